Context: an optimization exercise on an open-source flow, tuned for small area. The choices shown serve that exercise and are no tape-out recipe. In this exercise RTL edits were held to simulation tests only and were not proved equivalent to the original. The runs stand in the order in which they began. Some may have run side by side, so a run need not build on the results above it, and the first need not be the original design. The series may have gaps, and a smaller design here may also do less where the tests do not look. The clock cells of runs 6 to 9 come from the design's own scripts or RTL, not from TritonCTS. The clock input has no modelled driver; a real chip could not lean on it and would need a root buffer or a full tree. No activity file was given, so power comes from the tool's default toggle rates.

==> design.v <==
`timescale 1ns / 1ps
module processor(control_mem, enable, clk, reset_b, data_in, data_out, memory_assign , error , control_out);
input [2:0] control_mem;
input [2:0] control_out;
input clk;
input reset_b;
input [7:0] data_in;
input enable;
output [7:0] data_out;
output memory_assign;
output [2:0] error;
wire [2:0] control_mem;  
wire [2:0] control_out;
wire clk;
wire reset_b;
wire enable;  
wire [7:0] data_in;
reg [7:0] data_out;
reg memory_assign;
reg [2:0] error;  
reg [7:0] control;  
reg [7:0] program_mem [7:0];  
reg [7:0] a;
reg [7:0] b;
reg [7:0] c;
reg [7:0] memory [1:0];  
reg [2:0] count;  
reg [2:0] count_assign;  
reg count_mem;  
reg [1:0] opcode;
reg [1:0] operand_1;
reg [1:0] operand_2;
reg mem_0;
reg mem_1;
always @(posedge clk)
	begin
	if (reset_b == 0)
		begin
		count <= 3'b000;
		count_assign <= 3'b000;
		count_mem <= 1'b0;
		memory_assign<=0;
		error <= 3'b000;
		control <= 8'h40;
		opcode <= 2'b01;
		operand_1 <= 2'b00;
		operand_2 <= 2'b00;
		mem_0 <= 1'b0;
		mem_1 <= 1'b0;
		end
	else
	begin
		case (control_mem)
			3'b000:
				begin
					a<=data_in;
					memory_assign<=1;
				end
			3'b001:
				begin
					b<=data_in;
					memory_assign<=1;
				end
			3'b010:
				begin
					c<=data_in;
					memory_assign<=1;
				end
			3'b011:
				begin
					memory[count_mem]<=data_in;
					if (count_mem < 1'b1)
						begin
						count_mem <= count_mem + 1'b1;
						end
					memory_assign<=1;
				end
			3'b100:
				begin
					program_mem[count_assign]<=data_in;
					if (count_assign < 3'b111)
						begin
						count_assign <= count_assign + 3'b001;
						end
					memory_assign<=1;
				end
			default:memory_assign<=0;   
		endcase
		case (control_out)
			3'b000:
				begin
					data_out<=a;
				end
			3'b001:
				begin
					data_out<=b;
				end
			3'b010:
				begin
					data_out<=c;
				end
			default:data_out<=8'h00;
		endcase
		if (enable == 1)
			begin
				control <= program_mem[count];
				if (count < count_assign)
					begin
					count <= count + 3'b001;
					end
			end
		opcode <= control[7:6];
		operand_1 <= control[5:4];
      operand_2 <= control[3:2];
		mem_0 <= control[1];
		mem_1 <= control[0];
	if (enable == 1)
		begin
		case (opcode)
			2'b00:    
				begin
					case (operand_1)
						2'b00:
							begin
								case (operand_2)
									2'b00:
										begin
											a <= a + a;
										end
									2'b01:
										begin
											a <= a + b;
										end
									2'b10:
										begin
											a <= a + c;
										end
									2'b11:
										begin
											case (mem_1)
												1'b0:  
													begin
														a <= a + memory[0];
													end
												1'b1:  
													begin
														a <= a + memory[1];
													end
											endcase	 
										end
								endcase	 
							end
						2'b01:
							begin
								case (operand_2)
									2'b00:
										begin
											a <= b + a;
										end
									2'b01:
										begin
											a <= b + b;
										end
									2'b10:
										begin
											a <= b + c;
										end
									2'b11:
										begin
											case (mem_1)
												1'b0:
													begin
														a <= b + memory[0];
													end
												1'b1:
													begin
														a <= b + memory[1];
													end
											endcase	 
										end
								endcase  
							end
						2'b10:
							begin
								case (operand_2)
									2'b00:
										begin
											a <= c + a;
										end
									2'b01:
										begin
											a <= c + b;
										end
									2'b10:
										begin
											a <= c + c;
										end
									2'b11:
										begin
											case (mem_1)
												1'b0:
													begin
														a <= c + memory[0];
													end
												1'b1:
													begin
														a <= c + memory[1];
													end
											endcase	 
										end
								endcase  
							end
						2'b11:
							begin
								case (operand_2)
									2'b00:
										begin
											case (mem_0)
												1'b0:
													begin
														a <= memory[0] + a;
													end
												1'b1:
													begin
														a <= memory[1] + a;
													end
											endcase	 
										end
									2'b01:
										begin
											case (mem_0)
												1'b0:
													begin
														a <= memory[0] + b;
													end
												1'b1:
													begin
														a <= memory[1] + b;
													end
											endcase	 
										end
									2'b10:
										begin
											case (mem_0)
												1'b0:
													begin
														a <= memory[0] + c;
													end
												1'b1:
													begin
														a <= memory[1] + c;
													end
											endcase	 
										end
									2'b11:
										begin
											case (mem_0)
												1'b0:
													begin
														case (mem_1)
															1'b0:
																begin
																	a <= memory[0] + memory[0];
																end
															1'b1:
																begin
																	a <= memory[0] + memory[1];
																end
														endcase	 
													end
												1'b1:
													begin
														case (mem_1)
															1'b0:
																begin
																	a <= memory[0] + memory[1];
																end
															1'b1:
																begin
																	a <= memory[1] + memory[1];
																end
														endcase	 
													end
											endcase	 
										end
								endcase  
							end
					endcase	 
				end   
			2'b01:    
				begin
					case (operand_1)
						2'b00:
							begin
								case (operand_2)
									2'b00:
										begin
											a <= a;
										end
									2'b01:
										begin
											a <= b;
										end
									2'b10:
										begin
											a <= c;
										end
									2'b11:
										begin
											error <= error + 3'b001;  
										end
								endcase  
							end
						2'b01:
							begin
								case (operand_2)
									2'b00:
										begin
											b <= a;
										end
									2'b01:
										begin
											b <= b;
										end
									2'b10:
										begin
											b <= c;
										end
									2'b11:
										begin
											error <= error + 3'b001;  
										end
								endcase  
							end
						2'b10:
							begin
								case (operand_2)
									2'b00:
										begin
											c <= a;
										end
									2'b01:
										begin
											c <= b;
										end
									2'b10:
										begin
											c <= c;
										end
									2'b11:
										begin
											error <= error + 3'b001;  
										end
								endcase  
							end
						2'b11:
							begin
								error <= error + 3'b001; 
								if (operand_2 == 2'b11)
									begin
										error <= error + 3'b001; 
									end
							end
					endcase  
				end  
			2'b10:    
				begin
					case (operand_1)
						2'b00:
							begin
								case (operand_2)
									2'b00:
										begin
											error <= error + 3'b001;   
										end
									2'b01:
										begin
											error <= error + 3'b001;   
										end
									2'b10:
										begin
											error <= error + 3'b001;   
										end
									2'b11:
										begin
											case (mem_1)
												1'b0:
													begin
														a <= memory[0];
													end
												1'b1:
													begin
														a <= memory[1];
													end
											endcase	 
										end
								endcase  
							end
						2'b01:
							begin
								case (operand_2)
									2'b00:
										begin
											error <= error + 3'b001;   
										end
									2'b01:
										begin
											error <= error + 3'b001;   
										end
									2'b10:
										begin
											error <= error + 3'b001;   
										end
									2'b11:
										begin
											case (mem_1)
												1'b0:
													begin
														b <= memory[0];
													end
												1'b1:
													begin
														b <= memory[1];
													end
											endcase	 
										end
								endcase  
							end
						2'b10:
							begin
								case (operand_2)
									2'b00:
										begin
											error <= error + 3'b001;   
										end
									2'b01:
										begin
											error <= error + 3'b001;   
										end
									2'b10:
										begin
											error <= error + 3'b001;   
										end
									2'b11:
										begin
											case (mem_1)
												1'b0:
													begin
														c <= memory[0];
													end
												1'b1:
													begin
														c <= memory[1];
													end
											endcase	 
										end
								endcase  
							end
						2'b11:
							begin
								case (operand_2)
									2'b00:
										begin
											error <= error + 3'b001;   
										end
									2'b01:
										begin
											error <= error + 3'b001;   
										end
									2'b10:
										begin
											error <= error + 3'b001;   
										end
									2'b11:
										begin
											error <= error + 3'b001;   
										end
								endcase  
							end
					endcase  
				end  
			2'b11:    
				begin
					case (operand_1)
						2'b00:
							begin
								error <= error + 3'b001;   
							end
						2'b01:
							begin
								error <= error + 3'b001;   
							end
						2'b10:
							begin
								error <= error + 3'b001;   
							end
						2'b11:
							begin
								case (operand_2)
									2'b00:
										begin
											case (mem_0)
												1'b0:
													begin
														memory[0] <= a;
													end
												1'b1:
													begin
														memory[1] <= a;
													end
											endcase	 
										end
									2'b01:
										begin
											case (mem_0)
												1'b0:
													begin
														memory[0] <= b;
													end
												1'b1:
													begin
														memory[1] <= b;
													end
											endcase	 
										end
									2'b10:
										begin
											case (mem_0)
												1'b0:
													begin
														memory[0] <= c;
													end
												1'b1:
													begin
														memory[1] <= c;
													end
											endcase	 
										end
									2'b11:
										begin
											error <= error + 3'b001;   
										end
								endcase  
							end
					endcase  
				end  
		endcase	 
		end  
	end 
	end  
endmodule
==> run.sh <==
#!/bin/bash
# synth_recipe.tcl (not shown) runs the flow's synth.tcl, then flattens the netlist and writes it again
# the make line also repeats each setting of config.mk as NAME=value (left out here)
make -C /OpenROAD-flow-scripts/flow DESIGN_CONFIG=/design/flow/config.mk WORK_HOME=/design/flow/orfs CLKGATE_MAP_FILE= SYNTH_SCRIPT=/design/flow/synth_recipe.tcl finish
==> config.mk <==
export PLATFORM = sky130hd
export DESIGN_NAME = processor
export DESIGN_NICKNAME = processor
export VERILOG_FILES = /design/flow/design.v
export SDC_FILE = /design/flow/constraint.sdc
export NUM_CORES = 4
export LEC_CHECK = 0
export CAP_MARGIN = 20
export CORE_MARGIN = 2
export CORE_UTILIZATION = 40
export SLEW_MARGIN = 20
==> constraint.sdc <==
create_clock -name core_clock -period 5.0 [get_ports {clk}]
set_input_delay 1.0000 -clock core_clock [delete_from_list [all_inputs] [get_ports {clk}]]
set_output_delay 1.0000 -clock core_clock [all_outputs]
set_load 0.01 [all_outputs]
==> reports/metrics.csv, run 1 <==
stage,metric,value,unit
logic_synthesis,flip-flop and latch count after synthesis,139,
sta,final setup vio count,0,
routing,DR vias,10200,
floorplanning,I/O pin count,29,
min_path,Hold Path Cell Cnt,1,
logic_synthesis,post-synth top area share,29.5,%
pwr,Cell Pwr Density,294,nW/µm²
run,max-cap viol count,0,
sta,Final Cycle Share,68.9,%
cells_and_area,Layout area overhead,12.1,%
global_route,vias in the first global route,9639,
logic_synthesis,Yosys top cell by area,edfxtp_1,
setup_path,Worst setup SP type,flop,
min_path,Worst Hold Class,flop to flop,
routing,routed wire length,40200,µm
run_status,status,no timing/DRC/antenna violations,
cells_and_area,final net count,1315,
global_route,initial antenna violation count,0,
cells_and_area,Final Cell Area,12800,µm²
logic_synthesis,Main synth FF type,edfxtp_1,
sta,Total Neg Setup Slack,0,ps
clock_network,Post-CTS Setup Inserts,0,
setup_path,crit-path cells,"ha_1, fa_1, mux2_2, a222oi_1, nor2_1, a21oi_1, nor2_1, a221oi_1, o21ai_0, a221o_1",
clock_network,CTS Buffer Depth,2,
setup_path,critical path startpoint,memory[0][0],
floorplanning,num rows,61,
logic_synthesis,mapped cell area,11400,µm²
global_route,GRT overflow,0,
clock_network,"Gates resized, CTS repair",0,
sta,Slew HR,25.9,%
setup_path,Crit Reg-Reg Endpoint,a[1],
clock_network,CTS H-tree lvls,4,
logic_synthesis,"EDFF count, synth",112,
sta,Fmax,290,MHz
clock_network,CTS tree,done,
logic_synthesis,"FFs w/ async S/R, synth",0,%
setup_path,required time worst endpoint,5180,ps
setup_path,worst path arrival time,3620,ps
routing,vias per cell,6.41,
logic_synthesis,Post-Syn Nets,1294,
pwr,Max VDD drop,0.226,mV
floorplanning,full die area,29900,µm²
floorplanning,Die X-Extent,173,µm
setup_path,crit path max fanout,6,
clock_network,CTS buffer count,17,
global_route,largest net degree at the start of global routing,32,
setup_path,worst r2r path cells,10,
sta,Slew @ Worst Pin,1110,ps
logic_synthesis,Syn Inst Count,1180,
setup_path,crit-path max cell delay,590,ps
logic_synthesis,most area-consuming cells after synthesis,"edfxtp_1, ha_1, mux2i_1, dfxtp_1, a21oi_1",
setup_path,CP Capture Type,flop,
logic_synthesis,Synth top cells by count,"edfxtp_1, nor2_1, a21oi_1, ha_1, nand2_1",
routing,detailed-router iteration count before antenna repair,8,
sta,Slew Limit Fails,0,
setup_path,CP Class,flop to flop,
place,placed cell count,1560,
setup_path,origin of the critical flop-to-flop path,memory[0][0],
place,HPWL Detailed,28700,µm
sta,Final Hold Fails,0,
place,placed cell areas,12200,µm²
setup_path,CP max-delay cell,edfxtp_1,
setup_path,r2r setup slk,1560,ps
min_path,HP Start,control[6],
min_path,hold endpoint,opcode[0],
sta,Final min period,3440,ps
clock_network,clock latency on the worst-skew pair,430,ps
place,Port Buf Inserts,28,
logic_synthesis,Synth cell types,72,
global_route,gr usage total,26.6,%
logic_synthesis,number of warnings issued by yosys,1,
logic_synthesis,"Avg Cell Area, Syn",9.67,µm²
clock_network,Hold Buf Count CTS,0,
logic_synthesis,most common cell in the netlist,edfxtp_1,
setup_path,"most used cell, CP",nor2_1,
routing,# DRC,0,
sta,Fin Hold WS,451,ps
clock_network,clk sink count,139,
place,gpl congestion,0.983,
clock_network,Worst-path clk slew,70,ps
floorplanning,core area,27900,µm²
cells_and_area,diode count,0,
routing,ANT nets after route,0,
sta,Layout Skew,12.5,ps
setup_path,buffers and inverters on the worst path,0,
global_route,first-pass GRT wire length,60200,µm
routing,detailed router's first-iteration violation count,1086,
cells_and_area,Finished Layout Cells,1591,
floorplanning,DIE HEIGHT,173,µm
floorplanning,initial core utilization,40.8,%
setup_path,CP top delay family,compound AO/OA/AOI/OAI gates,
clock_network,Root Buffer,clkbuf_16,
cells_and_area,share of post-route cells with drive strength above 1,9.89,%
logic_synthesis,post-synthesis sequential area ratio,34.2,%
pwr,Leakage Power,4.58,nW
sta,RSZ-0062 raised after global routing,no,
routing,Routed WL per cell,25.3,µm
[cell usage in the layout, fill, tap and decap left out, types with 19 or more instances in the layout]
master and n:
edfxtp_1 112, nor2_1 109, a21oi_1 97, ha_1 86, nand2_1 85, mux2i_1 76, o21ai_0 58, xnor2_1 47
buf_4 38, nand3_1 35, inv_1 30, clkdlybuf4s50_1 28, mux2_2 27, dfxtp_1 26, a211oi_1 23, a22oi_1 23
xor2_1 22, a21o_1 19, o22ai_1 19
[power by group]
part / leakage [nW] / internal (mW) / switching [mW]
sequential: 1.26 / 1.30 / 0.107
combinational: 3.03 / 0.417 / 0.622
clock: 0.294 / 0.756 / 0.557
total: 4.58 / 2.47 / 1.28
[worst reg2reg max path, cell delays in order, from the launching register on]
cell and delay, ps:
edfxtp_1 590, ha_1 330, fa_1 480, mux2_2 300, a222oi_1 390, nor2_1 80, a21oi_1 120, nor2_1 50
a221oi_1 410, o21ai_0 150, a221o_1 300
[registers in the layout (all words and copies together) (netlist names)]
register       count
opcode             2
memory            16
a                  8
count_mem          1
c                  8
control            8
program_mem       64
operand_1          2
error              3
operand_2          2
data_out           8
mem_1              1
count_assign       3
memory_assign      1
count              3
mem_0              1
b                  8
[per-stage QoR]
| step | worst slack [ps] | power [mW] | utilization [%] |
|---|---|---|---|
| after global placement | 1250 | 2.42 | 43.6 |
| final | 1560 | 3.76 | 45.8 |
| after floorplan | 2020 | 2.09 | - |
| after detailed placement | 1200 | 2.43 | 43.6 |
| after global routing | 1390 | 3.92 | 45.8 |
| after CTS | 1630 | 3.74 | 45.8 |
[cell type report]
cell class                      count  area [µm²]
Fill cell                        2682       15100
Timing Repair Buffer               66         566
Clock buffer                       17         425
Clock inverter                     14         176
Sequential cell                   139        3910
Multi-Input combinational cell    947        7130
Inverter                           30         113
Tap cell                          378         473
[per-layer routing]
metal	routed length [µm]	part of all wire (%)	up-vias	track usage, %
li1	-	-	4595	-
met1	16300	41	4899	34.9
met2	17800	44	566	41.6
met3	3890	9.7	135	6.18
met4	2160	5.4	0	13.0
met5	0	0	-	0
[cells by family (layout without fill, tap and decap cells)]
group                      count (synthesis)  after routing  synth area share, %
AOI/OAI and AO/OA                        367            367                 21.7
muxes                                    119            119                 12.5
xor gates and xnor gates                  69             69                 5.30
and+or+nand+nor                          295            295                 11.7
buffers and inverters                     94            127                 3.31
DFF                                      139            139                 34.2
adders and majority gates                 97             97                 11.3
[worst max-delay path by stage]
stage / end / slack (ps) / depth (start not counted)
after floorplan: a[7] / 2020 / 9
after global placement: a[7] / 1250 / 9
after detailed placement: a[7] / 1200 / 9
after CTS: a[7] / 1630 / 9
after global routing: a[7] / 1390 / 9
final: a[1] / 1560 / 10
==> run 2: changes to the inputs <==
==> design.v (replaced) <==
module processor(control_mem, enable, clk, reset_b, data_in, data_out, memory_assign, error, control_out);
input [2:0] control_mem;
input [2:0] control_out;
input clk;
input reset_b;
input [7:0] data_in;
input enable;
output [7:0] data_out;
output memory_assign;
output [2:0] error;
reg [7:0] data_out;
reg memory_assign;
reg [2:0] error;
localparam [5:0] NOP = 6'b011_000;  
reg [7:0] a, b, c, r0, r1;
reg [5:0] prog [0:7];
reg [5:0] ir;
reg [5:0] dec;
reg [2:0] count;
reg [2:0] count_assign;
reg count_mem;
wire [1:0] e_op = data_in[7:6];
wire [1:0] e_x  = data_in[5:4];
wire [1:0] e_y  = data_in[3:2];
wire e_m0 = data_in[1];
wire e_m1 = data_in[0];
wire e_xm = (e_x == 2'b11);
wire e_ym = (e_y == 2'b11);
wire [2:0] e_xc = e_xm ? {2'b10, e_m0} : {1'b0, e_x};
wire [2:0] e_yc = e_ym ? {2'b10, e_m1} : {1'b0, e_y};
wire [2:0] e_dc = (e_x == 2'b00) ? 3'b011 : {2'b11, e_x[1]};
reg [5:0] enc;
always @(*) begin
	case (e_op)
	2'b00: enc = (e_xm & ~e_ym) ? {e_yc, e_xc} : {e_xc, e_yc};
	2'b01: enc = (~e_xm & ~e_ym) ? {e_dc, e_yc} : {e_dc, 3'b111};
	2'b10: enc = (~e_xm & e_ym) ? {e_dc, e_yc} : {e_dc, 3'b111};
	default: enc = (e_xm & ~e_ym) ? {e_xc, e_yc} : {e_xc, 3'b111};
	endcase
end
wire [2:0] P = dec[5:3];
wire [2:0] Y = dec[2:0];
wire ill = Y[1] & (Y[0] | Y[2]);
wire ya = ~Y[2] & ~Y[1] & ~Y[0];
wire yb = ~Y[2] & ~Y[1] &  Y[0];
wire yc = ~Y[2] &  Y[1];
wire y0 =  Y[2] & ~Y[0];
wire y1 =  Y[2] &  Y[0];
wire [7:0] ybus = ({8{ya}} & a) | ({8{yb}} & b) | ({8{yc}} & c) | ({8{y0}} & r0) | ({8{y1}} & r1);
wire xa = ~P[2] & ~P[1] & ~P[0];
wire xb = ~P[2] & ~P[1] &  P[0];
wire xc = ~P[2] &  P[1] & ~P[0];
wire x0 =  P[2] & ~P[0];
wire x1 =  P[2] &  P[0];
wire [7:0] xbus = ({8{xa}} & a) | ({8{xb}} & b) | ({8{xc}} & c) | ({8{x0}} & r0) | ({8{x1}} & r1);
wire [8:0] cy;
wire [7:0] sum;
assign cy[0] = 1'b0;
genvar gi;
generate for (gi = 0; gi < 8; gi = gi + 1) begin : add
	assign sum[gi] = xbus[gi] ^ ybus[gi] ^ cy[gi];
	assign cy[gi+1] = (xbus[gi] & ybus[gi]) | (cy[gi] & (xbus[gi] ^ ybus[gi]));
end endgenerate
wire ex = enable & ~ill;
wire we_a  = ex & (~P[2] | (~P[1] & Y[2]));
wire we_b  = ex & (P == 3'b110);
wire we_c  = ex & (P == 3'b111);
wire we_r0 = ex & (P == 3'b100) & ~Y[2];
wire we_r1 = ex & (P == 3'b101) & ~Y[2];
wire ld_a  = (control_mem == 3'd0);
wire ld_b  = (control_mem == 3'd1);
wire ld_c  = (control_mem == 3'd2);
wire ld_m  = (control_mem == 3'd3);
wire ld_p  = (control_mem == 3'd4);
always @(posedge clk) begin
	if (!reset_b) begin
		count <= 3'b000;
		count_assign <= 3'b000;
		count_mem <= 1'b0;
		memory_assign <= 1'b0;
		error <= 3'b000;
		ir <= NOP;
		dec <= NOP;
	end else begin
		memory_assign <= ~control_mem[2] | (control_mem[1:0] == 2'b00);
		if (we_a) a <= sum;
		else if (ld_a) a <= data_in;
		if (we_b) b <= ybus;
		else if (ld_b) b <= data_in;
		if (we_c) c <= ybus;
		else if (ld_c) c <= data_in;
		if (we_r0) r0 <= ybus;
		else if (ld_m & ~count_mem) r0 <= data_in;
		if (we_r1) r1 <= ybus;
		else if (ld_m & count_mem) r1 <= data_in;
		if (ld_m) count_mem <= 1'b1;
		if (ld_p) begin
			prog[count_assign] <= enc;
			if (count_assign != 3'b111) count_assign <= count_assign + 3'b001;
		end
		case (control_out)
		3'd0: data_out <= a;
		3'd1: data_out <= b;
		3'd2: data_out <= c;
		default: data_out <= 8'h00;
		endcase
		if (enable) begin
			ir <= prog[count];
			if (count != count_assign) count <= count + 3'b001;
		end
		dec <= ir;
		if (enable & ill) error <= error + 3'b001;
	end
end
endmodule
--- a/config.mk
+++ b/config.mk
@@ -5,6 +5,7 @@
 export SDC_FILE = /design/flow/constraint.sdc
 export NUM_CORES = 4
 export LEC_CHECK = 0
+export ABC_AREA = 1
 export CAP_MARGIN = 20
 export CORE_MARGIN = 2
 export CORE_UTILIZATION = 40
==> reports/metrics.csv, run 2 <==
stage,metric,value,unit,change
cells_and_area,Layout area overhead,17.0,%,
routing,DR vias,4790,,-53%
clock_network,Post-CTS Setup Inserts,0,,unchanged
place,gpl congestion,0.959,,-2.4%
setup_path,Levels on crit path,20,,+10
routing,ANT nets after route,0,,unchanged
pwr,Cell Pwr Density,384,nW/µm²,+31%
cells_and_area,"most common cell after layout, fill and taps aside",nand2_1,,
global_route,initial antenna violation count,0,,unchanged
global_route,GRT overflow,0,,unchanged
logic_synthesis,"Avg Cell Area, Syn",9.34,µm²,-3.4%
logic_synthesis,Syn Inst Count,648,,-45%
logic_synthesis,Yosys top cell by area,edfxtp_1,,
logic_synthesis,flip-flop and latch count after synthesis,119,,-14%
sta,Final min period,4410,ps,+964 ps
place,HPWL Detailed,12200,µm,-58%
sta,Final Hold Fails,0,,unchanged
cells_and_area,share of post-route cells with drive strength above 1,9.09,%,-0.80 points
global_route,largest net degree at the start of global routing,29,,-9.4%
sta,final setup vio count,0,,unchanged
cells_and_area,max reg flops,48,,-25%
sta,Slew Limit Fails,0,,unchanged
global_route,grt met2 use,36.0,%,-5.6 points
floorplanning,I/O pin count,29,,unchanged
setup_path,"most used cell, CP",fa_1,,
sta,Slew HR,32.4,%,+6.5 points
setup_path,Worst setup SP type,flop,,
sta,Final Cycle Share,88.1,%,+19 points
place,Port Buf Inserts,28,,unchanged
cells_and_area,post-layout util,48.3,%,+2.6 points
logic_synthesis,largest family of logic cells by synthesized area,simple AND/OR/NAND/NOR gates,,
routing,vias per cell,5.46,,-15%
setup_path,CP Class,flop to flop,,
cells_and_area,final net count,712,,-46%
global_route,layer with the highest usage,met2,,
logic_synthesis,"EDFF count, synth",96,,-14%
clock_network,CTS Buffer Depth,2,,unchanged
routing,routed wire length,16200,µm,-60%
global_route,first-pass GRT wire length,25700,µm,-57%
clock_network,"Gates resized, CTS repair",0,,unchanged
run,max-cap viol count,0,,unchanged
global_route,gr usage total,21.1,%,-5.5 points
place,placed cell count,845,,-46%
routing,detailed router's first-iteration violation count,412,,-62%
setup_path,r2r setup slk,590,ps,-960 ps
logic_synthesis,Synth Area in Simple Gates,17.5,%,+5.8 points
cells_and_area,"commonest cells after routing, fill and taps aside","nand2_1, edfxtp_1, inv_1",,
logic_synthesis,Synth cell types,39,,-46%
sta,RSZ-0062 raised after global routing,no,,
logic_synthesis,Post-Syn Nets,680,,-47%
cells_and_area,diode count,0,,unchanged
global_route,global routing usage on met3,5.23,%,-0.94 points
logic_synthesis,Main synth FF type,edfxtp_1,,
setup_path,required time worst endpoint,5180,ps,about the same
clock_network,clock latency on the worst-skew pair,420,ps,about the same
logic_synthesis,Synth Area in Compound Gates,15.2,%,-6.4 points
setup_path,critical path endpoint,a[7],,
pwr,total chip power,2.71,mW,-28%
setup_path,CP top delay family,adder cells,,
floorplanning,initial core utilization,41.3,%,+0.48 points
setup_path,worst r2r path cells,20,,+10
setup_path,worst path arrival time,4590,ps,+970 ps
sta,Layout Skew,7.20,ps,-5.30 ps
clock_network,clk sink count,119,,-14%
pwr,Max VDD drop,0.426,mV,+89%
setup_path,CP Capture Type,flop,,
routing,Routed WL per cell,18.5,µm,-27%
logic_synthesis,most common cell in the netlist,nand2_1,,
cells_and_area,Largest Register,prog,,
setup_path,crit path max fanout,8,,+2
routing,detailed-router iteration count before antenna repair,5,,-3
logic_synthesis,mapped cell area,6050,µm²,-47%
min_path,Worst Hold Class,flop to flop,,
global_route,vias in the first global route,4726,,-51%
logic_synthesis,post-synth top area share,47.6,%,+18 points
setup_path,origin of the critical flop-to-flop path,dec[2],,
cells_and_area,Finished Layout Cells,877,,-45%
cells_and_area,fill count,1374,,-49%
logic_synthesis,Synth Area in Adders,3.85,%,-7.5 points
clock_network,CTS H-tree lvls,4,,unchanged
sta,post-route worst setup slack,593,ps,-964 ps
pwr,Leakage Power,2.73,nW,-40%
setup_path,Crit Reg-Reg Endpoint,a[7],,
floorplanning,Die X-Extent,127,µm,-27%
cells_and_area,area of the multi-input gates,2240,µm²,-69%
sta,Fin Hold WS,443,ps,-7.97 ps
global_route,routing usage on met1,25.8,%,-9.0 points
floorplanning,num rows,44,,-28%
cells_and_area,Final Cell Area,7080,µm²,-45%
logic_synthesis,post-synthesis sequential area ratio,55.3,%,+21 points
sta,Slew @ Worst Pin,1000,ps,-107 ps
logic_synthesis,number of warnings issued by yosys,1,,unchanged
clock_network,Hold Buf Count CTS,0,,unchanged
cells_and_area,Register Area,3340,µm²,-14%
logic_synthesis,"FFs w/ async S/R, synth",0,%,unchanged
setup_path,buffers and inverters on the worst path,6,,+6
place,placed cell areas,6480,µm²,-47%
setup_path,CP max-delay cell,dfxtp_1,,
clock_network,CTS tree,done,,
clock_network,CTS buffer count,17,,unchanged
setup_path,crit-path cells,"inv_2, nand2_4, inv_1, a21oi_2, o211ai_2, ha_1, fa_1, fa_1, fa_1, inv_1, fa_1, inv_1, fa_1, inv_1, fa_1, inv_1, nand3_1, nand3_1, nand3_1, nand2_1",,
setup_path,crit-path max cell delay,540,ps,-50 ps
sta,Fmax,227,MHz,-22%
floorplanning,DIE HEIGHT,127,µm,-27%
logic_synthesis,multiplexer share of the synthesized area,0,%,-12 points
floorplanning,full die area,16100,µm²,-46%
logic_synthesis,Synth Area in XOR/XNOR,0.434,%,-4.9 points
place,placement-stage worst setup slack,595,ps,-604 ps
logic_synthesis,Synth top cells by count,"nand2_1, edfxtp_1, inv_1, o21ai_0, nor2_1",,
run_status,status,no timing/DRC/antenna violations,,
setup_path,critical path startpoint,dec[2],,
sta,Total Neg Setup Slack,0,ps,unchanged
clock_network,Root Buffer,clkbuf_16,,
floorplanning,core area,14600,µm²,-48%
clock_network,Worst-path clk slew,60,ps,about the same
logic_synthesis,most area-consuming cells after synthesis,"edfxtp_1, nand2_1, dfxtp_1, o21ai_0, inv_1",,
routing,# DRC,0,,unchanged
==> run 2: changes by cell type after synthesis, sizes merged, moves of 41 or more <==
cell | previous run | this run
ha | 87 | 9
mux2i | 76 | 0
inv | 30 | 91
xnor2 | 47 | 1
a21oi | 97 | 27
nand2 | 85 | 127
nor2 | 110 | 69
==> run 2: final cells by class <==
type	instances	area share (%)
clock buffers	17	6.01
well taps	184	3.25
repair buffers	34	4.60
flip-flops and latches	119	47.2
inverters	91	4.86
clock inverters	15	2.35
multi-input cells	417	31.7
==> run 2: report_power, final <==
part / internal (mW) / total (mW) / switching, mW
clock: 0.743 / 1.22 / 0.476
combinational: 0.116 / 0.343 / 0.227
sequential: 1.12 / 1.15 / 0.0362
total: 1.98 / 2.71 / 0.739
==> run 2: logic make-up (layout without fill, tap and decap cells) <==
kind of cell,count (synthesis),after routing
and+or+nand+nor,240,240
AOI/OAI and AO/OA,159,159
DFF,119,119
buffers and inverters,112,157
adders and majority gates,15,15
xor gates and xnor gates,3,3
==> run 2: tightest hold or removal path: cells and delay by family, from the launching register on <==
family | cells | cell delay (ps)
buffers and inverters | 1 | 50
flip-flops | 1 | 310
AND/OR/NAND/NOR | 1 | 60
==> run 2: worst min path at each step <==
stage | start | endpoint | slack (ps) | cells past startpoint
2_1_floorplan | ir[0] | dec[0] | 400 | 2
3_3_place_gp | ir[1] | dec[1] | 430 | 2
3_5_place_dp | ir[1] | dec[1] | 430 | 2
4_1_cts | ir[1] | dec[1] | 440 | 2
5_1_grt | ir[1] | dec[1] | 480 | 2
6_report | ir[1] | dec[1] | 440 | 2
==> run 2: layer usage <==
layer	part of all wire (%)	vias to the layer above
li1	-	2295
met1	43	2293
met2	49	168
met3	5.5	34
met4	2.6	0
met5	0	-
==> run 3: changes to the inputs <==
==> flow/run.sh (new file) <==
#!/bin/bash
# Layout flow: the standard ORFS flow with three changes.
#  1. Synthesis is synth_recipe.tcl, but ORFS's synth.tcl is sourced from a copy whose
#     ABC call uses flow/abc_area_nf.script (area-oriented &nf mapping) in place of ORFS's
#     script. Everything before ABC (including flip-flop mapping) is unchanged, so the
#     registers are the standard synthesis's.
#  2. Port buffers are sky130_fd_sc_hd__buf_1.
#  3. CTS uses clkbuf_4 and inserts no dummy loads.
set -euo pipefail
W=$PWD
sed 's|log_cmd abc {\*}$abc_args|lset abc_args 1 $::env(MY_ABC_SCRIPT)\n  log_cmd abc {*}$abc_args|' \
  "$FLOW_HOME/scripts/synth.tcl" > "$W/my_orfs_synth.tcl"
grep -q 'lset abc_args 1' "$W/my_orfs_synth.tcl"
sed "s|source \$::env(SCRIPTS_DIR)/synth.tcl|source $W/my_orfs_synth.tcl|" \
  "$W/synth_recipe.tcl" > "$W/my_synth.tcl"
grep -q "source $W/my_orfs_synth.tcl" "$W/my_synth.tcl"
export MY_ABC_SCRIPT="$W/flow/abc_area_nf.script"
bash "$W/standard.sh" finish \
  SYNTH_SCRIPT="$W/my_synth.tcl" \
  "BUFFER_PORTS_ARGS=-buffer_cell sky130_fd_sc_hd__buf_1" \
  "CTS_ARGS=-sink_clustering_enable -repair_clock_nets -sink_clustering_size 30 -sink_clustering_max_diameter 100 -buf_list sky130_fd_sc_hd__clkbuf_4 -dont_use_dummy_load" \
  > "$W/flow_make.log" 2>&1
==> flow/abc_area_nf.script (new file) <==
&get -n
&st
&dch -f
&nf -a
&put
==> standard.sh (new file) <==
#!/bin/bash
# synth_recipe.tcl (not shown) runs the flow's synth.tcl, then flattens the netlist and writes it again
# the make line also repeats each setting of config.mk as NAME=value (left out here)
make -C /OpenROAD-flow-scripts/flow DESIGN_CONFIG=/design/flow/config.mk WORK_HOME=/design/flow/orfs CLKGATE_MAP_FILE= SYNTH_SCRIPT=/design/flow/synth_recipe.tcl "${@:-finish}"
--- a/config.mk
+++ b/config.mk
@@ -6,7 +6,7 @@
 export NUM_CORES = 4
 export LEC_CHECK = 0
 export ABC_AREA = 1
-export CAP_MARGIN = 20
+export CAP_MARGIN = 0
 export CORE_MARGIN = 2
 export CORE_UTILIZATION = 40
-export SLEW_MARGIN = 20
+export SLEW_MARGIN = 0
removed: run.sh
==> reports/metrics.csv, run 3 <==
stage,metric,value,unit,change
run_status,status,no timing/DRC/antenna violations,,
cells_and_area,fill count,1287,,-6.3%
setup_path,origin of the critical flop-to-flop path,dec[0],,
clock_network,CTS H-tree lvls,4,,unchanged
floorplanning,Die X-Extent,122,µm,-3.8%
pwr,Cell Pwr Density,294,nW/µm²,-23%
floorplanning,core area,13800,µm²,-5.9%
cells_and_area,area of the multi-input gates,2170,µm²,-3.3%
routing,DR vias,3932,,-18%
setup_path,CP max-delay cell,fa_1,,
cells_and_area,final net count,541,,-24%
setup_path,worst r2r path cells,17,,-15%
sta,RSZ-0062 raised after global routing,no,,
setup_path,r2r setup slk,300,ps,-290 ps
min_path,Hold Path Cell Cnt,1,,-1
logic_synthesis,Synth Area in Compound Gates,13.7,%,-1.5 points
global_route,first-pass GRT wire length,21000,µm,-18%
place,placed cell count,670,,-21%
sta,Slew HR,19.4,%,-13 points
setup_path,worst path arrival time,4960,ps,+370 ps
logic_synthesis,"EDFF count, synth",96,,unchanged
clock_network,clk sink count,119,,unchanged
logic_synthesis,most common cell in the netlist,edfxtp_1,,
logic_synthesis,Yosys top cell by area,edfxtp_1,,
sta,Final min period,4700,ps,+293 ps
setup_path,required time worst endpoint,5260,ps,+80 ps
cells_and_area,"commonest cells after routing, fill and taps aside","edfxtp_1, nand2_1, o21ai_0",,
logic_synthesis,Synth top cells by count,"edfxtp_1, nand2_1, o21ai_0, a222oi_1, dfxtp_1",,
cells_and_area,Final Cell Area,6160,µm²,-13%
setup_path,crit-path cells,"nor3b_2, a222oi_1, nand2_1, a21oi_2, clkinv_1, ha_1, fa_1, fa_1, fa_1, clkinv_1, fa_1, clkinv_1, fa_1, clkinv_1, fa_1, xor3_1, mux2_1",,
logic_synthesis,mapped cell area,5580,µm²,-7.8%
routing,# DRC,0,,unchanged
setup_path,Crit Reg-Reg Endpoint,a[7],,
place,placed cell areas,6020,µm²,-7.1%
sta,final setup vio count,0,,unchanged
floorplanning,num rows,43,,-2.3%
place,HPWL Detailed,9480,µm,-22%
cells_and_area,Layout area overhead,10.4,%,
cells_and_area,Register Area,3340,µm²,about the same
logic_synthesis,Synth cell types,38,,-2.6%
cells_and_area,"most common cell after layout, fill and taps aside",edfxtp_1,,
setup_path,CP Capture Type,flop,,
logic_synthesis,post-synth top area share,51.6,%,+4.0 points
min_path,Worst Hold Class,flop to flop,,
clock_network,Hold Buf Count CTS,0,,unchanged
floorplanning,full die area,14900,µm²,-7.5%
sta,Total Neg Setup Slack,0,ps,unchanged
place,gpl congestion,0.916,,-4.5%
sta,Fmax,213,MHz,-6.2%
cells_and_area,Largest Register,prog,,
pwr,Max VDD drop,0.186,mV,-56%
global_route,initial antenna violation count,1,,+1
floorplanning,DIE HEIGHT,122,µm,-3.8%
setup_path,"most used cell, CP",fa_1,,
global_route,largest net degree at the start of global routing,20,,-31%
setup_path,Worst setup SP type,flop,,
logic_synthesis,multiplexer share of the synthesized area,7.29,%,+7.3 points
sta,Final Cycle Share,94.0,%,+5.9 points
routing,detailed router's first-iteration violation count,489,,+19%
clock_network,Worst-path clk slew,110,ps,+50 ps
cells_and_area,Finished Layout Cells,688,,-22%
setup_path,crit-path max cell delay,460,ps,-80 ps
clock_network,clock latency on the worst-skew pair,530,ps,+110 ps
run,max-cap viol count,0,,unchanged
pwr,Leakage Power,2.12,nW,-22%
clock_network,CTS Buffer Depth,2,,unchanged
logic_synthesis,"Avg Cell Area, Syn",12.5,µm²,+34%
logic_synthesis,Main synth FF type,edfxtp_1,,
setup_path,CP Class,flop to flop,,
sta,Slew Limit Fails,0,,unchanged
routing,ANT nets after route,0,,unchanged
logic_synthesis,"FFs w/ async S/R, synth",0,%,unchanged
setup_path,crit path max fanout,8,,unchanged
place,Port Buf Inserts,28,,unchanged
logic_synthesis,Synth Area in Simple Gates,12.3,%,-5.2 points
logic_synthesis,Synth Area in XOR/XNOR,1.21,%,+0.78 points
logic_synthesis,post-synthesis sequential area ratio,59.9,%,+4.6 points
sta,Final Hold Fails,0,,unchanged
global_route,GRT overflow,0,,unchanged
routing,routed wire length,13200,µm,-18%
floorplanning,I/O pin count,29,,unchanged
logic_synthesis,Post-Syn Nets,479,,-30%
setup_path,critical path startpoint,dec[0],,
sta,Fin Hold WS,466,ps,+23.4 ps
logic_synthesis,largest family of logic cells by synthesized area,compound AO/OA/AOI/OAI gates,,
pwr,total chip power,1.82,mW,-33%
routing,Routed WL per cell,19.3,µm,+3.9%
global_route,gr usage total,19.1,%,-2.0 points
logic_synthesis,number of warnings issued by yosys,1,,unchanged
clock_network,Root Buffer,clkbuf_4,,
global_route,vias in the first global route,3843,,-19%
clock_network,Post-CTS Setup Inserts,0,,unchanged
min_path,HP Start,ir[4],,
min_path,hold endpoint,dec[4],,
sta,Layout Skew,42.2,ps,+35.0 ps
routing,vias per cell,5.72,,+4.6%
logic_synthesis,flip-flop and latch count after synthesis,119,,unchanged
clock_network,CTS tree,done,,
logic_synthesis,most area-consuming cells after synthesis,"edfxtp_1, dfxtp_1, mux4_2, nand2_1, a222oi_1",,
sta,Slew @ Worst Pin,1210,ps,+203 ps
cells_and_area,share of post-route cells with drive strength above 1,9.27,%,+0.18 points
floorplanning,initial core utilization,40.5,%,-0.79 points
logic_synthesis,Synth Area in Adders,4.17,%,+0.32 points
cells_and_area,max reg flops,48,,unchanged
routing,detailed-router iteration count before antenna repair,9,,+4
clock_network,CTS buffer count,17,,unchanged
logic_synthesis,Syn Inst Count,447,,-31%
==> run 3: repair_timing <==
| item | 4_1_cts | 5_1_grt |
|---|---|---|
| endpoints found under the hold margin | 0 | 0 |
| resized for setup | 0 | 3 |
| endpoints found under the setup margin | 0 | 1 |
==> run 3: logic make-up after synthesis <==
kind of cell,Yosys count
AND/OR/NAND/NOR,146
multiplexers,25
XOR/XNOR,6
buffers and inverters,21
AO/OA/AOI/OAI,115
flip-flops,119
adder cells (fa/ha/maj),15
==> run 3: metrics by stage <==
| stage | utilization, % | worst slack [ps] |
|---|---|---|
| 2_1_floorplan | - | 344 |
| 4_1_cts | 44.7 | 203 |
| 3_3_place_gp | 43.7 | 257 |
| 5_1_grt | 44.8 | 35.4 |
| 6_report | 44.8 | 300 |
| 3_5_place_dp | 43.7 | 212 |
==> run 3: metal layers <==
| metal | up-vias | global-route usage [%] | routed length [µm] |
|---|---|---|---|
| li1 | 1850 | - | - |
| met1 | 1889 | 23.8 | 5630 |
| met2 | 171 | 32.1 | 6430 |
| met4 | 0 | 7.69 | 257 |
| met5 | - | 0 | 0 |
| met3 | 22 | 4.68 | 933 |
==> run 3: layout make-up <==
type / instances / area share, %
multi-input cells: 307 / 35.2
clock buffers: 17 / 2.07
inverters: 21 / 1.28
diodes: 1 / 0.0406
flip-flops and latches: 119 / 54.3
well taps: 180 / 3.65
repair buffers: 43 / 3.53
==> run 3: worst max-delay path: cells and delay by family, from the launching register on <==
kind	cells	cell delay [ps]
and+or+nand+nor	2	340
adders and majority gates	7	2310
DFF	1	360
muxes	1	300
buffers and inverters	4	320
AOI/OAI and AO/OA	2	420
xor gates and xnor gates	1	380
==> run 3: how the worst max path moves through the flow <==
stage	endpoint	slack [ps]	depth (start not counted)
6_report	a[7]	300	17
5_1_grt	a[7]	40	17
4_1_cts	a[7]	200	17
3_5_place_dp	a[7]	210	17
3_3_place_gp	a[7]	260	17
2_1_floorplan	a[7]	340	17
==> run 3: report_power, final <==
| part | internal (mW) | switching [mW] |
|---|---|---|
| logic | 0.0964 | 0.139 |
| registers | 1.11 | 0.0258 |
| clock network | 0.155 | 0.289 |
| total | 1.36 | 0.455 |
==> run 4: changes to the inputs <==
==> design.v (replaced) <==
module processor(control_mem, enable, clk, reset_b, data_in, data_out, memory_assign, error, control_out);
input [2:0] control_mem;
input [2:0] control_out;
input clk;
input reset_b;
input [7:0] data_in;
input enable;
output [7:0] data_out;
output memory_assign;
output [2:0] error;
reg [7:0] data_out;
reg memory_assign;
reg [2:0] error;
localparam [5:0] NOP = 6'b001_000;  
reg [7:0] a, b, c, r0, r1;
reg [5:0] prog [0:7];
reg [5:0] ir;
reg [5:0] dec;
reg [2:0] count;
reg [2:0] count_assign;
reg count_mem;
wire [1:0] e_op = data_in[7:6];
wire [1:0] e_x  = data_in[5:4];
wire [1:0] e_y  = data_in[3:2];
wire e_m0 = data_in[1];
wire e_m1 = data_in[0];
wire e_xm = e_x[1] & e_x[0];
wire e_ym = e_y[1] & e_y[0];
wire e_mov = e_op[1] | e_op[0];
wire e_legal = (e_xm == (e_op[1] & e_op[0])) & (e_ym == (e_op[1] & ~e_op[0]));
wire e_err = e_mov & ~e_legal;
wire e_fx = e_err | (e_xm ? e_m0 : e_mov);
wire e_fy = e_err | (e_ym ? e_m1 : (e_xm & e_mov));
wire [5:0] enc = {e_x & {2{~e_err}}, e_fx, e_y & {2{~e_err}}, e_fy};
wire [1:0] dx = dec[5:4];
wire fx = dec[3];
wire [1:0] dy = dec[2:1];
wire fy = dec[0];
wire xm = dx[1] & dx[0];
wire ym = dy[1] & dy[0];
wire ill = ~xm & ~ym & fy;
wire mov = ~ill & ((~xm & fx) | (xm & ~ym & fy));
wire add = ~ill & ~mov;
wire ya = ~dy[1] & ~dy[0];
wire yb = ~dy[1] &  dy[0];
wire yc =  dy[1] & ~dy[0];
wire y0 = ym & ~fy;
wire y1 = ym &  fy;
wire [7:0] ybus = ({8{ya}} & a) | ({8{yb}} & b) | ({8{yc}} & c) | ({8{y0}} & r0) | ({8{y1}} & r1);
wire xa = ~dx[1] & ~dx[0];
wire xb = ~dx[1] &  dx[0];
wire xc =  dx[1] & ~dx[0];
wire x0 = xm & ~fx;
wire x1 = xm &  fx;
wire [7:0] xbus = {8{add}} & (({8{xa}} & a) | ({8{xb}} & b) | ({8{xc}} & c) | ({8{x0}} & r0) | ({8{x1}} & r1));
wire [8:0] cy;
wire [7:0] sum;
assign cy[0] = 1'b0;
genvar gi;
generate for (gi = 0; gi < 8; gi = gi + 1) begin : add_bit
	assign sum[gi] = xbus[gi] ^ ybus[gi] ^ cy[gi];
	assign cy[gi+1] = (xbus[gi] & ybus[gi]) | (cy[gi] & (xbus[gi] ^ ybus[gi]));
end endgenerate
wire we_a  = enable & (add | (mov & xa));
wire we_b  = enable & mov & xb;
wire we_c  = enable & mov & xc;
wire we_r0 = enable & mov & x0;
wire we_r1 = enable & mov & x1;
wire [7:0] cnt_oh = 8'b1 << count;
reg [5:0] prog_rd;
integer pi;
always @(*) begin
	prog_rd = 6'b0;
	for (pi = 0; pi < 8; pi = pi + 1) prog_rd = prog_rd | ({6{cnt_oh[pi]}} & prog[pi]);
end
wire ld_a  = (control_mem == 3'd0);
wire ld_b  = (control_mem == 3'd1);
wire ld_c  = (control_mem == 3'd2);
wire ld_m  = (control_mem == 3'd3);
wire ld_p  = (control_mem == 3'd4);
function [7:0] nxt;
	input w, l;
	input [7:0] wv, q;
	nxt = ({8{w}} & wv) | ({8{~w & l}} & data_in) | ({8{~w & ~l}} & q);
endfunction
wire rw = reset_b;
always @(posedge clk) begin
	a  <= nxt(rw & we_a,  rw & ld_a, sum, a);
	b  <= nxt(rw & we_b,  rw & ld_b, ybus, b);
	c  <= nxt(rw & we_c,  rw & ld_c, ybus, c);
	r0 <= nxt(rw & we_r0, rw & ld_m & ~count_mem, ybus, r0);
	r1 <= nxt(rw & we_r1, rw & ld_m & count_mem, ybus, r1);
end
wire so_a = rw & (control_out == 3'd0);
wire so_b = rw & (control_out == 3'd1);
wire so_c = rw & (control_out == 3'd2);
always @(posedge clk)
	data_out <= ({8{so_a}} & a) | ({8{so_b}} & b) | ({8{so_c}} & c) | ({8{~rw}} & data_out);
always @(posedge clk) begin
	if (!reset_b) begin
		count <= 3'b000;
		count_assign <= 3'b000;
		count_mem <= 1'b0;
		memory_assign <= 1'b0;
		error <= 3'b000;
		ir <= NOP;
		dec <= NOP;
	end else begin
		memory_assign <= ~control_mem[2] | (control_mem[1:0] == 2'b00);
		if (ld_m) count_mem <= 1'b1;
		if (ld_p) begin
			prog[count_assign] <= enc;
			if (count_assign != 3'b100) count_assign <= {count_assign[1:0], count_assign[2] ^ (count_assign[1] | ~count_assign[0])};
		end
		if (enable) begin
			ir <= prog_rd;
			if (count != count_assign) count <= {count[1:0], count[2] ^ (count[1] | ~count[0])};
		end
		dec <= ir;
		if (enable & ill) error <= error + 3'b001;
	end
end
endmodule
--- a/config.mk
+++ b/config.mk
@@ -9,4 +9,5 @@
 export CAP_MARGIN = 0
 export CORE_MARGIN = 2
 export CORE_UTILIZATION = 40
+export GPL_TIMING_DRIVEN = 0
 export SLEW_MARGIN = 0
==> reports/metrics.csv, run 4 <==
stage,metric,value,unit,change
run_status,status,no timing/DRC/antenna violations,,
logic_synthesis,flip-flop and latch count after synthesis,119,,unchanged
logic_synthesis,post-synth top area share,27.8,%,-24 points
run,max-cap viol count,0,,unchanged
sta,Layout Skew,39.6,ps,-2.68 ps
setup_path,crit-path cells,"nor2b_1, a22oi_1, a31oi_1, ha_1, fa_1, fa_1, clkinv_1, fa_1, fa_1, fa_1, clkinv_1, fa_1, xor3_1, o21ai_0",,
setup_path,required time worst endpoint,5420,ps,+160 ps
routing,# DRC,0,,unchanged
pwr,Leakage Power,1.88,nW,-11%
sta,Final min period,4570,ps,-129 ps
place,Port Buf Inserts,28,,unchanged
global_route,initial antenna violation count,0,,-1
clock_network,CTS buffer count,17,,unchanged
logic_synthesis,mapped cell area,5180,µm²,-7.1%
clock_network,CTS Buffer Depth,2,,unchanged
sta,Slew @ Worst Pin,1210,ps,+7.01 ps
place,gpl congestion,0.846,,-7.6%
floorplanning,DIE HEIGHT,118,µm,-3.5%
setup_path,critical path endpoint,a[7],,
pwr,total chip power,2.31,mW,+27%
setup_path,Worst setup SP type,flop,,
setup_path,origin of the critical flop-to-flop path,dec[5],,
setup_path,worst r2r path cells,14,,-3
floorplanning,num rows,41,,-4.7%
cells_and_area,diode count,0,,-1
setup_path,r2r setup slk,430,ps,+130 ps
setup_path,crit-path max cell delay,600,ps,+140 ps
routing,DR vias,4080,,+3.8%
global_route,GRT overflow,0,,unchanged
cells_and_area,Layout area overhead,8.78,%,
floorplanning,Die X-Extent,118,µm,-3.5%
logic_synthesis,number of warnings issued by yosys,1,,unchanged
setup_path,CP max-delay cell,nor2b_1,,
sta,Fmax,219,MHz,+2.8%
logic_synthesis,"FFs w/ async S/R, synth",0,%,unchanged
routing,vias per cell,5.96,,+4.4%
logic_synthesis,"Avg Cell Area, Syn",11.1,µm²,-11%
sta,Fin Hold WS,447,ps,-18.7 ps
logic_synthesis,most area-consuming cells after synthesis,"edfxtp_1, dfxtp_1, a22oi_1, a222oi_1, nand2_1",,
min_path,Worst Hold Class,flop to flop,,
setup_path,critical path startpoint,dec[5],,
global_route,largest net degree at the start of global routing,34,,+70%
logic_synthesis,Synth top cells by count,"dfxtp_1, a22oi_1, edfxtp_1, nand2_1, a222oi_1",,
setup_path,"most used cell, CP",fa_1,,
floorplanning,core area,12600,µm²,-8.4%
logic_synthesis,Syn Inst Count,467,,+4.5%
pwr,Cell Pwr Density,410,nW/µm²,+39%
logic_synthesis,most common cell in the netlist,dfxtp_1,,
cells_and_area,share of post-route cells with drive strength above 1,3.71,%,-5.6 points
logic_synthesis,Post-Syn Nets,494,,+3.1%
cells_and_area,final net count,541,,unchanged
logic_synthesis,"EDFF count, synth",48,,-50%
place,placed cell areas,5510,µm²,-8.5%
clock_network,CTS tree,done,,
place,HPWL Detailed,9840,µm,+3.9%
clock_network,Hold Buf Count CTS,0,,unchanged
pwr,Max VDD drop,0.195,mV,+4.6%
sta,Total Neg Setup Slack,0,ps,unchanged
global_route,vias in the first global route,4043,,+5.2%
clock_network,Worst-path clk slew,110,ps,about the same
sta,Slew HR,18.3,%,-1.0 points
clock_network,"Gates resized, CTS repair",0,,unchanged
sta,Slew Limit Fails,0,,unchanged
logic_synthesis,post-synthesis sequential area ratio,55.2,%,-4.7 points
floorplanning,I/O pin count,29,,unchanged
setup_path,CP Capture Type,flop,,
clock_network,Post-CTS Setup Inserts,0,,unchanged
routing,routed wire length,13400,µm,+1.2%
cells_and_area,"commonest cells after routing, fill and taps aside","dfxtp_1, a22oi_1, edfxtp_1",,
sta,RSZ-0062 raised after global routing,no,,
setup_path,crit path max fanout,10,,+2
clock_network,Root Buffer,clkbuf_4,,
cells_and_area,post-layout util,44.7,%,-0.063 points
sta,Final Cycle Share,91.4,%,-2.6 points
cells_and_area,"most common cell after layout, fill and taps aside",dfxtp_1,,
setup_path,Crit Reg-Reg Endpoint,a[7],,
cells_and_area,Final Cell Area,5640,µm²,-8.5%
cells_and_area,Largest Register,prog,,
setup_path,CP Class,flop to flop,,
routing,Routed WL per cell,19.6,µm,+1.8%
floorplanning,full die area,13900,µm²,-6.9%
logic_synthesis,Main synth FF type,dfxtp_1,,
sta,Final Hold Fails,0,,unchanged
routing,detailed-router iteration count before antenna repair,6,,-3
cells_and_area,max reg flops,48,,unchanged
setup_path,worst path arrival time,4990,ps,+30 ps
sta,final setup vio count,0,,unchanged
global_route,first-pass GRT wire length,21300,µm,+1.7%
clock_network,clk sink count,119,,unchanged
floorplanning,initial core utilization,41.1,%,+0.56 points
global_route,gr usage total,19.7,%,+0.58 points
clock_network,CTS H-tree lvls,4,,unchanged
logic_synthesis,Synth cell types,44,,+16%
routing,detailed router's first-iteration violation count,472,,-3.5%
logic_synthesis,Yosys top cell by area,edfxtp_1,,
routing,ANT nets after route,0,,unchanged
clock_network,clock latency on the worst-skew pair,530,ps,about the same
[run 4: layout make-up]
class | count | area, µm²
inverter | 27 | 101
clock buffer | 17 | 128
sequential | 119 | 2860
timing repair buffer | 28 | 106
fill | 1198 | 6980
multi-input combinational | 321 | 2230
tap | 172 | 215
[run 4: report_power, final]
group / leakage [nW] / switching [mW] / internal [mW]
Clock: 0.0782 / 0.296 / 0.155
Combinational: 0.786 / 0.312 / 0.241
Sequential: 1.02 / 0.151 / 1.16
Total: 1.88 / 0.760 / 1.55
[run 4: logic make-up (layout without fill, tap and decap cells)]
family,after synthesis,count (layout),share of synthesized area (%)
AO/OA/AOI/OAI,160,160,24.0
AND/OR/NAND/NOR,143,143,13.9
flip-flops,119,119,55.2
buffers and inverters,27,72,1.95
adder cells (fa/ha/maj),10,10,3.28
XOR/XNOR,6,6,1.30
multiplexers,2,2,0.386
[run 4: metrics by stage]
step	std cells	setup WS, ps
detailed placement	667	475
CTS	684	408
global placement	667	537
finish	684	428
global route	684	127
floorplan	467	1000
[run 4: critical path: cells and delay by family, from the launching register on]
| kind | cells | cell delay, ps |
|---|---|---|
| adder cells (fa/ha/maj) | 7 | 2190 |
| XOR/XNOR | 1 | 410 |
| flip-flops | 1 | 510 |
| AND/OR/NAND/NOR | 1 | 600 |
| AO/OA/AOI/OAI | 3 | 590 |
| buffers and inverters | 2 | 170 |
[run 4: how the worst min path moves through the flow]
stage / end / startpoint / slack (ps) / depth (start not counted)
after CTS: dec[3] / ir[3] / 450 / 1
after global routing: data_out[6] / data_out[6] / 480 / 2
after global placement: dec[3] / ir[3] / 420 / 1
final: data_out[6] / data_out[6] / 450 / 2
after floorplan: dec[3] / ir[3] / 410 / 1
after detailed placement: dec[3] / ir[3] / 430 / 1
[run 4: routing by layer]
metal,global-route usage [%],share of wire [%]
met1,23.4,42
met2,34.9,51
met3,4.55,5.5
met4,7.00,1.4
met5,0,0
==> run 5: changes to the inputs <==
==> flow/abc_area_nf.script (replaced) <==
&get -n
&st
&dc2
&dc2
&st
&dch -f
&nf -a -R 1000 -C 32
&st
&dc2
&dch -f
&nf -a -R 1000 -C 32
&put
==> reports/metrics.csv, run 5 <==
stage,metric,value,unit,change
logic_synthesis,"Avg Cell Area, Syn",10.9,µm²,-2.1%
logic_synthesis,most common cell in the netlist,dfxtp_1,,
sta,Total Neg Setup Slack,0,ps,unchanged
cells_and_area,Largest Register,prog,,
setup_path,Worst setup SP type,flop,,
global_route,vias in the first global route,3852,,-4.7%
floorplanning,Die X-Extent,116,µm,-1.4%
clock_network,clk sink count,119,,unchanged
pwr,Comb pwr share,19.1,%,-4.8 points
pwr,Cell Pwr Density,381,nW/µm²,-6.9%
pwr,Leakage Power,1.85,nW,-2.0%
floorplanning,initial core utilization,41.4,%,+0.28 points
floorplanning,I/O pin count,29,,unchanged
run_status,status,no timing/DRC/antenna violations,,
cells_and_area,share of post-route cells with drive strength above 1,3.54,%,-0.17 points
min_path,Worst Hold Class,flop to flop,,
logic_synthesis,number of warnings issued by yosys,1,,unchanged
clock_network,CTS buffer count,17,,unchanged
setup_path,required time worst endpoint,5350,ps,-70 ps
cells_and_area,final net count,537,,-0.74%
clock_network,Root Buffer,clkbuf_4,,
floorplanning,core area,12200,µm²,-3.6%
clock_network,CTS Buffer Depth,2,,unchanged
pwr,clock network power share,21.0,%,+1.5 points
logic_synthesis,most area-consuming cells after synthesis,"edfxtp_1, dfxtp_1, a22oi_1, a222oi_1, o21ai_0",,
pwr,sequential share of power,59.9,%,+3.3 points
cells_and_area,max reg flops,48,,unchanged
logic_synthesis,flip-flop and latch count after synthesis,119,,unchanged
global_route,gr usage total,20.5,%,+0.77 points
sta,Slew @ Worst Pin,965,ps,-249 ps
logic_synthesis,Post-Syn Nets,490,,-0.81%
logic_synthesis,post-synth top area share,28.6,%,+0.85 points
sta,Layout Skew,34.1,ps,-5.51 ps
place,Port Buf Inserts,28,,unchanged
logic_synthesis,Yosys top cell by area,edfxtp_1,,
logic_synthesis,Syn Inst Count,463,,-0.86%
place,placed cell areas,5350,µm²,-3.0%
sta,final setup vio count,0,,unchanged
cells_and_area,Layout area overhead,8.85,%,about the same
clock_network,clock latency on the worst-skew pair,500,ps,-30 ps
logic_synthesis,Main synth FF type,dfxtp_1,,
logic_synthesis,Synth top cells by count,"dfxtp_1, nand2_1, edfxtp_1, a22oi_1, o21ai_0",,
routing,routed wire length,12800,µm,-4.8%
routing,detailed-router iteration count before antenna repair,7,,+1
sta,RSZ-0062 raised after global routing,no,,
clock_network,Hold Buf Count CTS,0,,unchanged
routing,ANT nets after route,0,,unchanged
run,max-cap viol count,0,,unchanged
pwr,Max VDD drop,0.109,mV,-44%
setup_path,CP Capture Type,flop,,
global_route,GRT overflow,0,,unchanged
routing,vias per cell,6.01,,+0.69%
sta,Final Cycle Share,93.5,%,+2.1 points
floorplanning,num rows,40,,-2.4%
logic_synthesis,post-synthesis sequential area ratio,56.9,%,+1.7 points
cells_and_area,"most common cell after layout, fill and taps aside",dfxtp_1,,
setup_path,r2r setup slk,330,ps,-100 ps
place,gpl congestion,0.879,,+3.9%
clock_network,CTS tree,done,,
pwr,Sw Share,30.9,%,-2.0 points
sta,Final min period,4670,ps,+103 ps
global_route,largest net degree at the start of global routing,22,,-35%
clock_network,CTS H-tree lvls,4,,unchanged
floorplanning,DIE HEIGHT,116,µm,-1.4%
pwr,Int Pwr,1.44,mW,-7.0%
logic_synthesis,mapped cell area,5030,µm²,-3.0%
cells_and_area,post-layout util,45.0,%,+0.34 points
place,HPWL Detailed,9490,µm,-3.6%
routing,detailed router's first-iteration violation count,543,,+15%
sta,Slew Limit Fails,0,,unchanged
sta,Slew HR,35.2,%,+17 points
routing,Routed WL per cell,18.9,µm,-3.7%
cells_and_area,Final Cell Area,5480,µm²,-2.9%
pwr,switching power,0.645,mW,-15%
routing,# DRC,0,,unchanged
cells_and_area,"commonest cells after routing, fill and taps aside","dfxtp_1, nand2_1, edfxtp_1",,
sta,Fmax,214,MHz,-2.2%
setup_path,worst path arrival time,5020,ps,+30 ps
clock_network,Worst-path clk slew,80,ps,-30 ps
logic_synthesis,"FFs w/ async S/R, synth",0,%,unchanged
logic_synthesis,"EDFF count, synth",48,,unchanged
global_route,first-pass GRT wire length,20700,µm,-2.8%
logic_synthesis,Synth cell types,28,,-36%
global_route,initial antenna violation count,0,,unchanged
setup_path,crit path max fanout,8,,-2
sta,Final Hold Fails,0,,unchanged
floorplanning,full die area,13500,µm²,-2.9%
cells_and_area,fill count,1170,,-2.3%
routing,DR vias,4060,,-0.49%
cells_and_area,diode count,0,,unchanged
setup_path,CP Class,flop to flop,,
-- run 5: changes by cell type after synthesis, moves of 6 or more --
cell	change
nor2b_1	-10
clkinv_1	-8
nand2_1	+10
a221o_1	-11
a221oi_1	+6
o21ai_0	+17
a21oi_1	+9
nor2_1	+6
-- run 5: area by class of cell --
type	count	area (µm²)	share of cell area, %
Sequential cell	119	2860	52.3
Tap cell	168	210	3.84
Inverter	19	71.3	1.30
Timing Repair Buffer	28	105	1.92
Clock buffer	17	128	2.33
Multi-Input combinational cell	325	2100	38.3
-- run 5: cells by family (layout without fill, tap and decap cells) --
family / Yosys count / count (layout) / synth area share, %
adder cells (fa/ha/maj): 10 / 10 / 3.38
AO/OA/AOI/OAI: 178 / 178 / 25.6
AND/OR/NAND/NOR: 134 / 134 / 12.2
XOR/XNOR: 3 / 3 / 0.522
buffers and inverters: 19 / 64 / 1.42
flip-flops: 119 / 119 / 56.9
-- run 5: layer usage --
layer | GRT usage (%) | part of all wire (%) | up-vias
li1 | - | - | 1933
met4 | 6.83 | 0.86 | 0
met5 | 0 | 0 | -
met1 | 29.8 | 48 | 1950
met2 | 30.1 | 43 | 167
met3 | 4.98 | 8.0 | 10
-- run 5: what timing repair did --
item | in CTS | in global routing
resized for setup | 0 | 1
endpoints found under the setup margin | 0 | 1
buffers inserted | 0 | 0
endpoints found under the hold margin | 0 | 0
-- run 5: per-stage QoR --
step	cells	setup slack [ps]	power, mW	hold slack [ps]
2_1_floorplan	463	964	1.50	410
4_1_cts	676	346	2.09	447
5_1_grt	676	68.0	2.22	466
3_5_place_dp	659	413	1.66	429
3_3_place_gp	659	472	1.64	424
6_report	676	326	2.09	447
-- run 5: power by group through the flow --
stage / clock, mW / sequential, mW / combinational (mW)
6_report: 0.439 / 1.25 / 0.400
3_5_place_dp: 0 / 1.26 / 0.393
4_1_cts: 0.456 / 1.24 / 0.395
3_3_place_gp: 0 / 1.26 / 0.384
5_1_grt: 0.499 / 1.27 / 0.455
2_1_floorplan: 0 / 1.23 / 0.279
-- run 5: path summary, 6_finish.rpt --
check             depth (start not counted)     end    from
setup reg to reg                         15    a[6]  dec[1]
hold / removal                            1  dec[3]   ir[3]
setup / recovery                         15    a[6]  dec[1]
hold reg to reg                           1  dec[3]   ir[3]
-- run 5: critical path: stages (launching register included) --
cell	delay [ps]
dfxtp_1	390
nor2b_1	580
a222oi_1	240
and3_1	290
clkinv_1	70
ha_1	180
fa_1	220
fa_1	200
clkinv_1	90
fa_1	470
fa_1	460
fa_1	430
clkinv_1	70
fa_1	390
a222oi_1	350
clkinv_1	100
==> run 6: changes to the inputs <==
==> flow/run.sh (replaced) <==
#!/bin/bash
# Layout flow: the standard ORFS flow with these changes.
#  1. Synthesis is synth_recipe.tcl, but ORFS's synth.tcl is sourced from a copy whose
#     ABC call uses flow/abc_area_nf.script (area-oriented &nf mapping) in place of ORFS's
#     script. Everything before ABC (including flip-flop mapping) is unchanged, so the
#     registers are the standard synthesis's.
#  2. Port buffers are sky130_fd_sc_hd__buf_1.
#  3. The clock tree is built by flow/manual_cts.tcl (ORFS's PRE_CTS_TCL hook):
#     clk port -> one clkbuf_4 -> 14 clkbuf_4, each driving a balanced k-means
#     cluster of flip-flops. The rest of ORFS's CTS step (legalisation, timing
#     repair) runs as usual.
set -euo pipefail
W=$PWD
sed 's|log_cmd abc {\*}$abc_args|lset abc_args 1 $::env(MY_ABC_SCRIPT)\n  log_cmd abc {*}$abc_args|' \
  "$FLOW_HOME/scripts/synth.tcl" > "$W/my_orfs_synth.tcl"
grep -q 'lset abc_args 1' "$W/my_orfs_synth.tcl"
sed "s|source \$::env(SCRIPTS_DIR)/synth.tcl|source $W/my_orfs_synth.tcl|" \
  "$W/synth_recipe.tcl" > "$W/my_synth.tcl"
grep -q "source $W/my_orfs_synth.tcl" "$W/my_synth.tcl"
export MY_ABC_SCRIPT="$W/flow/abc_area_nf.script"
export MCTS_LEAVES=14
export MCTS_LEAF_BUF=sky130_fd_sc_hd__clkbuf_4
export MCTS_ROOT_BUF=sky130_fd_sc_hd__clkbuf_4
bash "$W/standard.sh" finish \
  SYNTH_SCRIPT="$W/my_synth.tcl" \
  "BUFFER_PORTS_ARGS=-buffer_cell sky130_fd_sc_hd__buf_1" \
  PRE_CTS_TCL="$W/flow/manual_cts.tcl" \
  > "$W/flow_make.log" 2>&1
==> flow/manual_cts.tcl (new file) <==
# PRE_CTS_TCL hook: builds the clock tree by hand and turns the following
# clock_tree_synthesis call into a no-op. Tree: clk port -> one root buffer
# -> MCTS_LEAVES leaf buffers, each driving one k-means cluster of flip-flops.
set K $::env(MCTS_LEAVES)
set leaf_master $::env(MCTS_LEAF_BUF)
set root_master $::env(MCTS_ROOT_BUF)

set db [ord::get_db]
set block [ord::get_db_block]
set clk_net [$block findNet clk]
set sinks {}
foreach it [$clk_net getITerms] {
  lappend sinks $it
}
puts "manual_cts: [llength $sinks] clock sinks, $K leaves"

# sink positions (instance centre)
set pts {}
foreach it $sinks {
  set b [[$it getInst] getBBox]
  lappend pts [list [expr {([$b xMin] + [$b xMax]) / 2.0}] [expr {([$b yMin] + [$b yMax]) / 2.0}]]
}
# k-means, seeded along the sorted x (then y) order
set n [llength $pts]
set order [lsort -real -index 0 [lmap p $pts {set p}]]
set cent {}
for {set k 0} {$k < $K} {incr k} {
  lappend cent [lindex $order [expr {int(($k + 0.5) * $n / $K)}]]
}
set cap [expr {int(ceil(double($n) / $K))}]
for {set iter 0} {$iter < 50} {incr iter} {
  # capacity-limited assignment: points with the largest regret first
  set items {}
  set i 0
  foreach p $pts {
    set ds {}
    for {set k 0} {$k < $K} {incr k} {
      set c [lindex $cent $k]
      lappend ds [list $k [expr {abs([lindex $p 0] - [lindex $c 0]) + abs([lindex $p 1] - [lindex $c 1])}]]
    }
    set ds [lsort -real -index 1 $ds]
    set regret [expr {[lindex $ds end 1] - [lindex $ds 0 1]}]
    lappend items [list $i $regret $ds]
    incr i
  }
  set items [lsort -real -decreasing -index 1 $items]
  set asg [lrepeat $n 0]
  set fill [lrepeat $K 0]
  foreach item $items {
    foreach kd [lindex $item 2] {
      set k [lindex $kd 0]
      if {[lindex $fill $k] < $cap} {
        lset asg [lindex $item 0] $k
        lset fill $k [expr {[lindex $fill $k] + 1}]
        break
      }
    }
  }
  set newc {}
  for {set k 0} {$k < $K} {incr k} {
    set sx 0; set sy 0; set m 0
    foreach p $pts a $asg {
      if {$a == $k} { set sx [expr {$sx + [lindex $p 0]}]; set sy [expr {$sy + [lindex $p 1]}]; incr m }
    }
    if {$m > 0} { lappend newc [list [expr {$sx / $m}] [expr {$sy / $m}]] } else { lappend newc [lindex $cent $k] }
  }
  set cent $newc
}

proc mk_buf {block master name x y} {
  set m [[ord::get_db] findMaster $master]
  set inst [odb::dbInst_create $block $m $name]
  $inst setLocation [expr {int($x)}] [expr {int($y)}]
  $inst setPlacementStatus PLACED
  return $inst
}

# root buffer at the centre of the leaf buffers
set rx 0; set ry 0
foreach c $cent { set rx [expr {$rx + [lindex $c 0]}]; set ry [expr {$ry + [lindex $c 1]}] }
set rx [expr {$rx / $K}]; set ry [expr {$ry / $K}]
set root [mk_buf $block $root_master clkbuf_root $rx $ry]
set root_net [odb::dbNet_create $block clk_root]
$root_net setSigType CLOCK
[$root findITerm A] connect $clk_net
[$root findITerm X] connect $root_net

for {set k 0} {$k < $K} {incr k} {
  set c [lindex $cent $k]
  set lb [mk_buf $block $leaf_master clkbuf_leaf_$k [lindex $c 0] [lindex $c 1]]
  set ln [odb::dbNet_create $block clk_leaf_$k]
  $ln setSigType CLOCK
  [$lb findITerm A] connect $root_net
  [$lb findITerm X] connect $ln
  set cnt 0
  foreach it $sinks a $asg {
    if {$a == $k} { $it disconnect; $it connect $ln; incr cnt }
  }
  puts "manual_cts: leaf $k at $c drives $cnt sinks"
}

set_propagated_clock [all_clocks]
rename clock_tree_synthesis orig_clock_tree_synthesis
proc clock_tree_synthesis {args} { puts "manual_cts: clock tree built by hand, clock_tree_synthesis skipped" }
==> reports/metrics.csv, run 6 <==
stage,metric,value,unit,change
run_status,status,no timing/DRC/antenna violations,,
cells_and_area,diode count,0,,unchanged
logic_synthesis,Post-Syn Nets,490,,unchanged
sta,Final min period,4660,ps,-17.5 ps
setup_path,crit-path max cell delay,600,ps,+20 ps
cells_and_area,share of post-route cells with drive strength above 1,2.96,%,-0.58 points
sta,Total Neg Setup Slack,0,ps,unchanged
logic_synthesis,number of warnings issued by yosys,1,,unchanged
logic_synthesis,post-synthesis sequential area ratio,56.9,%,unchanged
logic_synthesis,Syn Inst Count,463,,unchanged
setup_path,critical path startpoint,dec[1],,
cells_and_area,Finished Layout Cells,674,,-0.30%
pwr,Cell Pwr Density,381,nW/µm²,-0.15%
logic_synthesis,most common cell in the netlist,dfxtp_1,,
cells_and_area,max reg flops,48,,unchanged
sta,Slew HR,34.6,%,-0.64 points
setup_path,"most used cell, CP",fa_1,,
logic_synthesis,Yosys top cell by area,edfxtp_1,,
place,gpl congestion,0.879,,unchanged
clock_network,Post-CTS Setup Inserts,0,,unchanged
global_route,GRT overflow,0,,unchanged
clock_network,"Gates resized, CTS repair",0,,unchanged
logic_synthesis,"EDFF count, synth",48,,unchanged
sta,Final Cycle Share,93.1,%,-0.35 points
logic_synthesis,flip-flop and latch count after synthesis,119,,unchanged
logic_synthesis,most area-consuming cells after synthesis,"edfxtp_1, dfxtp_1, a22oi_1, a222oi_1, o21ai_0",,
global_route,vias in the first global route,3829,,-0.60%
logic_synthesis,mapped cell area,5030,µm²,unchanged
floorplanning,initial core utilization,41.4,%,unchanged
logic_synthesis,Main synth FF type,dfxtp_1,,
place,placed cell count,659,,unchanged
setup_path,origin of the critical flop-to-flop path,dec[1],,
sta,Slew Limit Fails,0,,unchanged
routing,detailed-router iteration count before antenna repair,6,,-1
routing,# DRC,0,,unchanged
routing,vias per cell,6.04,,+0.59%
pwr,sequential share of power,60.1,%,+0.2 points
sta,Slew @ Worst Pin,976,ps,+11.1 ps
pwr,Leakage Power,1.84,nW,-0.49%
global_route,initial antenna violation count,1,,+1
logic_synthesis,Synth cell types,28,,unchanged
sta,Fin Hold WS,432,ps,-14.8 ps
sta,final setup vio count,0,,unchanged
logic_synthesis,post-synth top area share,28.6,%,unchanged
sta,RSZ-0062 raised after global routing,no,,
clock_network,Worst-path clk slew,110,ps,+30 ps
clock_network,Hold Buf Count CTS,0,,unchanged
cells_and_area,final net count,535,,-0.37%
sta,Fmax,215,MHz,+0.38%
pwr,switching power,0.654,mW,+1.4%
sta,Final Hold Fails,0,,unchanged
floorplanning,full die area,13500,µm²,unchanged
routing,DR vias,4072,,+0.30%
pwr,Int Pwr,1.42,mW,-1.3%
logic_synthesis,Synth top cells by count,"dfxtp_1, nand2_1, edfxtp_1, a22oi_1, o21ai_0",,
global_route,routing usage on met1,29.8,%,unchanged
cells_and_area,"most common cell after layout, fill and taps aside",dfxtp_1,,
run,max-cap viol count,0,,unchanged
floorplanning,num rows,40,,unchanged
routing,Routed WL per cell,19.0,µm,+0.88%
setup_path,CP Capture Type,flop,,
routing,detailed router's first-iteration violation count,568,,+4.6%
setup_path,worst path arrival time,5100,ps,+80 ps
global_route,global routing usage on met3,2.08,%,-2.9 points
cells_and_area,"commonest cells after routing, fill and taps aside","dfxtp_1, nand2_1, edfxtp_1",,
setup_path,crit-path cells,"nor2b_1, a222oi_1, and3_1, clkinv_1, ha_1, fa_1, fa_1, clkinv_1, fa_1, fa_1, fa_1, clkinv_1, fa_1, a222oi_1, clkinv_1",,
sta,Layout Skew,27.1,ps,-6.93 ps
floorplanning,DIE HEIGHT,116,µm,unchanged
cells_and_area,Largest Register,prog,,
setup_path,CP top delay family,adder cells,,
logic_synthesis,"Avg Cell Area, Syn",10.9,µm²,unchanged
global_route,grt met2 use,29.9,%,-0.12 points
floorplanning,Die X-Extent,116,µm,unchanged
pwr,Comb pwr share,19.2,%,about the same
floorplanning,I/O pin count,29,,unchanged
setup_path,Worst setup SP type,flop,,
pwr,clock network power share,20.6,%,-0.4 points
setup_path,required time worst endpoint,5440,ps,+90 ps
global_route,first-pass GRT wire length,20800,µm,+0.40%
place,HPWL Detailed,9490,µm,unchanged
setup_path,crit path max fanout,8,,unchanged
logic_synthesis,"FFs w/ async S/R, synth",0,%,unchanged
global_route,layer with the highest usage,met2,,
clock_network,clock latency on the worst-skew pair,550,ps,+50 ps
routing,routed wire length,12800,µm,+0.58%
floorplanning,core area,12200,µm²,unchanged
setup_path,CP Class,flop to flop,,
min_path,Worst Hold Class,flop to flop,,
place,Port Buf Inserts,28,,unchanged
global_route,largest net degree at the start of global routing,22,,unchanged
min_path,HP Start,ir[3],,
setup_path,buffers and inverters on the worst path,4,,unchanged
cells_and_area,Layout area overhead,8.51,%,
setup_path,CP max-delay cell,nor2b_1,,
pwr,Max VDD drop,0.121,mV,+11%
routing,ANT nets after route,0,,unchanged
pwr,Sw Share,31.5,%,+0.57 points
global_route,gr usage total,19.4,%,-1.1 points
-- run 6: cell count changes in the layout (fill, tap and decap cells not counted), sizes merged --
cell,before,now
clkbuf,17,15
-- run 6: area by class of cell --
type                    instances  area (µm²)
flip-flops and latches        119        2860
fillers                      1163        6700
plain buffers                  15         113
repair buffers                 28         105
well taps                     168         210
inverters                      19        71.3
multi-input cells             325        2100
-- run 6: path summary, 6_finish.rpt --
| path | cells after the start | to | slack [ps] |
|---|---|---|---|
| worst max register to register | 15 | a[6] | 340 |
| worst max-delay path | 15 | a[6] | 340 |
| worst min register to register | 1 | dec[3] | 430 |
| worst min-delay path | 1 | dec[3] | 430 |
-- run 6: cells by family after synthesis --
kind of cell / after synthesis / share of synthesized area (%)
compound gates: 178 / 25.6
buf+inv: 19 / 1.42
xor+xnor: 3 / 0.522
fa+ha+maj: 10 / 3.38
simple gates: 134 / 12.2
flops: 119 / 56.9
-- run 6: stage by stage --
step | instance area [µm²] | total power, mW | utilization, % | setup WS, ps
after detailed placement | 5350 | 1.66 | 44.0 | 413
after floorplan | 5030 | 1.50 | - | 964
after global routing | 5460 | 2.20 | 44.9 | 43.5
final | 5460 | 2.08 | 44.9 | 343
after global placement | 5350 | 1.64 | 44.0 | 472
after CTS | 5460 | 2.08 | 44.9 | 386
-- run 6: routing by layer --
metal  vias to the layer above  part of all wire (%)
li1                       1927                     -
met1                      1958                    48
met2                       165                    43
met3                        20                   7.1
met4                         2                   1.6
met5                         -                  0.12
-- run 6: power by group through the flow --
| stage | Clock, mW | Sequential [mW] | Combinational (mW) |
|---|---|---|---|
| after global routing | 0.479 | 1.27 | 0.455 |
| after floorplan | 0 | 1.23 | 0.279 |
| after global placement | 0 | 1.26 | 0.384 |
| after CTS | 0.438 | 1.24 | 0.395 |
| after detailed placement | 0 | 1.26 | 0.393 |
| final | 0.429 | 1.25 | 0.400 |
==> run 7: changes to the inputs <==
--- a/flow/run.sh
+++ b/flow/run.sh
@@ -6,7 +6,7 @@
 #     registers are the standard synthesis's.
 #  2. Port buffers are sky130_fd_sc_hd__buf_1.
 #  3. The clock tree is built by flow/manual_cts.tcl (ORFS's PRE_CTS_TCL hook):
-#     clk port -> one clkbuf_4 -> 14 clkbuf_4, each driving a balanced k-means
+#     clk port -> one clkbuf_4 -> 13 clkbuf_4, each driving a balanced k-means
 #     cluster of flip-flops. The rest of ORFS's CTS step (legalisation, timing
 #     repair) runs as usual.
 set -euo pipefail
@@ -18,7 +18,7 @@
   "$W/synth_recipe.tcl" > "$W/my_synth.tcl"
 grep -q "source $W/my_orfs_synth.tcl" "$W/my_synth.tcl"
 export MY_ABC_SCRIPT="$W/flow/abc_area_nf.script"
-export MCTS_LEAVES=14
+export MCTS_LEAVES=13
 export MCTS_LEAF_BUF=sky130_fd_sc_hd__clkbuf_4
 export MCTS_ROOT_BUF=sky130_fd_sc_hd__clkbuf_4
 bash "$W/standard.sh" finish \
==> reports/metrics.csv, run 7 <==
stage,metric,value,unit,change
run_status,status,no timing/DRC/antenna violations,,
logic_synthesis,Syn Inst Count,463,,unchanged
logic_synthesis,"Avg Cell Area, Syn",10.9,µm²,unchanged
setup_path,worst r2r path cells,15,,unchanged
clock_network,Worst-path clk slew,110,ps,about the same
sta,Final Hold Fails,0,,unchanged
cells_and_area,post-layout util,44.8,%,about the same
pwr,switching power,0.652,mW,-0.27%
cells_and_area,max reg flops,48,,unchanged
floorplanning,full die area,13500,µm²,unchanged
cells_and_area,Largest Register,prog,,
floorplanning,core area,12200,µm²,unchanged
pwr,Sw Share,31.5,%,+0.065 points
routing,DR vias,4081,,+0.22%
floorplanning,initial core utilization,41.4,%,unchanged
logic_synthesis,most common cell in the netlist,dfxtp_1,,
setup_path,Crit Reg-Reg Endpoint,a[6],,
setup_path,Worst setup SP type,flop,,
logic_synthesis,Synth cell types,28,,unchanged
routing,detailed-router iteration count before antenna repair,6,,unchanged
place,gpl congestion,0.879,,unchanged
cells_and_area,Register Area,2860,µm²,unchanged
routing,vias per cell,6.05,,+0.22%
global_route,largest net degree at the start of global routing,22,,unchanged
cells_and_area,area of the multi-input gates,2100,µm²,unchanged
floorplanning,Die X-Extent,116,µm,unchanged
clock_network,clock latency on the worst-skew pair,540,ps,about the same
pwr,clock network power share,20.3,%,-0.3 points
setup_path,worst path arrival time,5080,ps,-20 ps
logic_synthesis,"EDFF count, synth",48,,unchanged
logic_synthesis,Main synth FF type,dfxtp_1,,
sta,RSZ-0062 raised after global routing,no,,
global_route,GRT overflow,0,,unchanged
setup_path,required time worst endpoint,5430,ps,about the same
floorplanning,I/O pin count,29,,unchanged
cells_and_area,final net count,534,,-0.19%
global_route,first-pass GRT wire length,20900,µm,+0.30%
routing,# DRC,0,,unchanged
sta,Fmax,215,MHz,about the same
sta,Layout Skew,25.4,ps,-1.71 ps
cells_and_area,share of post-route cells with drive strength above 1,2.77,%,-0.19 points
min_path,hold endpoint,dec[3],,
place,Port Buf Inserts,28,,unchanged
run,max-cap viol count,0,,unchanged
clock_network,"Gates resized, CTS repair",0,,unchanged
min_path,HP Start,ir[3],,
cells_and_area,Finished Layout Cells,674,,unchanged
setup_path,crit path max fanout,8,,unchanged
floorplanning,DIE HEIGHT,116,µm,unchanged
sta,Final min period,4650,ps,-4.10 ps
logic_synthesis,flip-flop and latch count after synthesis,119,,unchanged
setup_path,origin of the critical flop-to-flop path,dec[1],,
global_route,initial antenna violation count,1,,unchanged
logic_synthesis,number of warnings issued by yosys,1,,unchanged
logic_synthesis,post-synth top area share,28.6,%,unchanged
routing,routed wire length,12800,µm,-0.25%
logic_synthesis,most area-consuming cells after synthesis,"edfxtp_1, dfxtp_1, a22oi_1, a222oi_1, o21ai_0",,
pwr,Leakage Power,1.83,nW,-0.25%
sta,Slew @ Worst Pin,970,ps,-5.62 ps
clock_network,Hold Buf Count CTS,0,,unchanged
place,placed cell count,659,,unchanged
logic_synthesis,Synth top cells by count,"dfxtp_1, nand2_1, edfxtp_1, a22oi_1, o21ai_0",,
setup_path,CP Capture Type,flop,,
pwr,sequential share of power,60.4,%,+0.3 points
logic_synthesis,"FFs w/ async S/R, synth",0,%,unchanged
routing,detailed router's first-iteration violation count,571,,+0.53%
setup_path,r2r setup slk,350,ps,about the same
logic_synthesis,mapped cell area,5030,µm²,unchanged
global_route,gr usage total,19.4,%,+0.066 points
logic_synthesis,Post-Syn Nets,490,,unchanged
pwr,Cell Pwr Density,379,nW/µm²,-0.39%
pwr,Max VDD drop,0.123,mV,+2.2%
cells_and_area,fill count,1172,,+0.77%
min_path,Worst Hold Class,flop to flop,,
min_path,Hold Path Cell Cnt,1,,unchanged
sta,Total Neg Setup Slack,0,ps,unchanged
logic_synthesis,post-synthesis sequential area ratio,56.9,%,unchanged
logic_synthesis,Yosys top cell by area,edfxtp_1,,
place,HPWL Detailed,9490,µm,unchanged
sta,Final Cycle Share,93.1,%,about the same
cells_and_area,Final Cell Area,5450,µm²,about the same
setup_path,CP Class,flop to flop,,
cells_and_area,"commonest cells after routing, fill and taps aside","dfxtp_1, nand2_1, edfxtp_1",,
pwr,total chip power,2.07,mW,-0.48%
clock_network,Post-CTS Setup Inserts,0,,unchanged
routing,ANT nets after route,0,,unchanged
sta,final setup vio count,0,,unchanged
pwr,Comb pwr share,19.3,%,about the same
cells_and_area,"most common cell after layout, fill and taps aside",dfxtp_1,,
place,placed cell areas,5350,µm²,unchanged
global_route,vias in the first global route,3853,,+0.63%
routing,Routed WL per cell,19.0,µm,-0.25%
sta,Slew HR,34.8,%,+0.27 points
pwr,Int Pwr,1.42,mW,-0.57%
cells_and_area,Layout area overhead,8.41,%,about the same
sta,Slew Limit Fails,0,,unchanged
floorplanning,num rows,40,,unchanged
## run 7: cell counts after synthesis
Identical to the previous run, type by type.
## run 7: how the worst max path moves through the flow
| stage | slack [ps] | endpoint | start | depth (start not counted) |
|---|---|---|---|---|
| CTS | 360 | a[6] | dec[1] | 15 |
| floorplan | 960 | a[6] | dec[5] | 14 |
| global placement | 470 | a[6] | dec[2] | 15 |
| detailed placement | 410 | a[6] | dec[1] | 15 |
| finish | 350 | a[6] | dec[1] | 15 |
| global route | 30 | a[6] | dec[4] | 15 |
## run 7: through the flow
stage,setup slack (ps),hold WS [ps]
floorplan,964,410
global placement,472,424
detailed placement,413,429
CTS,363,444
global route,26.9,467
finish,347,446
## run 7: layout make-up
cell class / count / area share [%]
Sequential cell: 119 / 52.5
Multi-Input combinational cell: 325 / 38.4
Tap cell: 168 / 3.85
Timing Repair Buffer: 28 / 1.93
Buffer: 14 / 1.93
Inverter: 19 / 1.31
Antenna cell: 1 / 0.0459
## run 7: worst max-delay path, cell delays in order (launching register included)
cell and delay (ps):
dfxtp_1 400, nor2b_1 610, a222oi_1 240, and3_1 290, clkinv_1 70, ha_1 180
fa_1 220, fa_1 200, clkinv_1 90, fa_1 470, fa_1 460, fa_1 430
clkinv_1 70, fa_1 390, a222oi_1 330, clkinv_1 100
## run 7: cells by family (layout without fill, tap and decap cells)
kind of cell | after synthesis | after routing | synth area share (%)
AOI/OAI and AO/OA | 178 | 178 | 25.6
xor gates and xnor gates | 3 | 3 | 0.522
other | 0 | 1 | 0
adders and majority gates | 10 | 10 | 3.38
DFF | 119 | 119 | 56.9
buffers and inverters | 19 | 61 | 1.42
and+or+nand+nor | 134 | 134 | 12.2
## run 7: power groups by stage
stage	logic [mW]	registers (mW)	clock network (mW)
final	0.399	1.25	0.420
after detailed placement	0.393	1.26	0
after global placement	0.384	1.26	0
after CTS	0.396	1.24	0.425
after global routing	0.455	1.27	0.471
after floorplan	0.279	1.23	0
## run 7: per-layer routing
metal	vias up	track usage (%)	part of all wire, %
li1	1931	-	-
met1	1966	30.2	48
met2	170	29.7	43
met3	14	2.08	7.3
met4	0	3.65	1.6
met5	-	0	0
==> run 8: changes to the inputs <==
--- a/design.v
+++ b/design.v
@@ -12,7 +12,8 @@
 reg memory_assign;
 reg [2:0] error;
 localparam [5:0] NOP = 6'b001_000;  
-reg [7:0] a, b, c, r0, r1;
+reg [7:0] a_n, b_n, c_n, r0_n, r1_n;  
+wire [7:0] a = ~a_n, b = ~b_n, c = ~c_n, r0 = ~r0_n, r1 = ~r1_n;
 reg [5:0] prog [0:7];
 reg [5:0] ir;
 reg [5:0] dec;
@@ -85,11 +86,11 @@
 endfunction
 wire rw = reset_b;
 always @(posedge clk) begin
-	a  <= nxt(rw & we_a,  rw & ld_a, sum, a);
-	b  <= nxt(rw & we_b,  rw & ld_b, ybus, b);
-	c  <= nxt(rw & we_c,  rw & ld_c, ybus, c);
-	r0 <= nxt(rw & we_r0, rw & ld_m & ~count_mem, ybus, r0);
-	r1 <= nxt(rw & we_r1, rw & ld_m & count_mem, ybus, r1);
+	a_n <= ~nxt(rw & we_a,  rw & ld_a, sum, a);
+	b_n <= ~nxt(rw & we_b,  rw & ld_b, ybus, b);
+	c_n <= ~nxt(rw & we_c,  rw & ld_c, ybus, c);
+	r0_n <= ~nxt(rw & we_r0, rw & ld_m & ~count_mem, ybus, r0);
+	r1_n <= ~nxt(rw & we_r1, rw & ld_m & count_mem, ybus, r1);
 end
 wire so_a = rw & (control_out == 3'd0);
 wire so_b = rw & (control_out == 3'd1);
==> reports/metrics.csv, run 8 <==
stage,metric,value,unit,change
logic_synthesis,Yosys top cell by area,edfxtp_1,,
global_route,gr usage total,19.3,%,-0.099 points
cells_and_area,share of post-route cells with drive strength above 1,2.69,%,-0.085 points
sta,Fin Hold WS,446,ps,-0.895 ps
place,placement-stage worst setup slack,372,ps,-41.1 ps
global_route,initial antenna violation count,1,,unchanged
floorplanning,num rows,40,,unchanged
routing,routed wire length,12800,µm,+0.34%
sta,Slew @ Worst Pin,1070,ps,+96.2 ps
cells_and_area,max reg flops,48,,unchanged
place,HPWL Detailed,9660,µm,+1.8%
logic_synthesis,most area-consuming cells after synthesis,"edfxtp_1, dfxtp_1, a221oi_1, nor2_1, o22ai_1",,
logic_synthesis,Synth Area in Adders,3.39,%,+0.0067 points
setup_path,Worst setup SP type,flop,,
logic_synthesis,Synth top cells by count,"nor2_1, dfxtp_1, edfxtp_1, a221oi_1, nand2_1",,
setup_path,r2r setup slk,330,ps,about the same
min_path,Worst Hold Class,flop to flop,,
logic_synthesis,largest family of logic cells by synthesized area,compound AO/OA/AOI/OAI gates,,
sta,post-route worst setup slack,334,ps,-13.2 ps
place,placed cell areas,5340,µm²,-0.19%
pwr,Cell Pwr Density,440,nW/µm²,+16%
setup_path,worst path arrival time,5110,ps,+30 ps
run_status,status,no timing/DRC/antenna violations,,
logic_synthesis,"Avg Cell Area, Syn",10.5,µm²,-3.5%
floorplanning,core area,12100,µm²,-0.41%
logic_synthesis,multiplexer share of the synthesized area,0.199,%,+0.20 points
floorplanning,DIE HEIGHT,116,µm,about the same
floorplanning,initial core utilization,41.5,%,+0.088 points
cells_and_area,final net count,550,,+3.0%
routing,# DRC,0,,unchanged
logic_synthesis,Syn Inst Count,479,,+3.5%
sta,Final min period,4670,ps,+13.2 ps
run,max-cap viol count,0,,unchanged
sta,Slew HR,28.4,%,-6.5 points
pwr,Max VDD drop,0.179,mV,+45%
setup_path,crit path max fanout,8,,unchanged
floorplanning,Die X-Extent,116,µm,about the same
cells_and_area,diode count,0,,-1
global_route,vias in the first global route,3952,,+2.6%
logic_synthesis,Synth cell types,32,,+14%
routing,vias per cell,5.97,,-1.4%
pwr,Leakage Power,1.81,nW,-1.3%
logic_synthesis,Main synth FF type,dfxtp_1,,
setup_path,critical path startpoint,dec[1],,
routing,detailed router's first-iteration violation count,383,,-33%
cells_and_area,Layout area overhead,8.37,%,about the same
sta,Final Cycle Share,93.3,%,+0.26 points
sta,Final Hold Fails,0,,unchanged
setup_path,CP Class,flop to flop,,
global_route,grt met2 use,31.2,%,+1.6 points
routing,detailed-router iteration count before antenna repair,5,,-1
sta,Fmax,214,MHz,-0.28%
logic_synthesis,Post-Syn Nets,506,,+3.3%
clock_network,Post-CTS Setup Inserts,0,,unchanged
global_route,routing usage on met1,28.4,%,-1.8 points
logic_synthesis,"EDFF count, synth",48,,unchanged
clock_network,"Gates resized, CTS repair",0,,unchanged
place,Port Buf Inserts,28,,unchanged
logic_synthesis,Synth Area in XOR/XNOR,0.698,%,+0.18 points
cells_and_area,fill count,1157,,-1.3%
setup_path,origin of the critical flop-to-flop path,dec[1],,
clock_network,Hold Buf Count CTS,0,,unchanged
cells_and_area,"commonest cells after routing, fill and taps aside","nor2_1, dfxtp_1, edfxtp_1",,
logic_synthesis,post-synthesis sequential area ratio,57.0,%,+0.11 points
global_route,largest net degree at the start of global routing,21,,-4.5%
logic_synthesis,Synth Area in Simple Gates,16.8,%,+4.7 points
setup_path,required time worst endpoint,5440,ps,about the same
logic_synthesis,number of warnings issued by yosys,1,,unchanged
floorplanning,full die area,13500,µm²,-0.19%
cells_and_area,"most common cell after layout, fill and taps aside",nor2_1,,
logic_synthesis,post-synth top area share,28.7,%,+0.057 points
logic_synthesis,most common cell in the netlist,nor2_1,,
sta,final setup vio count,0,,unchanged
setup_path,worst r2r path cells,15,,unchanged
routing,Routed WL per cell,18.6,µm,-1.8%
sta,Layout Skew,29.7,ps,+4.27 ps
logic_synthesis,flip-flop and latch count after synthesis,119,,unchanged
sta,Slew Limit Fails,0,,unchanged
logic_synthesis,"FFs w/ async S/R, synth",0,%,unchanged
global_route,layer with the highest usage,met2,,
cells_and_area,Largest Register,prog,,
clock_network,Worst-path clk slew,110,ps,about the same
min_path,HP Start,ir[3],,
logic_synthesis,mapped cell area,5020,µm²,-0.20%
sta,RSZ-0062 raised after global routing,no,,
routing,ANT nets after route,0,,unchanged
global_route,GRT overflow,0,,unchanged
sta,Total Neg Setup Slack,0,ps,unchanged
routing,DR vias,4113,,+0.78%
global_route,first-pass GRT wire length,20900,µm,+0.20%
place,gpl congestion,0.913,,+3.8%
cells_and_area,Final Cell Area,5440,µm²,-0.23%
clock_network,clock latency on the worst-skew pair,530,ps,about the same
setup_path,critical path endpoint,a_n[7],,
setup_path,Crit Reg-Reg Endpoint,a_n[7],,
logic_synthesis,Synth Area in Compound Gates,21.1,%,-4.5 points
floorplanning,I/O pin count,29,,unchanged
global_route,global routing usage on met3,2.14,%,+0.069 points
setup_path,CP Capture Type,flop,,
==> run 8: changes by cell type after synthesis, sizes merged, moves of 16 or more <==
cell    change
o221ai     +16
nand2      -26
o21ai      -31
a222oi     -28
a22oi      -40
a221oi     +38
o22ai      +24
nor2       +72
==> run 8: where the power goes <==
| group | switching [mW] | total, mW | internal [mW] | leakage (nW) |
|---|---|---|---|---|
| sequential | 0.166 | 1.33 | 1.17 | 1.02 |
| combinational | 0.388 | 0.649 | 0.261 | 0.722 |
| clock | 0.286 | 0.414 | 0.128 | 0.0644 |
| total | 0.841 | 2.40 | 1.55 | 1.81 |
==> run 8: cells by family (layout without fill, tap and decap cells) <==
group	count (synthesis)	in the layout
AO/OA/AOI/OAI	143	143
XOR/XNOR	4	4
multiplexers	1	1
adder cells (fa/ha/maj)	10	10
buffers and inverters	10	52
AND/OR/NAND/NOR	192	192
flip-flops	119	119
==> run 8: metrics by stage <==
| step | cells | power, mW | utilization [%] |
|---|---|---|---|
| CTS | 689 | 2.40 | 44.9 |
| global placement | 675 | 1.97 | 44.1 |
| detailed placement | 675 | 1.99 | 44.1 |
| global route | 689 | 2.55 | 44.9 |
| finish | 689 | 2.40 | 44.9 |
| floorplan | 479 | 1.77 | - |
==> run 8: how the worst min path moves through the flow <==
stage                  end  cells past startpoint
global route        dec[3]                      1
global placement    dec[3]                      1
floorplan           dec[3]                      1
CTS                 dec[3]                      1
finish              dec[3]                      1
detailed placement  dec[3]                      1
==> run 8: layer usage <==
| layer | wire length (µm) | share of wire [%] |
|---|---|---|
| met1 | 5710 | 44 |
| met2 | 5700 | 44 |
| met3 | 1210 | 9.4 |
| met4 | 212 | 1.7 |
| met5 | 16 | 0.12 |
==> run 8: layout make-up <==
cell class | instances | area (µm²) | share of cell area [%]
plain buffers | 14 | 105 | 1.93
inverters | 10 | 37.5 | 0.690
multi-input cells | 350 | 2120 | 39.0
flip-flops and latches | 119 | 2860 | 52.6
well taps | 168 | 210 | 3.86
repair buffers | 28 | 105 | 1.93
==> run 8: critical path, stage by stage, from the launching register on <==
cell and delay, ps:
dfxtp_1 440, or2_0 440, o22ai_1 140, nor2_1 120, o221ai_1 300, ha_1 330, fa_1 460, fa_1 480
fa_1 460, fa_1 430, clkinv_1 70, fa_1 200, fa_1 190, xnor2_1 90, xnor2_1 160, a221oi_1 260
==> run 9: changes to the inputs <==
--- a/flow/run.sh
+++ b/flow/run.sh
@@ -6,7 +6,7 @@
 #     registers are the standard synthesis's.
 #  2. Port buffers are sky130_fd_sc_hd__buf_1.
 #  3. The clock tree is built by flow/manual_cts.tcl (ORFS's PRE_CTS_TCL hook):
-#     clk port -> one clkbuf_4 -> 13 clkbuf_4, each driving a balanced k-means
+#     clk port -> one clkbuf_4 -> 11 clkbuf_4, each driving a balanced k-means
 #     cluster of flip-flops. The rest of ORFS's CTS step (legalisation, timing
 #     repair) runs as usual.
 set -euo pipefail
@@ -18,7 +18,7 @@
   "$W/synth_recipe.tcl" > "$W/my_synth.tcl"
 grep -q "source $W/my_orfs_synth.tcl" "$W/my_synth.tcl"
 export MY_ABC_SCRIPT="$W/flow/abc_area_nf.script"
-export MCTS_LEAVES=13
+export MCTS_LEAVES=11
 export MCTS_LEAF_BUF=sky130_fd_sc_hd__clkbuf_4
 export MCTS_ROOT_BUF=sky130_fd_sc_hd__clkbuf_4
 bash "$W/standard.sh" finish \
==> reports/metrics.csv, run 9 <==
stage,metric,value,unit,change
run_status,status,no timing/DRC/antenna violations,,
logic_synthesis,Synth top cells by count,"nor2_1, dfxtp_1, edfxtp_1, a221oi_1, nand2_1",,
sta,Total Neg Setup Slack,0,ps,unchanged
pwr,Leakage Power,1.80,nW,-0.51%
floorplanning,DIE HEIGHT,116,µm,unchanged
setup_path,CP Class,flop to flop,,
sta,Layout Skew,20.7,ps,-8.95 ps
pwr,Max VDD drop,0.151,mV,-15%
cells_and_area,max reg flops,48,,unchanged
setup_path,worst r2r path cells,15,,unchanged
place,HPWL Detailed,9660,µm,unchanged
clock_network,clock latency on the worst-skew pair,520,ps,about the same
logic_synthesis,"FFs w/ async S/R, synth",0,%,unchanged
routing,# DRC,0,,unchanged
routing,vias per cell,6.00,,+0.44%
cells_and_area,Layout area overhead,8.12,%,
logic_synthesis,most common cell in the netlist,nor2_1,,
logic_synthesis,most area-consuming cells after synthesis,"edfxtp_1, dfxtp_1, a221oi_1, nor2_1, o22ai_1",,
setup_path,crit-path max cell delay,480,ps,about the same
cells_and_area,final net count,548,,-0.36%
sta,RSZ-0062 raised after global routing,no,,
cells_and_area,"most common cell after layout, fill and taps aside",nor2_1,,
global_route,GRT overflow,0,,unchanged
logic_synthesis,Syn Inst Count,479,,unchanged
place,placed cell count,675,,unchanged
logic_synthesis,post-synthesis sequential area ratio,57.0,%,unchanged
place,gpl congestion,0.913,,unchanged
floorplanning,I/O pin count,29,,unchanged
setup_path,Crit Reg-Reg Endpoint,a_n[7],,
floorplanning,Die X-Extent,116,µm,unchanged
routing,Routed WL per cell,18.7,µm,+0.42%
global_route,first-pass GRT wire length,21000,µm,+0.33%
setup_path,required time worst endpoint,5430,ps,about the same
logic_synthesis,Synth cell types,32,,unchanged
setup_path,CP top delay family,adder cells,,
setup_path,crit-path cells,"or2_0, o22ai_1, nor2_1, o221ai_1, ha_1, fa_1, fa_1, fa_1, fa_1, clkinv_1, fa_1, fa_1, xnor2_1, xnor2_1, a221oi_1",,
sta,Final Hold Fails,0,,unchanged
setup_path,"most used cell, CP",fa_1,,
floorplanning,initial core utilization,41.5,%,unchanged
logic_synthesis,"EDFF count, synth",48,,unchanged
logic_synthesis,mapped cell area,5020,µm²,unchanged
routing,DR vias,4125,,+0.29%
global_route,gr usage total,19.4,%,+0.056 points
logic_synthesis,number of warnings issued by yosys,1,,unchanged
logic_synthesis,"Avg Cell Area, Syn",10.5,µm²,unchanged
min_path,Hold Path Cell Cnt,1,,unchanged
min_path,Worst Hold Class,flop to flop,,
place,Port Buf Inserts,28,,unchanged
setup_path,r2r setup slk,330,ps,about the same
setup_path,worst path arrival time,5090,ps,-20 ps
clock_network,"Gates resized, CTS repair",0,,unchanged
routing,detailed router's first-iteration violation count,423,,+10%
clock_network,Post-CTS Setup Inserts,0,,unchanged
cells_and_area,Finished Layout Cells,688,,-0.15%
logic_synthesis,flip-flop and latch count after synthesis,119,,unchanged
sta,Slew HR,28.2,%,-0.16 points
cells_and_area,"commonest cells after routing, fill and taps aside","nor2_1, dfxtp_1, edfxtp_1",,
cells_and_area,Largest Register,prog,,
logic_synthesis,post-synth top area share,28.7,%,unchanged
logic_synthesis,Post-Syn Nets,506,,unchanged
logic_synthesis,Yosys top cell by area,edfxtp_1,,
sta,Slew @ Worst Pin,1070,ps,+2.41 ps
setup_path,CP Capture Type,flop,,
clock_network,Worst-path clk slew,120,ps,about the same
sta,Final min period,4670,ps,+2.16 ps
sta,final setup vio count,0,,unchanged
routing,detailed-router iteration count before antenna repair,5,,unchanged
logic_synthesis,Main synth FF type,dfxtp_1,,
global_route,vias in the first global route,3923,,-0.73%
sta,Fmax,214,MHz,about the same
sta,Fin Hold WS,451,ps,+4.95 ps
sta,Final Cycle Share,93.4,%,about the same
global_route,largest net degree at the start of global routing,21,,unchanged
pwr,Cell Pwr Density,438,nW/µm²,-0.57%
setup_path,origin of the critical flop-to-flop path,dec[1],,
setup_path,crit path max fanout,8,,unchanged
routing,ANT nets after route,0,,unchanged
run,max-cap viol count,0,,unchanged
routing,routed wire length,12900,µm,+0.27%
floorplanning,num rows,40,,unchanged
setup_path,CP max-delay cell,fa_1,,
cells_and_area,share of post-route cells with drive strength above 1,2.31,%,-0.38 points
clock_network,Hold Buf Count CTS,0,,unchanged
min_path,HP Start,ir[3],,
setup_path,Worst setup SP type,flop,,
floorplanning,full die area,13500,µm²,unchanged
global_route,initial antenna violation count,1,,unchanged
setup_path,buffers and inverters on the worst path,1,,unchanged
floorplanning,core area,12100,µm²,unchanged
sta,Slew Limit Fails,0,,unchanged
min_path,hold endpoint,dec[3],,
[run 9: cell type report]
type,instances,area [µm²]
Inverter,10,37.5
Antenna cell,1,2.50
Multi-Input combinational cell,350,2120
Buffer,12,90.1
Sequential cell,119,2860
Tap cell,168,210
Timing Repair Buffer,28,105
Fill cell,1162,6680
[run 9: metrics by stage]
step	worst slack, ps	area (µm²)	power [mW]	utilization, %
6_report	332	5430	2.38	44.8
5_1_grt	92.6	5430	2.53	44.8
4_1_cts	335	5430	2.38	44.8
3_5_place_dp	372	5340	1.99	44.1
3_3_place_gp	429	5340	1.97	44.1
2_1_floorplan	961	5020	1.77	-
[run 9: worst reg2reg max path, stage by stage (launching register included)]
cell and delay, ps:
dfxtp_1 440, or2_0 450, o22ai_1 140, nor2_1 120, o221ai_1 300, ha_1 330
fa_1 460, fa_1 480, fa_1 460, fa_1 430, clkinv_1 70, fa_1 200
fa_1 190, xnor2_1 90, xnor2_1 160, a221oi_1 260
[run 9: cell families (layout without fill, tap and decap cells)]
logic type,after synthesis,after routing,synth area share (%)
compound gates,143,143,21.1
other cells,0,1,0
mux,1,1,0.199
xor+xnor,4,4,0.698
fa+ha+maj,10,10,3.39
simple gates,192,192,16.8
buf+inv,10,50,0.748
flops,119,119,57.0
[run 9: power by group]
group          switching [mW]  internal, mW
Clock                   0.286         0.110
Combinational           0.387         0.261
Sequential              0.167          1.17
[run 9: worst max path at each step]
stage	to	depth (start not counted)	start
2_1_floorplan	a_n[7]	16	dec[5]
3_3_place_gp	a_n[7]	15	dec[1]
3_5_place_dp	a_n[7]	15	dec[1]
4_1_cts	a_n[7]	15	dec[1]
5_1_grt	a_n[7]	15	dec[1]
6_report	a_n[7]	15	dec[1]
[run 9: per-layer routing]
metal  routed length (µm)  share of wire, %  vias to the layer above  global-route usage, %
li1                     -                 -                     1949                      -
met1                 5930                46                     1971                   28.7
met2                 5670                44                      184                   31.3
met3                  997               7.7                       21                   1.67
met4                  284               2.2                        0                   4.05
met5                    0                 0                        -                      0

## port drivers added, routing unchanged
How much do the figures lean on ideal ports? The routed layouts below were timed once more, with nothing changed but the port constraints. Step 1 assumes that a clkbuf_16 drives the clock port and a buf_2 every other input. Step 2 also shifts input and output timing later by t, the mid clock arrival at the registers, as if the neighbouring blocks saw the same clock. Slacks: ideal ports / drivers / drivers and shift; pairs: ideal ports / drivers.
run | t, ns | setup WS [ns] | slew at the worst register clock pin (ns)
run 1 | 0.468 | 1.557 / 1.557 / 1.145 | 0.07 / 0.07
run 2 | 0.461 | 0.593 / 0.593 / 0.593 | 0.06 / 0.06
run 3 | 0.549 | 0.300 / 0.300 / 0.300 | 0.11 / 0.11
run 4 | 0.537 | 0.428 / 0.428 / 0.428 | 0.12 / 0.12
run 5 | 0.522 | 0.326 / 0.326 / 0.326 | 0.10 / 0.10
run 6 | 0.568 | 0.343 / 0.343 / 0.343 | 0.11 / 0.11
run 7 | 0.556 | 0.347 / 0.347 / 0.347 | 0.11 / 0.11
run 8 | 0.551 | 0.334 / 0.334 / 0.334 | 0.11 / 0.11
run 9 | 0.546 | 0.332 / 0.332 / 0.332 | 0.12 / 0.12
After both steps every run listed still meets setup and hold. The setup slack of run 1, which loses most, moves by 0.000 ns with the drivers and by -0.412 ns with both steps.
